Source: an optimization exercise on an open RTL-to-GDS flow (aim: small area and a short achievable clock period). Production flows keep margins and buffers that such runs may drop. At most, simulation tests tie the RTL to the original design; equivalence was not proved. Runs are listed by start time; runs that overlapped did not see each other's results, and the first one shown may already differ from the original design. Not every run is shown, and edits may drop behaviour that the tests do not exercise. No functional check of the RTL was part of runs 3 to 6. Power is estimated from default activity; no workload was simulated.

[flow/config.mk]
export PLATFORM = sky130hd
export DESIGN_NAME = posit8_mul
export DESIGN_NICKNAME = posit8_mul
export VERILOG_FILES = /design/flow/design.v
export SDC_FILE = /design/flow/constraint.sdc
export NUM_CORES = 4
export LEC_CHECK = 0
export CAP_MARGIN = 20
export CORE_MARGIN = 2
export CORE_UTILIZATION = 40
export SLEW_MARGIN = 20
[flow/constraint.sdc]
create_clock -name core_clock -period 9.0 [get_ports {clock}]
set_input_delay 1.8000 -clock core_clock [delete_from_list [all_inputs] [get_ports {clock}]]
set_output_delay 1.8000 -clock core_clock [all_outputs]
set_load 0.01 [all_outputs]
[flow/design.v]
module ZeroPadRight(  
  input  [9:0] io_in,  
  output [2:0] io_out  
);
  wire [3:0] _T_9;  
  assign _T_9 = io_in[9:6];  
  assign io_out = _T_9[2:0];  
endmodule
module ShiftRightSticky(  
  input  [9:0] io_in,  
  output [2:0] io_out,  
  output       io_sticky  
);
  wire [9:0] padding_io_in;  
  wire [2:0] padding_io_out;  
  wire  valVectorOfVecs_0_2;  
  wire  valVectorOfVecs_0_1;  
  wire  valVectorOfVecs_0_0;  
  wire [2:0] valVector_0;  
  wire  valVectorOfVecs_1_2;  
  wire  valVectorOfVecs_1_1;  
  wire  valVectorOfVecs_1_0;  
  wire [2:0] valVector_1;  
  wire  valVectorOfVecs_2_2;  
  wire  valVectorOfVecs_2_1;  
  wire [1:0] _T_109;  
  wire  valVectorOfVecs_2_0;  
  wire [6:0] _T_141;  
  wire  valStickyVec_0;  
  wire [2:0] valSticky;  
  ZeroPadRight padding (  
    .io_in(padding_io_in),
    .io_out(padding_io_out)
  );
  assign valVectorOfVecs_0_2 = padding_io_out[2];  
  assign valVectorOfVecs_0_1 = padding_io_out[1];  
  assign valVectorOfVecs_0_0 = padding_io_out[0];  
  assign valVector_0 = {valVectorOfVecs_0_2,valVectorOfVecs_0_1,valVectorOfVecs_0_0};  
  assign valVectorOfVecs_1_2 = valVector_0[2];  
  assign valVectorOfVecs_1_1 = valVector_0[1];  
  assign valVectorOfVecs_1_0 = valVector_0[0];  
  assign valVector_1 = {valVectorOfVecs_1_2,valVectorOfVecs_1_1,valVectorOfVecs_1_0};  
  assign valVectorOfVecs_2_2 = valVector_1[2];  
  assign valVectorOfVecs_2_1 = valVector_1[1];  
  assign _T_109 = {valVectorOfVecs_2_2,valVectorOfVecs_2_1};  
  assign valVectorOfVecs_2_0 = valVector_1[0];  
  assign _T_141 = io_in[6:0];  
  assign valStickyVec_0 = _T_141 != 7'h0;  
  assign valSticky = {valStickyVec_0,valStickyVec_0,valStickyVec_0};  
  assign io_out = {_T_109,valVectorOfVecs_2_0};  
  assign io_sticky = valSticky[2];  
  assign padding_io_in = io_in;  
endmodule
module ZeroPadRight_1(  
  input  [3:0] io_in,  
  output [1:0] io_out  
);
  wire [2:0] _T_9;  
  assign _T_9 = io_in[3:1];  
  assign io_out = _T_9[1:0];  
endmodule
module PositMultiply(  
  input        io_a_isZero,  
  input        io_a_isInf,  
  input        io_a_sign,  
  input  [4:0] io_a_exponent,  
  input  [3:0] io_a_fraction,  
  input        io_b_isZero,  
  input        io_b_isInf,  
  input        io_b_sign,  
  input  [4:0] io_b_exponent,  
  input  [3:0] io_b_fraction,  
  output       io_out_isZero,  
  output       io_out_isInf,  
  output       io_out_sign,  
  output [4:0] io_out_exponent,  
  output [3:0] io_out_fraction,  
  output [1:0] io_trailingBits,  
  output       io_stickyBit  
);
  wire [9:0] shiftRightWithSticky_io_in;  
  wire [2:0] shiftRightWithSticky_io_out;  
  wire  shiftRightWithSticky_io_sticky;  
  wire [3:0] zeroPadRight_io_in;  
  wire [1:0] zeroPadRight_io_out;  
  wire [4:0] _T_33;  
  wire [4:0] _T_35;  
  wire [9:0] abUnshiftedProduct;  
  wire  abExpShift;  
  wire [8:0] _T_43;  
  wire [9:0] _T_45;  
  wire [9:0] abShiftedProduct;  
  wire  abSign;  
  wire [5:0] _T_38;  
  wire [4:0] _T_39;  
  wire [4:0] _GEN_8;  
  wire [5:0] _T_40;  
  wire [4:0] _T_41;  
  wire [5:0] abExp;  
  wire  abExpTooSmall;  
  wire  abExpTooLarge;  
  wire [6:0] _T_51;  
  wire [6:0] _T_52;  
  wire [5:0] finalExpExtended;  
  wire [4:0] finalExp;  
  wire  _T_62;  
  wire  _T_63;  
  wire  _T_69;  
  wire [4:0] _GEN_1;  
  wire  _T_73;  
  wire  _T_75;  
  wire [3:0] _T_77;  
  wire  _T_78;  
  wire  _T_79;  
  wire  _T_81;  
  wire [2:0] underflowProduct;  
  wire [1:0] _T_84;  
  wire [1:0] normalTrailingBits;  
  wire [1:0] _GEN_4;  
  wire  underflowSticky;  
  wire [1:0] _T_91;  
  wire  normalStickyBit;  
  wire  _GEN_6;  
  ShiftRightSticky shiftRightWithSticky (  
    .io_in(shiftRightWithSticky_io_in),
    .io_out(shiftRightWithSticky_io_out),
    .io_sticky(shiftRightWithSticky_io_sticky)
  );
  ZeroPadRight_1 zeroPadRight (  
    .io_in(zeroPadRight_io_in),
    .io_out(zeroPadRight_io_out)
  );
  assign _T_33 = {1'h1,io_a_fraction};  
  assign _T_35 = {1'h1,io_b_fraction};  
  assign abUnshiftedProduct = _T_33 * _T_35;  
  assign abExpShift = abUnshiftedProduct[9];  
  assign _T_43 = abUnshiftedProduct[8:0];  
  assign _T_45 = {_T_43,1'h0};  
  assign abShiftedProduct = abExpShift ? abUnshiftedProduct : _T_45;  
  assign abSign = io_a_sign ^ io_b_sign;  
  assign _T_38 = io_a_exponent + io_b_exponent;  
  assign _T_39 = io_a_exponent + io_b_exponent;  
  assign _GEN_8 = {{4'd0}, abExpShift};  
  assign _T_40 = _T_39 + _GEN_8;  
  assign _T_41 = _T_39 + _GEN_8;  
  assign abExp = _T_38 + {{5'd0}, abExpShift};  
  assign abExpTooSmall = abExp < 6'hc;  
  assign abExpTooLarge = abExp > 6'h24;  
  assign _T_51 = abExp - 6'hc;  
  assign _T_52 = $unsigned(_T_51);  
  assign finalExpExtended = _T_52[5:0];  
  assign finalExp = finalExpExtended[4:0];  
  assign _T_62 = io_out_isInf == 1'h0;  
  assign _T_63 = io_a_isZero | io_b_isZero;  
  assign _T_69 = io_out_isZero | io_out_isInf;  
  assign _GEN_1 = abExpTooLarge ? 5'h18 : (abExpTooSmall ? 5'h0 : finalExp);  
  assign _T_73 = io_out_isInf | io_out_isZero;  
  assign _T_75 = _T_73 | abExpTooLarge | abExpTooSmall;  
  assign _T_77 = abShiftedProduct[8:5];  
  assign _T_78 = io_out_isInf | io_a_isZero;  
  assign _T_79 = _T_78 | io_b_isZero;  
  assign _T_81 = _T_79 | abExpTooLarge;  
  assign underflowProduct = shiftRightWithSticky_io_out;  
  assign _T_84 = underflowProduct[1:0];  
  assign normalTrailingBits = zeroPadRight_io_out;  
  assign _GEN_4 = abExpTooSmall ? _T_84 : normalTrailingBits;  
  assign underflowSticky = shiftRightWithSticky_io_sticky;  
  assign _T_91 = abShiftedProduct[1:0];  
  assign normalStickyBit = _T_91 != 2'h0;  
  assign _GEN_6 = abExpTooSmall ? underflowSticky : normalStickyBit;  
  assign io_out_isZero = _T_62 & _T_63;  
  assign io_out_isInf = io_a_isInf | io_b_isInf;  
  assign io_out_sign = _T_62 & abSign;  
  assign io_out_exponent = _T_69 ? 5'h0 : _GEN_1;  
  assign io_out_fraction = _T_75 ? 4'h0 : _T_77;  
  assign io_trailingBits = _T_81 ? 2'h0 : _GEN_4;  
  assign io_stickyBit = _T_81 ? 1'h0 : _GEN_6;  
  assign shiftRightWithSticky_io_in = abExpShift ? abUnshiftedProduct : _T_45;  
  assign zeroPadRight_io_in = abShiftedProduct[3:0];  
endmodule
module PositEncode(  
  input        io_in_isZero,  
  input        io_in_isInf,  
  input        io_in_sign,  
  input  [4:0] io_in_exponent,  
  input  [3:0] io_in_fraction,  
  output [7:0] io_out_bits  
);
  wire [3:0] _T_26;  
  wire [4:0] _T_28;  
  wire [4:0] _T_29;  
  wire [3:0] _T_30;  
  wire [3:0] signedRegime;  
  wire  posRegime;  
  wire [1:0] firstBits;  
  wire  _T_20;  
  wire [6:0] _T_22;  
  wire [6:0] esAndFraction;  
  wire [2:0] _T_36;  
  wire [2:0] _T_38;  
  wire [2:0] shiftBits;  
  wire [6:0] esAndFractionShifted;  
  wire  _T_84;  
  wire  _GEN_3;  
  wire  outBitsVec_1;  
  wire  _T_85;  
  wire  _GEN_2;  
  wire  outBitsVec_0;  
  wire  _T_82;  
  wire  _GEN_5;  
  wire  outBitsVec_3;  
  wire  _T_83;  
  wire  _GEN_4;  
  wire  outBitsVec_2;  
  wire [3:0] _T_54;  
  wire  _T_80;  
  wire  _GEN_7;  
  wire  outBitsVec_5;  
  wire  _T_81;  
  wire  _GEN_6;  
  wire  outBitsVec_4;  
  wire  _GEN_9;  
  wire  outBitsVec_7;  
  wire  _T_79;  
  wire  _GEN_8;  
  wire  outBitsVec_6;  
  wire [3:0] _T_57;  
  assign _T_26 = io_in_exponent[4:1];  
  assign _T_28 = _T_26 - 4'h6;  
  assign _T_29 = $unsigned(_T_28);  
  assign _T_30 = _T_29[3:0];  
  assign signedRegime = $signed(_T_30);  
  assign posRegime = $signed(signedRegime) >= $signed(4'sh0);  
  assign firstBits = posRegime ? 2'h2 : 2'h1;  
  assign _T_20 = io_in_exponent[0];  
  assign _T_22 = {firstBits,_T_20,io_in_fraction};  
  assign esAndFraction = $signed(_T_22);  
  assign _T_36 = signedRegime[2:0];  
  assign _T_38 = ~ _T_36;  
  assign shiftBits = posRegime ? _T_36 : _T_38;  
  assign esAndFractionShifted = $signed(esAndFraction) >>> shiftBits;  
  assign _T_84 = esAndFractionShifted[1];  
  assign _GEN_3 = io_in_isInf ? 1'h0 : _T_84;  
  assign outBitsVec_1 = io_in_isZero ? 1'h0 : _GEN_3;  
  assign _T_85 = esAndFractionShifted[0];  
  assign _GEN_2 = io_in_isInf ? 1'h0 : _T_85;  
  assign outBitsVec_0 = io_in_isZero ? 1'h0 : _GEN_2;  
  assign _T_82 = esAndFractionShifted[3];  
  assign _GEN_5 = io_in_isInf ? 1'h0 : _T_82;  
  assign outBitsVec_3 = io_in_isZero ? 1'h0 : _GEN_5;  
  assign _T_83 = esAndFractionShifted[2];  
  assign _GEN_4 = io_in_isInf ? 1'h0 : _T_83;  
  assign outBitsVec_2 = io_in_isZero ? 1'h0 : _GEN_4;  
  assign _T_54 = {outBitsVec_3,outBitsVec_2,outBitsVec_1,outBitsVec_0};  
  assign _T_80 = esAndFractionShifted[5];  
  assign _GEN_7 = io_in_isInf ? 1'h0 : _T_80;  
  assign outBitsVec_5 = io_in_isZero ? 1'h0 : _GEN_7;  
  assign _T_81 = esAndFractionShifted[4];  
  assign _GEN_6 = io_in_isInf ? 1'h0 : _T_81;  
  assign outBitsVec_4 = io_in_isZero ? 1'h0 : _GEN_6;  
  assign _GEN_9 = io_in_isInf ? 1'h1 : io_in_sign;  
  assign outBitsVec_7 = io_in_isZero ? 1'h0 : _GEN_9;  
  assign _T_79 = esAndFractionShifted[6];  
  assign _GEN_8 = io_in_isInf ? 1'h0 : _T_79;  
  assign outBitsVec_6 = io_in_isZero ? 1'h0 : _GEN_8;  
  assign _T_57 = {outBitsVec_7,outBitsVec_6,outBitsVec_5,outBitsVec_4};  
  assign io_out_bits = {_T_57,_T_54};  
endmodule
module CountLeadingZerosTree(  
  input        io_left,  
  input        io_right,  
  output [1:0] io_out  
);
  wire  rCount;  
  wire  lCount;  
  wire  _T_27;  
  wire  _T_33;  
  wire [1:0] _T_35;  
  wire [1:0] _GEN_0;  
  assign rCount = ~ io_right;  
  assign lCount = ~ io_left;  
  assign _T_27 = lCount & rCount;  
  assign _T_33 = lCount == 1'h0;  
  assign _T_35 = {1'h0,lCount};  
  assign _GEN_0 = _T_33 ? _T_35 : 2'h1;  
  assign io_out = _T_27 ? 2'h2 : _GEN_0;  
endmodule
module CountLeadingZerosTree_2(  
  input  [1:0] io_left,  
  input  [1:0] io_right,  
  output [2:0] io_out  
);
  wire  CountLeadingZerosTree_io_left;  
  wire  CountLeadingZerosTree_io_right;  
  wire [1:0] CountLeadingZerosTree_io_out;  
  wire  CountLeadingZerosTree_1_io_left;  
  wire  CountLeadingZerosTree_1_io_right;  
  wire [1:0] CountLeadingZerosTree_1_io_out;  
  wire [1:0] rCount;  
  wire  rCountExtendVec_1;  
  wire  rCountExtendVec_0;  
  wire [1:0] rCountExtend;  
  wire [1:0] lCount;  
  wire  _T_28;  
  wire  _T_29;  
  wire  _T_30;  
  wire  _T_36;  
  wire [2:0] _T_38;  
  wire  _T_40;  
  wire [2:0] _T_41;  
  wire [2:0] _GEN_0;  
  CountLeadingZerosTree CountLeadingZerosTree (  
    .io_left(CountLeadingZerosTree_io_left),
    .io_right(CountLeadingZerosTree_io_right),
    .io_out(CountLeadingZerosTree_io_out)
  );
  CountLeadingZerosTree CountLeadingZerosTree_1 (  
    .io_left(CountLeadingZerosTree_1_io_left),
    .io_right(CountLeadingZerosTree_1_io_right),
    .io_out(CountLeadingZerosTree_1_io_out)
  );
  assign rCount = CountLeadingZerosTree_1_io_out;  
  assign rCountExtendVec_1 = rCount[1];  
  assign rCountExtendVec_0 = rCount[0];  
  assign rCountExtend = {rCountExtendVec_1,rCountExtendVec_0};  
  assign lCount = CountLeadingZerosTree_io_out;  
  assign _T_28 = lCount[1];  
  assign _T_29 = rCountExtend[1];  
  assign _T_30 = _T_28 & _T_29;  
  assign _T_36 = _T_28 == 1'h0;  
  assign _T_38 = {1'h0,lCount};  
  assign _T_40 = rCountExtend[0];  
  assign _T_41 = {2'h1,_T_40};  
  assign _GEN_0 = _T_36 ? _T_38 : _T_41;  
  assign io_out = _T_30 ? 3'h4 : _GEN_0;  
  assign CountLeadingZerosTree_io_left = io_left[1];  
  assign CountLeadingZerosTree_io_right = io_left[0];  
  assign CountLeadingZerosTree_1_io_left = io_right[1];  
  assign CountLeadingZerosTree_1_io_right = io_right[0];  
endmodule
module CountLeadingZerosTree_4(  
  input  [3:0] io_left,  
  input  [1:0] io_right,  
  output [2:0] io_out  
);
  wire [1:0] CountLeadingZerosTree_io_left;  
  wire [1:0] CountLeadingZerosTree_io_right;  
  wire [2:0] CountLeadingZerosTree_io_out;  
  wire  CountLeadingZerosTree_1_io_left;  
  wire  CountLeadingZerosTree_1_io_right;  
  wire [1:0] CountLeadingZerosTree_1_io_out;  
  wire [1:0] rCount;  
  wire  rCountExtendVec_1;  
  wire  rCountExtendVec_0;  
  wire [2:0] rCountExtend;  
  wire [2:0] lCount;  
  wire  _T_31;  
  wire  _T_32;  
  wire  _T_33;  
  wire  _T_39;  
  wire [3:0] _T_41;  
  wire [1:0] _T_43;  
  wire [3:0] _T_44;  
  wire [3:0] _GEN_0;  
  wire [3:0] _GEN_1;  
  CountLeadingZerosTree_2 CountLeadingZerosTree (  
    .io_left(CountLeadingZerosTree_io_left),
    .io_right(CountLeadingZerosTree_io_right),
    .io_out(CountLeadingZerosTree_io_out)
  );
  CountLeadingZerosTree CountLeadingZerosTree_1 (  
    .io_left(CountLeadingZerosTree_1_io_left),
    .io_right(CountLeadingZerosTree_1_io_right),
    .io_out(CountLeadingZerosTree_1_io_out)
  );
  assign rCount = CountLeadingZerosTree_1_io_out;  
  assign rCountExtendVec_1 = rCount[1];  
  assign rCountExtendVec_0 = rCount[0];  
  assign rCountExtend = {1'h0,rCountExtendVec_1,rCountExtendVec_0};  
  assign lCount = CountLeadingZerosTree_io_out;  
  assign _T_31 = lCount[2];  
  assign _T_32 = rCountExtend[2];  
  assign _T_33 = _T_31 & _T_32;  
  assign _T_39 = _T_31 == 1'h0;  
  assign _T_41 = {1'h0,lCount};  
  assign _T_43 = rCountExtend[1:0];  
  assign _T_44 = {2'h1,_T_43};  
  assign _GEN_0 = _T_39 ? _T_41 : _T_44;  
  assign _GEN_1 = _T_33 ? 4'h4 : _GEN_0;  
  assign io_out = _GEN_1[2:0];  
  assign CountLeadingZerosTree_io_left = io_left[3:2];  
  assign CountLeadingZerosTree_io_right = io_left[1:0];  
  assign CountLeadingZerosTree_1_io_left = io_right[1];  
  assign CountLeadingZerosTree_1_io_right = io_right[0];  
endmodule
module CountLeadingZeros(  
  input  [5:0] io_in,  
  output [2:0] io_out  
);
  wire [3:0] tree_io_left;  
  wire [1:0] tree_io_right;  
  wire [2:0] tree_io_out;  
  wire  inPadVec_5;  
  wire  inPadVec_4;  
  wire  inPadVec_3;  
  wire  inPadVec_2;  
  wire  inPadVec_1;  
  wire  inPadVec_0;  
  wire [5:0] inPad;  
  CountLeadingZerosTree_4 tree (  
    .io_left(tree_io_left),
    .io_right(tree_io_right),
    .io_out(tree_io_out)
  );
  assign inPadVec_5 = io_in[5];  
  assign inPadVec_4 = io_in[4];  
  assign inPadVec_3 = io_in[3];  
  assign inPadVec_2 = io_in[2];  
  assign inPadVec_1 = io_in[1];  
  assign inPadVec_0 = io_in[0];  
  assign inPad = {inPadVec_5,inPadVec_4,inPadVec_3,inPadVec_2,inPadVec_1,inPadVec_0};  
  assign io_out = tree_io_out;  
  assign tree_io_left = inPad[5:2];  
  assign tree_io_right = io_in[1:0];  
endmodule
module PositDecode(  
  input  [7:0] io_in_bits,  
  output       io_out_isZero,  
  output       io_out_isInf,  
  output       io_out_sign,  
  output [4:0] io_out_exponent,  
  output [3:0] io_out_fraction  
);
  wire [5:0] countingLeadingZeros_io_in;  
  wire [2:0] countingLeadingZeros_io_out;  
  wire [6:0] remainderBits;  
  wire  _T_28;  
  wire  _T_29;  
  wire  remainderXorVec_5;  
  wire  _T_32;  
  wire  remainderXorVec_4;  
  wire  _T_35;  
  wire  remainderXorVec_3;  
  wire  _T_38;  
  wire  remainderXorVec_2;  
  wire  _T_41;  
  wire  remainderXorVec_1;  
  wire  _T_44;  
  wire  remainderXorVec_0;  
  wire [2:0] _T_47;  
  wire [2:0] _T_49;  
  wire [4:0] _T_51;  
  wire [2:0] cl0;  
  wire [11:0] _GEN_2;  
  wire [11:0] _T_52;  
  wire  _T_56;  
  wire  isSpecial;  
  wire [2:0] _T_67;  
  wire [3:0] _T_68;  
  wire [2:0] _T_69;  
  wire [3:0] cl0extended;  
  wire [3:0] _GEN_0;  
  wire [3:0] unsignedRegime;  
  wire  _T_70;  
  wire  _T_75;  
  wire  _T_79;  
  wire [4:0] esAndFractionBits;  
  wire  _T_84;  
  CountLeadingZeros countingLeadingZeros (  
    .io_in(countingLeadingZeros_io_in),
    .io_out(countingLeadingZeros_io_out)
  );
  assign remainderBits = io_in_bits[6:0];  
  assign _T_28 = remainderBits[6];  
  assign _T_29 = remainderBits[5];  
  assign remainderXorVec_5 = _T_28 ^ _T_29;  
  assign _T_32 = remainderBits[4];  
  assign remainderXorVec_4 = _T_29 ^ _T_32;  
  assign _T_35 = remainderBits[3];  
  assign remainderXorVec_3 = _T_32 ^ _T_35;  
  assign _T_38 = remainderBits[2];  
  assign remainderXorVec_2 = _T_35 ^ _T_38;  
  assign _T_41 = remainderBits[1];  
  assign remainderXorVec_1 = _T_38 ^ _T_41;  
  assign _T_44 = remainderBits[0];  
  assign remainderXorVec_0 = _T_41 ^ _T_44;  
  assign _T_47 = {remainderXorVec_2,remainderXorVec_1,remainderXorVec_0};  
  assign _T_49 = {remainderXorVec_5,remainderXorVec_4,remainderXorVec_3};  
  assign _T_51 = remainderBits[4:0];  
  assign cl0 = countingLeadingZeros_io_out;  
  assign _GEN_2 = {{7'd0}, _T_51};  
  assign _T_52 = _GEN_2 << cl0;  
  assign _T_56 = remainderBits != 7'h0;  
  assign isSpecial = _T_56 == 1'h0;  
  assign _T_67 = ~ cl0;  
  assign _T_68 = 3'h6 + _T_67;  
  assign _T_69 = 3'h6 + _T_67;  
  assign cl0extended = {{1'd0}, cl0};  
  assign _GEN_0 = _T_28 ? (4'h6 + cl0extended) : {{1'd0}, _T_69};  
  assign unsignedRegime = isSpecial ? 4'h0 : _GEN_0;  
  assign _T_70 = io_in_bits[7];  
  assign _T_75 = _T_70 == 1'h0;  
  assign _T_79 = isSpecial == 1'h0;  
  assign esAndFractionBits = _T_52[4:0];  
  assign _T_84 = esAndFractionBits[4];  
  assign io_out_isZero = _T_75 & isSpecial;  
  assign io_out_isInf = _T_70 & isSpecial;  
  assign io_out_sign = _T_79 & _T_70;  
  assign io_out_exponent = {unsignedRegime,_T_84};  
  assign io_out_fraction = esAndFractionBits[3:0];  
  assign countingLeadingZeros_io_in = {_T_49,_T_47};  
endmodule
module PositMultiplyPackedToPacked(  
  input  [7:0] io_a_bits,  
  input  [7:0] io_b_bits,  
  output [7:0] io_out_bits  
);
  wire [7:0] decodeA_io_in_bits;  
  wire  decodeA_io_out_isZero;  
  wire  decodeA_io_out_isInf;  
  wire  decodeA_io_out_sign;  
  wire [4:0] decodeA_io_out_exponent;  
  wire [3:0] decodeA_io_out_fraction;  
  wire [7:0] decodeB_io_in_bits;  
  wire  decodeB_io_out_isZero;  
  wire  decodeB_io_out_isInf;  
  wire  decodeB_io_out_sign;  
  wire [4:0] decodeB_io_out_exponent;  
  wire [3:0] decodeB_io_out_fraction;  
  wire  multiply_io_a_isZero;  
  wire  multiply_io_a_isInf;  
  wire  multiply_io_a_sign;  
  wire [4:0] multiply_io_a_exponent;  
  wire [3:0] multiply_io_a_fraction;  
  wire  multiply_io_b_isZero;  
  wire  multiply_io_b_isInf;  
  wire  multiply_io_b_sign;  
  wire [4:0] multiply_io_b_exponent;  
  wire [3:0] multiply_io_b_fraction;  
  wire  multiply_io_out_isZero;  
  wire  multiply_io_out_isInf;  
  wire  multiply_io_out_sign;  
  wire [4:0] multiply_io_out_exponent;  
  wire [3:0] multiply_io_out_fraction;  
  wire [1:0] multiply_io_trailingBits;  
  wire  multiply_io_stickyBit;  
  wire  encode_io_in_isZero;  
  wire  encode_io_in_isInf;  
  wire  encode_io_in_sign;  
  wire [4:0] encode_io_in_exponent;  
  wire [3:0] encode_io_in_fraction;  
  wire [7:0] encode_io_out_bits;  
  PositDecode decodeA (  
    .io_in_bits(decodeA_io_in_bits),
    .io_out_isZero(decodeA_io_out_isZero),
    .io_out_isInf(decodeA_io_out_isInf),
    .io_out_sign(decodeA_io_out_sign),
    .io_out_exponent(decodeA_io_out_exponent),
    .io_out_fraction(decodeA_io_out_fraction)
  );
  PositDecode decodeB (  
    .io_in_bits(decodeB_io_in_bits),
    .io_out_isZero(decodeB_io_out_isZero),
    .io_out_isInf(decodeB_io_out_isInf),
    .io_out_sign(decodeB_io_out_sign),
    .io_out_exponent(decodeB_io_out_exponent),
    .io_out_fraction(decodeB_io_out_fraction)
  );
  PositMultiply multiply (  
    .io_a_isZero(multiply_io_a_isZero),
    .io_a_isInf(multiply_io_a_isInf),
    .io_a_sign(multiply_io_a_sign),
    .io_a_exponent(multiply_io_a_exponent),
    .io_a_fraction(multiply_io_a_fraction),
    .io_b_isZero(multiply_io_b_isZero),
    .io_b_isInf(multiply_io_b_isInf),
    .io_b_sign(multiply_io_b_sign),
    .io_b_exponent(multiply_io_b_exponent),
    .io_b_fraction(multiply_io_b_fraction),
    .io_out_isZero(multiply_io_out_isZero),
    .io_out_isInf(multiply_io_out_isInf),
    .io_out_sign(multiply_io_out_sign),
    .io_out_exponent(multiply_io_out_exponent),
    .io_out_fraction(multiply_io_out_fraction),
    .io_trailingBits(multiply_io_trailingBits),
    .io_stickyBit(multiply_io_stickyBit)
  );
  PositEncode encode (  
    .io_in_isZero(encode_io_in_isZero),
    .io_in_isInf(encode_io_in_isInf),
    .io_in_sign(encode_io_in_sign),
    .io_in_exponent(encode_io_in_exponent),
    .io_in_fraction(encode_io_in_fraction),
    .io_out_bits(encode_io_out_bits)
  );
  assign io_out_bits = encode_io_out_bits;  
  assign decodeA_io_in_bits = io_a_bits;  
  assign decodeB_io_in_bits = io_b_bits;  
  assign multiply_io_a_isZero = decodeA_io_out_isZero;  
  assign multiply_io_a_isInf = decodeA_io_out_isInf;  
  assign multiply_io_a_sign = decodeA_io_out_sign;  
  assign multiply_io_a_exponent = decodeA_io_out_exponent;  
  assign multiply_io_a_fraction = decodeA_io_out_fraction;  
  assign multiply_io_b_isZero = decodeB_io_out_isZero;  
  assign multiply_io_b_isInf = decodeB_io_out_isInf;  
  assign multiply_io_b_sign = decodeB_io_out_sign;  
  assign multiply_io_b_exponent = decodeB_io_out_exponent;  
  assign multiply_io_b_fraction = decodeB_io_out_fraction;  
  assign encode_io_in_isZero = multiply_io_out_isZero;  
  assign encode_io_in_isInf = multiply_io_out_isInf;  
  assign encode_io_in_sign = multiply_io_out_sign;  
  assign encode_io_in_exponent = multiply_io_out_exponent;  
  assign encode_io_in_fraction = multiply_io_out_fraction;  
endmodule
module posit8_mul (
  input        clock,
  input  [7:0] io_a_bits,
  input  [7:0] io_b_bits,
  output [7:0] io_out_bits
);
  reg  [7:0] a_q;
  reg  [7:0] b_q;
  reg  [7:0] out_q;
  wire [7:0] prod;
  PositMultiplyPackedToPacked mul (
    .io_a_bits(a_q),
    .io_b_bits(b_q),
    .io_out_bits(prod)
  );
  always @(posedge clock) begin
    a_q   <= io_a_bits;
    b_q   <= io_b_bits;
    out_q <= prod;
  end
  assign io_out_bits = out_q;
endmodule
[flow/run.sh]
#!/bin/bash
# synth_recipe.tcl (not shown) runs the flow's synth.tcl, then flattens the netlist and writes it again
# the make line also repeats each setting of config.mk as NAME=value (left out here)
make -C /OpenROAD-flow-scripts/flow DESIGN_CONFIG=/design/flow/config.mk WORK_HOME=/design/flow/orfs CLKGATE_MAP_FILE= SYNTH_SCRIPT=/design/flow/synth_recipe.tcl finish
==> results of run 1 <==
layout make-up:
| type | count | share of cell area |
|---|---|---|
| multi-input cells | 270 | 0.662 |
| flip-flops and latches | 24 | 0.148 |
| repair buffers | 36 | 0.102 |
| inverters | 39 | 0.0451 |
| well taps | 80 | 0.0308 |
| clock buffers | 3 | 0.0127 |
cells in the mapped netlist (all sizes together), types with 4 or more instances:
cell,instances,area share
inv,39,0.053
nor2,30,0.044
ha,29,0.13
nand2,28,0.038
a21oi,26,0.047
dfxtp,24,0.17
o21ai,19,0.034
mux2i,11,0.040
xnor2,11,0.035
fa,10,0.072
nor2b,9,0.020
nand3,7,0.013
nor3,7,0.014
clkbuf,6,0.0081
xor2,6,0.034
and3,5,0.013
buf,5,0.0090
a211oi,4,0.013
a31oi,4,0.0090
and2,4,0.0095
nand2b,4,0.0090
nor4,4,0.014
o31ai,4,0.016
sequential cells by signal, summed over array words and instances (netlist names):
register	cells
a_q	8
b_q	8
out_q	8
path summary, 6_finish.rpt:
check	cells after the start	to	startpoint	slack, ns
setup / recovery	35	out_q[0]	b_q[5]	0.54
setup reg to reg	35	out_q[0]	b_q[5]	0.54
hold / removal	2	out_q[7]	a_q[7]	0.48
hold reg to reg	2	out_q[7]	a_q[7]	0.48
stage by stage:
step / instances / hold slack, ns / instance area, µm²
after floorplan: 344 / 0.436 / 2780
after global placement: 447 / 0.465 / 3140
after detailed placement: 447 / 0.457 / 3140
after CTS: 450 / 0.474 / 3180
after global routing: 452 / 0.524 / 3250
final: 452 / 0.476 / 3250
kinds of logic after synthesis:
kind of cell,after synthesis,synth area share
and+or+nand+nor,115,0.222
AOI/OAI and AO/OA,86,0.213
buffers and inverters,50,0.0699
adders and majority gates,39,0.203
DFF,24,0.173
xor gates and xnor gates,17,0.0685
muxes,13,0.0505
what timing repair did:
| action | CTS | global route |
|---|---|---|
| gates resized for setup | 0 | 12 |
| endpoints found under the setup margin | 0 | 5 |
| setup buffers | 0 | 2 |
where the power goes:
part	internal (µW)	switching (µW)	total [µW]
combinational	389	504	893
clock	30.0	35.5	65.5
sequential	132	8.09	140
total	551	547	1100
layer usage:
metal  vias to the layer above  part of all wire  track usage
met1                      1128              0.46        0.221
met4                         0             0.018       0.0531
met3                         8             0.037       0.0199
li1                       1267                 -            -
met2                        55              0.48        0.292
met5                         -                 0            0
worst register-to-register path: cells and delay by family (launching register included):
| family | cells | cell delay, ns |
|---|---|---|
| multiplexers | 1 | 0.16 |
| flip-flops | 1 | 0.37 |
| XOR/XNOR | 2 | 0.37 |
| buffers and inverters | 6 | 0.62 |
| AND/OR/NAND/NOR | 8 | 1.37 |
| AO/OA/AOI/OAI | 9 | 2.23 |
| adder cells (fa/ha/maj) | 9 | 3.22 |
==> out/results.tsv, run 1 <==
stage	metric	value	unit
status	status	finished clean	
routing	vias	2458	
die	num_rows	30	
logic_synthesis	synth_ff_type	dfxtp_1	
worst_setup_path	critPathRequiredTime	9.17	ns
die	ios	25	
global_routing	grt_usage	0.170	
worst_setup_path	critPathBufInv	6	
clock_network	worstSkewPairLatency	0.27	ns
clock_network	cts_inserted_buffers	3	
global_routing	globalRouteOverflowTotal	0	
layout	register_area	480	µm²
clock_network	clk_pin_slew	0.10	ns
clock_network	clock-sinks	24	
worst_setup_path	crit_fanout	18	
global_routing	grt_antenna_before_repair	0	
sta	fmax	118	MHz
pwr	power.density	339	nW/µm²
worst_setup_path	slowest_stage	fa_1	
sta	rsz0062_at_grt	false	
routing	drtIter0Drc	52	
layout	multi_input_area	2150	µm²
placement	hpwl	4.86	mm
clock_network	ctsRootBufferMaster	clkbuf_8	
clock_network	cts_hold_buf	0	
routing	ant_nets	0	
pwr	power	1100	µW
logic_synthesis	syn_area_per_cell	8.07	µm²
sta	fin_worst_skew	0.0143	ns
die	dieArea	7620	µm²
worst_setup_path	critical_path.top_delay_family	adder cells	
sta	setup_violations	0	
worst_setup_path	critPathLaunchType	register	
worst_hold_path	min_path_type	reg -> reg	
worst_setup_path	crit_type	reg -> reg	
sta	slew_viol_final	0	
flow_run	maxCapViolCount	0	
routing	viasPerCell	5.44	
logic_synthesis	synth_fp_nets	400	
sta	slew_headroom	0.733	
clock_network	cts_buffer_depth	2	
logic_synthesis	synth_edf_count	0	
die	core-area	6760	µm²
layout	fin_util	0.480	
logic_synthesis	ys_warn_count	1	
sta	setup_ws	0.541	ns
logic_synthesis	synth_seq_cells	24	
logic_synthesis	synth.distinct_cells	67	
sta	setup_tns	0	ns
clock_network	tritoncts	built	
placement	io_buffers	24	
worst_setup_path	cp-end-kind	register	
layout	insertedDiodeCount	0	
routing	wirelength	5.97	mm
layout	final_common_cell	inv_1	
routing	route.detailed.drc	0	
sta	tightest_slew	0.396	ns
logic_synthesis	syn_area	2780	µm²
global_routing	grt_pass1_wl	10.5	mm
logic_synthesis	async_reset_ff_frac	0	
worst_setup_path	max_stage_delay	0.54	ns
layout	drive_gt1_frac	0.113	
sta	min_period	8.46	ns
die	start_util	0.411	
pwr	power_leakage	0.00144	µW
layout	final_nets	430	
sta	hold_viol_final	0	
layout	fillers	672	
layout	final_cell_mix	inv_1 (39), ha_1 (28), nand2_1 (27), nor2_1 (27), a21oi_1 (26)	
logic_synthesis	ys_seq_area_frac	0.173	
sta	period_share	0.940	
global_routing	grt_start_max_net_pins	19	
global_routing	grt_pass1_vias	2367	
pwr	vdd_drop_max	0.000148	V
routing	drt-wirelength-per-cell	13.2	µm
worst_setup_path	cp_data_arrival_time	8.63	ns
placement	gp_congestion	0.840	
layout	area_growth	17.0	%
placement	dp_slack	0.110	ns
die	die_x	87.3	µm
logic_synthesis	netlist_instances	344	
routing	firstDrtPassIters	4	
clock_network	cts_max_level	1	
die	die_y	87.3	µm
==> run 2: changes to the inputs <==
==> flow/design.v (replaced) <==
module posit8_decode (
  input  [6:0] m,
  output signed [4:0] scale,
  output [3:0] frac
);
  wire       s = m[6];
  wire [5:0] x = m[5:0] ^ {6{s}};    
  reg  [2:0] lz;
  always @* begin
    casez (x)
      6'b1?????: lz = 3'd0;
      6'b01????: lz = 3'd1;
      6'b001???: lz = 3'd2;
      6'b0001??: lz = 3'd3;
      6'b00001?: lz = 3'd4;
      6'b000001: lz = 3'd5;
      default:   lz = 3'd6;
    endcase
  end
  wire [4:0] rest = m[4:0] << lz;
  wire signed [4:0] regime = s ? {2'b00, lz} : ~{2'b00, lz};
  assign scale = {regime[3:0], rest[4]};
  assign frac  = rest[3:0];
endmodule
module PositMultiplyPackedToPacked (
  input  [7:0] io_a_bits,
  input  [7:0] io_b_bits,
  output [7:0] io_out_bits
);
  wire za = io_a_bits[6:0] == 7'd0;
  wire zb = io_b_bits[6:0] == 7'd0;
  wire nar = (za & io_a_bits[7]) | (zb & io_b_bits[7]);
  wire zero = za | zb;
  wire signed [4:0] sa, sb;
  wire [3:0] fa, fb;
  posit8_decode da (.m(io_a_bits[6:0]), .scale(sa), .frac(fa));
  posit8_decode db (.m(io_b_bits[6:0]), .scale(sb), .frac(fb));
  wire [9:0] p = {1'b1, fa} * {1'b1, fb};
  wire       c = p[9];
  wire [3:0] f = c ? p[8:5] : p[7:4];
  wire signed [6:0] s = sa + sb + $signed({1'b0, c});
  reg [6:0] mag;
  always @* begin
    if (s >= 7'sd12)       mag = 7'h7f;
    else if (s <= -7'sd12) mag = 7'h01;
    else begin : enc
      reg signed [3:0] r;
      reg [2:0] sh;
      reg signed [7:0] w;
      r = s[4:1];
      if (!r[3]) begin sh = r[2:0];  w = {2'b10, s[0], f, 1'b0}; end
      else       begin sh = ~r[2:0]; w = {2'b01, s[0], f, 1'b0}; end
      w = w >>> sh;
      mag = w[7:1];
    end
  end
  assign io_out_bits = nar ? 8'h80 : zero ? 8'h00 : {io_a_bits[7] ^ io_b_bits[7], mag};
endmodule
module posit8_mul (
  input        clock,
  input  [7:0] io_a_bits,
  input  [7:0] io_b_bits,
  output [7:0] io_out_bits
);
  reg  [7:0] a_q;
  reg  [7:0] b_q;
  reg  [7:0] out_q;
  wire [7:0] prod;
  PositMultiplyPackedToPacked mul (
    .io_a_bits(a_q),
    .io_b_bits(b_q),
    .io_out_bits(prod)
  );
  always @(posedge clock) begin
    a_q   <= io_a_bits;
    b_q   <= io_b_bits;
    out_q <= prod;
  end
  assign io_out_bits = out_q;
endmodule
--- a/flow/config.mk
+++ b/flow/config.mk
@@ -5,6 +5,7 @@
 export SDC_FILE = /design/flow/constraint.sdc
 export NUM_CORES = 4
 export LEC_CHECK = 0
+export ABC_AREA = 1
 export CAP_MARGIN = 20
 export CORE_MARGIN = 2
 export CORE_UTILIZATION = 40
==> out/results.tsv, run 2 <==
stage	metric	value	unit
logic_synthesis	synth_area_leader_cell	dfxtp_1	
die	die_x	85.8	µm
pwr	switchingPower	410	µW
sta	setup_tns	0	ns
clock_network	cts_inserted_buffers	3	
clock_network	ctsRootBufferMaster	clkbuf_8	
layout	reg.largest.list	a_q x8, b_q x8, out_q x8	
global_routing	globalRouteOverflowTotal	0	
layout	area_growth	14.4	%
layout	fin_cells	493	
logic_synthesis	yosysMostFrequentCell	nand2_1	
pwr	seq_power_share	0.163	
sta	min_period	7.15	ns
routing	wirelength	5.39	mm
global_routing	grt_pass1_vias	2333	
routing	route.detailed.drc	0	
worst_setup_path	critPathLaunchType	register	
logic_synthesis	synth.distinct_cells	37	
routing	firstDrtPassIters	4	
clock_network	cts_buffer_depth	2	
layout	final_nets	465	
sta	fin_worst_skew	0.00424	ns
sta	tightest_slew	0.732	ns
global_routing	grt_usage	0.159	
worst_setup_path	max_stage_delay	0.61	ns
logic_synthesis	ys_seq_area_frac	0.179	
worst_setup_path	cp-end-kind	register	
routing	drtIter0Drc	110	
sta	period_share	0.795	
routing	vias	2380	
pwr	power_leakage	0.00155	µW
logic_synthesis	synth_ff_type	dfxtp_1	
logic_synthesis	syn_area	2680	µm²
die	core-area	6420	µm²
worst_setup_path	slowest_stage	dfxtp_1	
die	die_y	85.8	µm
pwr	power.density	269	nW/µm²
logic_synthesis	ys_warn_count	3	
worst_setup_path	crit_fanout	11	
global_routing	grt_start_max_net_pins	15	
clock_network	worstSkewPairLatency	0.27	ns
worst_setup_path	crit_type	reg -> reg	
clock_network	tritoncts	built	
routing	ant_nets	0	
die	start_util	0.417	
clock_network	postCtsSetupBuffers	0	
pwr	pwr-share-clk	0.114	
logic_synthesis	synth_top_area_share	0.179	
clock_network	post_cts_resized	0	
routing	viasPerCell	4.83	
logic_synthesis	netlist_instances	390	
logic_synthesis	synth_seq_cells	24	
placement	hpwl	4.64	mm
pwr	p_int	415	µW
pwr	power	824	µW
routing	drt-wirelength-per-cell	10.9	µm
logic_synthesis	synth_edf_count	0	
logic_synthesis	synthTopCellsByArea	dfxtp_1 (18%), nand2_1 (13%), ha_1 (10%)	
sta	setup_violations	0	
placement	dpl.cell_count	489	
logic_synthesis	async_reset_ff_frac	0	
logic_synthesis	synth_commonest_cells	nand2_1 (90), inv_1 (59), nor2_1 (32)	
pwr	combPwrFrac	0.723	
worst_setup_path	reg2reg_slack	1.85	ns
clock_network	clk_pin_slew	0.08	ns
layout	final_cell_mix	nand2_1 (90), inv_1 (59), nor2_1 (32)	
sta	slew_viol_final	0	
clock_network	cts_hold_buf	0	
pwr	p_sw_frac	0.497	
layout	fin_util	0.477	
die	dieArea	7370	µm²
die	num_rows	29	
logic_synthesis	synth_fp_nets	438	
sta	fmax	140	MHz
logic_synthesis	syn_area_per_cell	6.87	µm²
flow_run	maxCapViolCount	0	
status	status	finished clean	
layout	drive_gt1_frac	0.135	
sta	rsz0062_at_grt	false	
layout	final_common_cell	nand2_1	
global_routing	grt_pass1_wl	9.79	mm
layout	insertedDiodeCount	0	
worst_setup_path	cp_data_arrival_time	7.30	ns
sta	hold_viol_final	0	
layout	fillers	630	
sta	slew_headroom	0.507	
global_routing	grt_antenna_before_repair	0	
pwr	vdd_drop_max	0.000134	V
placement	io_buffers	24	
placement	gp_congestion	0.925	
worst_hold_path	min_path_type	reg -> reg	
clock_network	cts_max_level	1	
worst_setup_path	critPathRequiredTime	9.15	ns
clock_network	clock-sinks	24	
die	ios	25	
-- run 2: changes by cell type in the layout (fill, tap and decap cells not counted), moves of 5 or more --
cell | before | now
nand2_1 | 27 | 90
mux2i_1 | 10 | 0
nand2_2 | 1 | 17
nor2b_1 | 9 | 0
xor2_1 | 1 | 9
nand3_1 | 7 | 26
inv_1 | 39 | 59
nor2_1 | 27 | 32
buf_4 | 12 | 0
ha_1 | 28 | 22
inv_2 | 0 | 7
-- run 2: cell families (layout without fill, tap and decap cells) --
family | Yosys count | count (layout) | synth area share
simple gates | 198 | 198 | 0.378
buf+inv | 68 | 94 | 0.101
compound gates | 51 | 51 | 0.110
fa+ha+maj | 31 | 31 | 0.170
flops | 24 | 24 | 0.179
xor+xnor | 18 | 18 | 0.0617
-- run 2: final timing paths --
check | startpoint | end | cells after the start
worst max-delay path | a_q[6] | out_q[4] | 32
worst min-delay path | b_q[7] | out_q[7] | 2
worst max register to register | a_q[6] | out_q[4] | 32
worst min register to register | b_q[7] | out_q[7] | 2
-- run 2: stage by stage --
stage | instance area [µm²] | hold slack [ns] | worst slack (ns)
after floorplan | 2680 | 0.456 | 2.85
after global routing | 3060 | 0.581 | 1.06
after CTS | 3060 | 0.516 | 1.94
after global placement | 2990 | 0.487 | 2.26
final | 3060 | 0.517 | 1.85
after detailed placement | 2990 | 0.494 | 1.97
-- run 2: cell type report --
type,count,area (µm²),area share
timing repair buffer,24,240,0.0784
clock buffer,3,41.3,0.0135
tap,77,96.3,0.0314
sequential,24,480,0.157
inverter,66,248,0.0808
clock inverter,1,30.0,0.00980
multi-input combinational,298,1930,0.629
-- run 2: per-layer routing --
layer / vias up / GRT usage / share of wire
met2: 30 / 0.262 / 0.43
met1: 1053 / 0.221 / 0.53
met3: 7 / 0.0154 / 0.021
li1: 1290 / - / -
met5: - / 0 / 0
met4: 0 / 0.0447 / 0.015
-- run 2: worst max-delay path: cells and delay by family, from the launching register on --
kind                     cells  cell delay (ns)
adder cells (fa/ha/maj)      6             2.27
flip-flops                   1             0.61
AO/OA/AOI/OAI                6             1.32
AND/OR/NAND/NOR             14             1.94
XOR/XNOR                     1             0.36
buffers and inverters        5             0.52
-- run 2: power by group through the flow --
stage | Combinational [µW] | Sequential [µW] | Clock, µW
CTS | 596 | 135 | 97.3
global route | 691 | 137 | 102
detailed placement | 592 | 137 | 0
floorplan | 455 | 141 | 0
global placement | 592 | 136 | 0
finish | 596 | 134 | 94.1
==> run 3: changes to the inputs <==
==> flow/design.v (replaced) <==
module posit8_decode (
  input  [6:0] m,
  output [4:0] scale,
  output [3:0] frac
);
  wire       s = m[6];
  wire [5:0] x = m[5:0] ^ {6{s}};    
  reg  [2:0] lz;
  always @* begin
    casez (x)
      6'b1?????: lz = 3'd0;
      6'b01????: lz = 3'd1;
      6'b001???: lz = 3'd2;
      6'b0001??: lz = 3'd3;
      6'b00001?: lz = 3'd4;
      6'b000001: lz = 3'd5;
      default:   lz = 3'd6;
    endcase
  end
  wire [4:0] rest = m[4:0] << lz;
  wire [3:0] regime = s ? {1'b0, lz} : ~{1'b0, lz};
  assign scale = {regime, rest[4]};
  assign frac  = rest[3:0];
endmodule
module posit8_mul_operands (
  input  [7:0] a,
  input  [7:0] b,
  output [5:0] ssum,      
  output [3:0] fa,
  output [3:0] fb,
  output       special,   
  output       sign       
);
  wire za = a[6:0] == 7'd0;
  wire zb = b[6:0] == 7'd0;
  wire nar = (za & a[7]) | (zb & b[7]);
  wire [4:0] sa, sb;
  posit8_decode da (.m(a[6:0]), .scale(sa), .frac(fa));
  posit8_decode db (.m(b[6:0]), .scale(sb), .frac(fb));
  assign ssum    = {sa[4], sa} + {sb[4], sb};
  assign special = za | zb;
  assign sign    = nar | (~special & (a[7] ^ b[7]));
endmodule
module posit8_mul_product (
  input  [5:0] ssum,
  input  [3:0] fa,
  input  [3:0] fb,
  input        special,
  input        sign,
  output [7:0] out
);
  wire [9:0] p = {1'b1, fa} * {1'b1, fb};
  wire       c = p[9];
  wire [3:0] f = c ? p[8:5] : p[7:4];
  wire signed [6:0] s = $signed({ssum[5], ssum}) + $signed({1'b0, c});
  reg [6:0] mag;
  always @* begin
    if (s >= 7'sd12)       mag = 7'h7f;
    else if (s <= -7'sd12) mag = 7'h01;
    else begin : enc
      reg signed [3:0] r;
      reg [2:0] sh;
      reg signed [7:0] w;
      r = s[4:1];
      if (!r[3]) begin sh = r[2:0];  w = {2'b10, s[0], f, 1'b0}; end
      else       begin sh = ~r[2:0]; w = {2'b01, s[0], f, 1'b0}; end
      w = w >>> sh;
      mag = w[7:1];
    end
  end
  assign out = {sign, special ? 7'd0 : mag};
endmodule
module posit8_mul (
  input        clock,
  input  [7:0] io_a_bits,
  input  [7:0] io_b_bits,
  output [7:0] io_out_bits
);
  wire [5:0] ssum;
  wire [3:0] fa, fb;
  wire       special, sign;
  reg  [5:0] ssum_q;
  reg  [3:0] fa_q, fb_q;
  reg        special_q, sign_q;
  reg  [7:0] out_q;
  wire [7:0] prod;
  posit8_mul_operands ops (
    .a(io_a_bits), .b(io_b_bits),
    .ssum(ssum), .fa(fa), .fb(fb), .special(special), .sign(sign)
  );
  posit8_mul_product mul (
    .ssum(ssum_q), .fa(fa_q), .fb(fb_q), .special(special_q), .sign(sign_q),
    .out(prod)
  );
  always @(posedge clock) begin
    ssum_q    <= ssum;
    fa_q      <= fa;
    fb_q      <= fb;
    special_q <= special;
    sign_q    <= sign;
    out_q     <= prod;
  end
  assign io_out_bits = out_q;
endmodule
==> out/results.tsv, run 3 <==
stage	metric	value	unit
die	ios	25	
clock_network	clock-sinks	24	
routing	wl_met1	2.23	mm
clock_network	ctsRootBufferMaster	clkbuf_8	
worst_setup_path	timing.critical_path.mode_cell	nand2_1	
layout	fin_cells	484	
die	start_util	0.408	
logic_synthesis	synth_ff_type	dfxtp_1	
logic_synthesis	ys_seq_area_frac	0.189	
placement	hpwl	4.09	mm
sta	setup_violations	0	
placement	io_buffers	24	
global_routing	grt_pass1_wl	8.39	mm
routing	firstDrtPassIters	4	
sta	rsz0062_at_grt	false	
sta	fin_worst_skew	0.00954	ns
routing	wirelength	4.60	mm
logic_synthesis	synth_fp_nets	429	
status	status	finished clean	
worst_setup_path	critPathBufInv	4	
sta	tightest_slew	0.507	ns
placement	dpl.cell_count	480	
worst_setup_path	slowest_stage	fa_1	
worst_setup_path	crit_fanout	6	
layout	drive_gt1_frac	0.0860	
layout	top_register	out_q	
worst_setup_path	r2r_end	out_q[0]	
layout	largest_register_ffs	8	
worst_setup_path	crit_end	out_q[0]	
routing	vias	2263	
pwr	power_leakage	0.00160	µW
logic_synthesis	synth_area_leader_cell	dfxtp_1	
logic_synthesis	netlist_instances	381	
layout	design_area	2930	µm²
die	die_x	83.7	µm
global_routing	grt_antenna_before_repair	0	
logic_synthesis	ys_warn_count	3	
routing	topRoutingLayerUsed	met4	
die	num_rows	29	
routing	drtIter0Drc	65	
layout	insertedDiodeCount	0	
worst_hold_path	min_path_type	reg -> reg	
pwr	power.density	300	nW/µm²
logic_synthesis	synth_top_area_share	0.189	
placement	dp_slack	3.98	ns
worst_setup_path	ff2ff_path_depth	27	
routing	route.met3.wl	87	µm
clock_network	postCtsSetupBuffers	0	
clock_network	cts_max_level	1	
sta	hold_viol_final	0	
layout	area_growth	15.2	%
sta	setup_ws	4.14	ns
routing	drt-wirelength-per-cell	9.51	µm
clock_network	post_cts_resized	0	
worst_setup_path	crit_type	reg -> reg	
sta	min_period	4.86	ns
sta	fmax	206	MHz
global_routing	grt_usage	0.140	
layout	fillers	682	
sta	setup_tns	0	ns
logic_synthesis	async_reset_ff_frac	0	
global_routing	grt_pass1_vias	2185	
layout	final_cell_mix	nand2_1 (94), inv_1 (70), nand3_1 (28)	
logic_synthesis	synth_seq_cells	24	
worst_setup_path	critPathRequiredTime	9.21	ns
pwr	vdd_drop_max	0.000173	V
layout	final_common_cell	nand2_1	
layout	final_nets	456	
worst_setup_path	startpoint	fb_q[3]	
worst_setup_path	cp-end-kind	register	
worst_setup_path	r2r-start	fb_q[3]	
clock_network	tritoncts	built	
logic_synthesis	synth_commonest_cells	nand2_1 (94), inv_1 (70), nand3_1 (28)	
clock_network	clk_pin_slew	0.09	ns
placement	dpl_cell_area	2860	µm²
placement	gp_congestion	0.858	
routing	route.detailed.drc	0	
sta	slew_viol_final	0	
layout	fin_util	0.469	
worst_setup_path	critPathLaunchType	register	
logic_synthesis	synthTopCellsByArea	dfxtp_1 (19%), nand2_1 (14%), ha_1 (11%)	
worst_setup_path	worst-path-stages	27	
logic_synthesis	synth.distinct_cells	37	
die	core-area	6240	µm²
clock_network	cts_buffer_depth	2	
worst_setup_path	max_stage_delay	0.51	ns
global_routing	grt_start_max_net_pins	15	
logic_synthesis	yosysMostFrequentCell	nand2_1	
clock_network	cts_inserted_buffers	3	
routing	met2_wirelength	2.19	mm
worst_setup_path	cp_data_arrival_time	5.07	ns
logic_synthesis	synth_edf_count	0	
worst_setup_path	reg2reg_slack	4.14	ns
clock_network	worstSkewPairLatency	0.27	ns
global_routing	globalRouteOverflowTotal	0	
flow_run	maxCapViolCount	0	
routing	ant_nets	0	
worst_setup_path	critical_path.top_delay_family	adder cells	
sta	period_share	0.540	
layout	reg.largest.list	out_q x8, ssum_q x6	
clock_network	cts_hold_buf	0	
logic_synthesis	syn_area	2540	µm²
die	dieArea	7010	µm²
die	die_y	83.7	µm
sta	slew_headroom	0.661	
routing	viasPerCell	4.68	
logic_synthesis	syn_area_per_cell	6.68	µm²
## run 3: through the flow
stage,hold WS (ns),power [µW]
finish,0.333,877
global route,0.346,999
floorplan,0.310,650
detailed placement,0.314,790
CTS,0.335,887
global placement,0.311,786
## run 3: per-layer routing
layer	vias to the layer above	track usage
met3	12	0.0119
met2	38	0.262
met5	-	0
met1	966	0.164
met4	0	0.0499
li1	1247	-
## run 3: report_power, final
group          switching, µW  total [µW]  internal [µW]
registers               17.1         158            141
clock network           32.7        92.1           59.4
logic                    380         627            247
## run 3: worst reg2reg max path, delay by kind of cell (launching register included)
kind	cells	cell delay, ns
adder cells (fa/ha/maj)	6	2.20
AO/OA/AOI/OAI	4	0.57
AND/OR/NAND/NOR	12	1.16
buffers and inverters	4	0.20
XOR/XNOR	1	0.30
flip-flops	1	0.36
## run 3: area by class of cell
type                    count  area [µm²]  share of cell area
flip-flops and latches     24         480               0.164
clock inverters             1        30.0              0.0103
clock buffers               3        41.3              0.0141
well taps                  77        96.3              0.0329
inverters                  79         297               0.101
multi-input cells         276        1740               0.595
repair buffers             24         240              0.0820
## run 3: cell families after synthesis
logic type / Yosys count / synth area share
compound gates: 57 / 0.135
xor+xnor: 18 / 0.0708
fa+ha+maj: 31 / 0.179
buf+inv: 81 / 0.125
flops: 24 / 0.189
simple gates: 170 / 0.301
## run 3: worst min path at each step
stage	cells after the start	slack, ns	to	startpoint
CTS	0	0.33	out_q[7]	sign_q
floorplan	0	0.31	out_q[7]	sign_q
global placement	0	0.31	out_q[7]	sign_q
finish	0	0.33	out_q[7]	sign_q
global route	0	0.35	out_q[7]	sign_q
detailed placement	0	0.31	out_q[7]	sign_q
==> run 4: changes to the inputs <==
--- a/flow/config.mk
+++ b/flow/config.mk
@@ -9,4 +9,5 @@
 export CAP_MARGIN = 20
 export CORE_MARGIN = 2
 export CORE_UTILIZATION = 40
+export SETUP_SLACK_MARGIN = 5
 export SLEW_MARGIN = 20
==> out/results.tsv, run 4 <==
stage	metric	value	unit
sta	hold_viol_final	0	
sta	period_share	0.483	
worst_setup_path	max_stage_delay	0.50	ns
placement	dpl.cell_count	480	
sta	slew_viol_final	0	
worst_setup_path	crit_fanout	6	
pwr	vdd_drop_max	0.000271	V
clock_network	ctsRootBufferMaster	clkbuf_8	
worst_setup_path	crit_type	reg -> reg	
worst_setup_path	reg2reg_slack	4.65	ns
global_routing	grt_start_max_net_pins	14	
layout	reg.largest.list	out_q x8, ssum_q x6	
logic_synthesis	synth.distinct_cells	37	
global_routing	grt_pass1_vias	2355	
sta	min_period	4.35	ns
pwr	combPwrFrac	0.792	
global_routing	globalRouteOverflowTotal	0	
logic_synthesis	synth_edf_count	0	
status	status	finished clean	
logic_synthesis	netlist_instances	381	
sta	fin_worst_skew	0.0109	ns
clock_network	cts_buffer_depth	2	
logic_synthesis	ys_seq_area_frac	0.189	
clock_network	cts_inserted_buffers	3	
die	core-area	6240	µm²
logic_synthesis	synth_area_leader_cell	dfxtp_1	
worst_hold_path	min_path_type	reg -> reg	
worst_setup_path	crit_end	out_q[2]	
pwr	power.density	313	nW/µm²
pwr	switchingPower	540	µW
clock_network	clock-sinks	24	
die	num_rows	29	
routing	viasPerCell	4.82	
logic_synthesis	ys_warn_count	3	
layout	register_area	494	µm²
worst_setup_path	slowest_stage	fa_1	
logic_synthesis	async_reset_ff_frac	0	
logic_synthesis	syn_area	2540	µm²
global_routing	grt_pass1_wl	9.49	mm
worst_setup_path	cp_data_arrival_time	4.51	ns
logic_synthesis	synth_ff_type	dfxtp_1	
routing	wirelength	5.74	mm
logic_synthesis	synth_seq_cells	24	
clock_network	cts_hold_buf	0	
pwr	pwr-share-clk	0.064	
pwr	power_leakage	0.00193	µW
sta	tightest_slew	0.322	ns
worst_setup_path	ff2ff_path_depth	29	
logic_synthesis	syn_area_per_cell	6.68	µm²
layout	fillers	604	
routing	vias	2545	
placement	gp_congestion	0.857	
layout	fin_cells	528	
layout	fin_util	0.572	
placement	io_buffers	24	
global_routing	grt_antenna_before_repair	0	
sta	slew_headroom	0.783	
routing	ant_nets	0	
die	die_x	83.7	µm
layout	design_area	3570	µm²
layout	insertedDiodeCount	0	
die	dieArea	7010	µm²
layout	largest_register_ffs	8	
routing	route.detailed.drc	0	
clock_network	worstSkewPairLatency	0.27	ns
logic_synthesis	synth_commonest_cells	nand2_1 (94), inv_1 (70), nand3_1 (28)	
routing	firstDrtPassIters	4	
clock_network	cts_max_level	1	
logic_synthesis	synthTopCellsByArea	dfxtp_1 (19%), nand2_1 (14%), ha_1 (11%)	
pwr	seq_power_share	0.144	
sta	fmax	230	MHz
global_routing	grt_usage	0.160	
placement	hpwl	4.25	mm
worst_setup_path	critPathRequiredTime	9.16	ns
layout	final_nets	500	
sta	fin_hold_ws	0.324	ns
die	ios	25	
clock_network	clk_pin_slew	0.08	ns
logic_synthesis	synth_fp_nets	429	
layout	final_cell_mix	nand2_1 (75), inv_1 (59), buf_4 (43)	
layout	area_growth	40.4	%
pwr	p_int	577	µW
worst_setup_path	cp-end-kind	register	
sta	rsz0062_at_grt	true	
sta	setup_violations	0	
flow_run	maxCapViolCount	0	
logic_synthesis	synth_top_area_share	0.189	
worst_setup_path	critPathLaunchType	register	
die	start_util	0.408	
die	die_y	83.7	µm
sta	setup_tns	0	ns
layout	top_register	out_q	
routing	drt-wirelength-per-cell	10.9	µm
pwr	p_sw_frac	0.483	
layout	final_common_cell	nand2_1	
logic_synthesis	yosysMostFrequentCell	nand2_1	
placement	dpl_cell_area	2950	µm²
worst_setup_path	r2r-start	fb_q[3]	
clock_network	tritoncts	built	
worst_setup_path	startpoint	fb_q[3]	
routing	drtIter0Drc	55	
layout	drive_gt1_frac	0.341	
worst_setup_path	r2r_end	out_q[2]	
layout	multi_input_area	2050	µm²
## run 4: cell counts after synthesis
Identical to the previous run, type by type.
## run 4: worst max-delay path: cells and delay by family, from the launching register on
kind	cells	cell delay (ns)
AOI/OAI and AO/OA	1	0.07
xor gates and xnor gates	1	0.23
adders and majority gates	6	1.98
buffers and inverters	6	0.45
DFF	1	0.35
and+or+nand+nor	15	1.16
## run 4: logic make-up after synthesis
family	count (synthesis)	synth area share
buf+inv	81	0.125
compound gates	57	0.135
flops	24	0.189
simple gates	170	0.301
xor+xnor	18	0.0708
fa+ha+maj	31	0.179
## run 4: repair_timing
| action | in CTS | in global routing |
|---|---|---|
| resized for setup | 36 | 64 |
| setup endpoints to repair | 11 | 12 |
| setup buffers | 29 | 15 |
| pin swaps | 22 | 30 |
| gates cloned | 0 | 0 |
## run 4: per-stage QoR
stage               total power, µW  setup slack [ns]
finish                         1120              4.65
global route                   1240              4.41
CTS                            1010              4.64
detailed placement              849              4.02
global placement                846              4.12
floorplan                       705              4.80
## run 4: final cells by class
cell class,count,area share
Multi-Input combinational cell,276,0.573
Timing Repair Buffer,68,0.163
Inverter,79,0.0837
Sequential cell,24,0.138
Clock buffer,4,0.0154
Tap cell,77,0.0270
## run 4: how the worst min path moves through the flow
stage	startpoint	end	slack, ns	cells after the start
2_1_floorplan	sign_q	out_q[7]	0.31	0
3_3_place_gp	sign_q	out_q[7]	0.31	0
3_5_place_dp	sign_q	out_q[7]	0.33	0
4_1_cts	sign_q	out_q[7]	0.33	0
5_1_grt	sign_q	out_q[7]	0.33	0
6_report	sign_q	out_q[7]	0.32	0
## run 4: per-layer routing
metal | routed length, µm | part of all wire | vias up | GRT usage
met5 | 0 | 0 | - | 0
met4 | 151 | 0.026 | 0 | 0.0587
met3 | 133 | 0.023 | 10 | 0.0148
met2 | 2950 | 0.51 | 44 | 0.295
met1 | 2510 | 0.44 | 1147 | 0.192
li1 | - | - | 1344 | -
## run 4: power by group through the flow
stage / clock [µW] / combinational (µW) / sequential (µW)
after floorplan: 0 / 535 / 169
after global placement: 0 / 682 / 164
after detailed placement: 0 / 684 / 165
after CTS: 75.4 / 776 / 160
after global routing: 78.3 / 1000 / 164
final: 71.7 / 884 / 161
==> run 5: changes to the inputs <==
==> flow/flow/run.sh (new file) <==
#!/bin/bash
# Standard ORFS layout with three changes: adders are left to ABC (no
# extract_fa / adder cells), and ports are buffered with a small buffer.
set -euo pipefail
bash standard.sh ADDER_MAP_FILE= \
  "BUFFER_PORTS_ARGS=-buffer_cell sky130_fd_sc_hd__buf_2" \
  finish > flow_make.log 2>&1
==> flow/standard.sh (new file) <==
#!/bin/bash
# synth_recipe.tcl (not shown) runs the flow's synth.tcl, then flattens the netlist and writes it again
# the make line also repeats each setting of config.mk as NAME=value (left out here)
make -C /OpenROAD-flow-scripts/flow DESIGN_CONFIG=/design/flow/config.mk WORK_HOME=/design/flow/orfs CLKGATE_MAP_FILE= SYNTH_SCRIPT=/design/flow/synth_recipe.tcl "${@:-finish}"
--- a/flow/config.mk
+++ b/flow/config.mk
@@ -9,5 +9,4 @@
 export CAP_MARGIN = 20
 export CORE_MARGIN = 2
 export CORE_UTILIZATION = 40
-export SETUP_SLACK_MARGIN = 5
 export SLEW_MARGIN = 20
removed: flow/run.sh
==> out/results.tsv, run 5 <==
stage	metric	value	unit
worst_setup_path	ff2ff_path_depth	22	
logic_synthesis	synth.distinct_cells	31	
worst_setup_path	startpoint	io_b_bits[6]	
routing	vias	2586	
clock_network	tritoncts	built	
worst_setup_path	cp_data_arrival_time	4.22	ns
layout	drive_gt1_frac	0.156	
worst_setup_path	r2r_end	out_q[0]	
worst_setup_path	crit_end	ssum_q[5]	
clock_network	clk_pin_slew	0.09	ns
logic_synthesis	syn_area	2490	µm²
worst_setup_path	critPathBufInv	3	
die	start_util	0.418	
die	core-area	5960	µm²
routing	route.met3.wl	111	µm
pwr	power.density	301	nW/µm²
placement	hpwl	4.41	mm
worst_setup_path	timing.critical_path.mode_cell	nand2_1	
sta	period_share	0.451	
routing	wl_met1	2.64	mm
placement	io_buffers	24	
clock_network	cts_max_level	1	
logic_synthesis	synth_commonest_cells	nand2_1 (146), inv_1 (59), nand3_1 (41)	
worst_setup_path	max_stage_delay	0.30	ns
worst_setup_path	r2r-start	fb_q[2]	
worst_setup_path	reg2reg_slack	5.98	ns
die	num_rows	28	
routing	wirelength	5.09	mm
logic_synthesis	synth_seq_cells	24	
sta	tightest_slew	0.489	ns
global_routing	grt_pass1_wl	9.43	mm
worst_setup_path	crit_fanout	9	
global_routing	grt_antenna_before_repair	0	
worst_hold_path	min_path_type	reg -> reg	
clock_network	cts_hold_buf	0	
die	ios	25	
routing	drt-wirelength-per-cell	9.35	µm
global_routing	grt_usage	0.156	
placement	dpl.cell_count	540	
placement	gp_congestion	0.797	
logic_synthesis	async_reset_ff_frac	0	
routing	firstDrtPassIters	4	
pwr	power_leakage	0.00157	µW
layout	final_common_cell	nand2_1	
sta	fin_hold_ws	0.337	ns
layout	fin_cells	544	
layout	largest_register_ffs	8	
logic_synthesis	netlist_instances	443	
logic_synthesis	yosysMostFrequentCell	nand2_1	
global_routing	grt_start_max_net_pins	15	
worst_setup_path	critPathLaunchType	input pin	
status	status	finished clean	
die	die_x	82.9	µm
clock_network	ctsRootBufferMaster	clkbuf_8	
logic_synthesis	ys_warn_count	3	
sta	setup_tns	0	ns
sta	slew_headroom	0.671	
worst_setup_path	critical_path.top_delay_family	simple AND/OR/NAND/NOR gates	
clock_network	clock-sinks	24	
routing	topRoutingLayerUsed	met4	
clock_network	worstSkewPairLatency	0.27	ns
global_routing	grt_pass1_vias	2294	
clock_network	postCtsSetupBuffers	0	
layout	reg.largest.list	out_q x8, ssum_q x6	
worst_setup_path	cp_cell_sequence	buf_2 > inv_2 > nand2_1 > nand2_1 > nand2_1 > nor2_1 > nand2_1 > o21ai_1 > inv_1 > o21ai_1 > nand2_1 > o21ai_0 > nand2_1 > o21ai_1 > nand2_1 > nand2_1 > and3_1 > nor2_1 > nand2_1 > o21ai_0	
layout	fin_util	0.464	
layout	top_register	out_q	
die	dieArea	6860	µm²
sta	rsz0062_at_grt	false	
worst_setup_path	critPathRequiredTime	9.16	ns
routing	drtIter0Drc	129	
logic_synthesis	syn_area_per_cell	5.61	µm²
layout	final_nets	487	
logic_synthesis	synth_edf_count	0	
sta	setup_violations	0	
worst_setup_path	cp-end-kind	register	
worst_setup_path	worst-path-stages	20	
routing	met2_wirelength	2.27	mm
pwr	vdd_drop_max	0.000121	V
flow_run	maxCapViolCount	0	
logic_synthesis	synth_ff_type	dfxtp_1	
global_routing	globalRouteOverflowTotal	0	
logic_synthesis	synth_top_area_share	0.220	
sta	fin_worst_skew	0.0183	ns
logic_synthesis	synth_area_leader_cell	nand2_1	
logic_synthesis	ys_seq_area_frac	0.193	
layout	fillers	666	
sta	fmax	247	MHz
routing	viasPerCell	4.75	
layout	final_cell_mix	nand2_1 (146), inv_1 (59), nand3_1 (41)	
routing	route.detailed.drc	0	
clock_network	cts_buffer_depth	2	
logic_synthesis	synth_fp_nets	460	
sta	slew_viol_final	0	
layout	insertedDiodeCount	0	
clock_network	cts_inserted_buffers	3	
layout	multi_input_area	1730	µm²
routing	ant_nets	0	
clock_network	post_cts_resized	0	
layout	area_growth	11.1	%
layout	register_area	480	µm²
sta	hold_viol_final	0	
worst_setup_path	slowest_stage	o21ai_1	
worst_setup_path	crit_type	in -> reg	
die	die_y	82.9	µm
logic_synthesis	synthTopCellsByArea	nand2_1 (22%), dfxtp_1 (19%), inv_1 (8.9%)	
sta	min_period	4.06	ns
run 5: cell count changes in the layout (fill, tap and decap cells not counted), moves of 7 or more:
cell / delta
nand2_1: +71
buf_4: -43
buf_2: +23
nand3_1: +18
nor2_1: +18
o21ai_0: +18
ha_1: -16
clkdlybuf4s50_1: -12
inv_2: -10
fa_1: -8
o21ai_2: -8
dlymetal6s2s_1: -7
xnor2_1: +7
run 5: logic make-up after synthesis:
kind of cell    share of synthesized area
buf+inv                             0.111
simple gates                        0.491
compound gates                      0.130
xor+xnor                           0.0739
flops                               0.193
run 5: metrics by stage:
stage	worst slack, ns	cell area [µm²]	power (µW)
after floorplan	4.95	2490	636
after detailed placement	4.63	2690	744
after CTS	4.92	2760	840
final	4.94	2760	832
after global routing	4.48	2760	939
after global placement	4.70	2690	738
run 5: report_power, final:
| part | internal [µW] | leakage, µW | switching [µW] |
|---|---|---|---|
| Clock | 59.4 | 0.0000357 | 33.6 |
| Combinational | 201 | 0.00134 | 370 |
| Sequential | 142 | 0.000202 | 26.0 |
run 5: worst min path at each step:
stage	startpoint	end	slack [ns]	depth (start not counted)
floorplan	sign_q	out_q[7]	0.31	0
global placement	sign_q	out_q[7]	0.31	0
detailed placement	sign_q	out_q[7]	0.32	0
CTS	sign_q	out_q[7]	0.34	0
global route	sign_q	out_q[7]	0.34	0
finish	sign_q	out_q[7]	0.34	0
run 5: final cells by class:
cell class | instances | area share
Sequential cell | 24 | 0.174
Inverter | 71 | 0.0965
Timing Repair Buffer | 24 | 0.0435
Clock buffer | 3 | 0.0149
Clock inverter | 1 | 0.0109
Tap cell | 75 | 0.0340
Multi-Input combinational cell | 346 | 0.626
run 5: per-layer routing:
layer / track usage / vias up
met5: 0 / -
met3: 0.0149 / 4
met1: 0.215 / 1096
li1: - / 1450
met2: 0.265 / 36
met4: 0.0343 / 0
run 5: worst register-to-register path, cell delays in order, from the launching register on:
cell and delay (ns):
dfxtp_1 0.47, inv_1 0.11, o21ai_1 0.17, nand2_1 0.10, nor2_2 0.14, inv_2 0.06, nand3_1 0.10, nand3_1 0.10
nand2_1 0.11, nand3_2 0.12, nand3_1 0.14, nand2_1 0.12, nand2_2 0.11, nand3_4 0.17, nand2_2 0.13, nand2_1 0.05
nand2_1 0.11, nand3_2 0.13, nand2_2 0.13, nand2_1 0.08, nand3_1 0.07, nand3_1 0.11, a21oi_1 0.15
==> run 6: changes to the inputs <==
==> flow/design.v (replaced) <==
module posit8_decode (
  input  [6:0] m,
  output [4:0] scale,
  output [3:0] frac
);
  wire [5:0] y = ~(m[5:0] ^ {6{m[6]}});
  wire t1 = y[5];
  wire t2 = t1 & y[4];
  wire t3 = t2 & y[3];
  wire t4 = t3 & y[2];
  wire t5 = t4 & y[1];
  wire t6 = t5 & y[0];
  wire [6:0] h = {t6, t5 & ~t6, t4 & ~t5, t3 & ~t4, t2 & ~t3, t1 & ~t2, ~t1};
  wire [2:0] lz = {h[4] | h[5] | h[6], h[2] | h[3] | h[6], h[1] | h[3] | h[5]};
  wire [4:0] rest;
  assign rest[4] = (h[0] & m[4]) | (h[1] & m[3]) | (h[2] & m[2]) | (h[3] & m[1]) | (h[4] & m[0]);
  assign rest[3] = (h[0] & m[3]) | (h[1] & m[2]) | (h[2] & m[1]) | (h[3] & m[0]);
  assign rest[2] = (h[0] & m[2]) | (h[1] & m[1]) | (h[2] & m[0]);
  assign rest[1] = (h[0] & m[1]) | (h[1] & m[0]);
  assign rest[0] = h[0] & m[0];
  wire [3:0] regime = m[6] ? {1'b0, lz} : ~{1'b0, lz};
  assign scale = {regime, rest[4]};
  assign frac  = rest[3:0];
endmodule
module posit8_mul_operands (
  input  [7:0] a,
  input  [7:0] b,
  output [4:0] sa,        
  output [4:0] sb,        
  output [3:0] fa,
  output [3:0] fb,
  output       special,   
  output       sign       
);
  wire za = a[6:0] == 7'd0;
  wire zb = b[6:0] == 7'd0;
  wire nar = (za & a[7]) | (zb & b[7]);
  posit8_decode da (.m(a[6:0]), .scale(sa), .frac(fa));
  posit8_decode db (.m(b[6:0]), .scale(sb), .frac(fb));
  assign special = za | zb;
  assign sign    = nar | (~special & (a[7] ^ b[7]));
endmodule
module posit8_mul_product (
  input  [4:0] sa,
  input  [4:0] sb,
  input  [3:0] fa,
  input  [3:0] fb,
  input        special,
  input        sign,
  output [7:0] out
);
  wire [9:0] p = {1'b1, fa} * {1'b1, fb};
  wire       c = p[9];
  wire [3:0] f = c ? p[8:5] : p[7:4];
  wire signed [6:0] s = $signed(sa) + $signed(sb) + $signed({1'b0, c});
  reg [6:0] mag;
  always @* begin
    if (s >= 7'sd12)       mag = 7'h7f;
    else if (s <= -7'sd12) mag = 7'h01;
    else begin : enc
      reg signed [3:0] r;
      reg [2:0] sh;
      reg signed [7:0] w;
      r = s[4:1];
      if (!r[3]) begin sh = r[2:0];  w = {2'b10, s[0], f, 1'b0}; end
      else       begin sh = ~r[2:0]; w = {2'b01, s[0], f, 1'b0}; end
      w = w >>> sh;
      mag = w[7:1];
    end
  end
  assign out = {sign, special ? 7'd0 : mag};
endmodule
module posit8_mul (
  input        clock,
  input  [7:0] io_a_bits,
  input  [7:0] io_b_bits,
  output [7:0] io_out_bits
);
  wire [4:0] sa, sb;
  wire [3:0] fa, fb;
  wire       special, sign;
  reg  [4:0] sa_q, sb_q;
  reg  [3:0] fa_q, fb_q;
  reg        special_q, sign_q;
  reg  [7:0] out_q;
  wire [7:0] prod;
  posit8_mul_operands ops (
    .a(io_a_bits), .b(io_b_bits),
    .sa(sa), .sb(sb), .fa(fa), .fb(fb), .special(special), .sign(sign)
  );
  posit8_mul_product mul (
    .sa(sa_q), .sb(sb_q), .fa(fa_q), .fb(fb_q), .special(special_q), .sign(sign_q),
    .out(prod)
  );
  always @(posedge clock) begin
    sa_q      <= sa;
    sb_q      <= sb;
    fa_q      <= fa;
    fb_q      <= fb;
    special_q <= special;
    sign_q    <= sign;
    out_q     <= prod;
  end
  assign io_out_bits = out_q;
endmodule
==> flow/flow/run.sh (replaced) <==
#!/bin/bash
# Layout flow: the standard ORFS flow (standard.sh) with these changes:
#  - synthesis maps the operand stage (input ports to the first registers)
#    and the rest of the logic in two ABC runs, each with its own delay
#    target (flow/synth_stages.tcl, flow/abc_stage*.script);
#  - adders are left to ABC instead of being mapped to adder cells;
#  - ports are buffered with sky130_fd_sc_hd__buf_2.
# Each tool's output goes to the ORFS logs under orfs/logs; make's own
# output goes to flow_make.log.
set -euo pipefail
export STAGE_FLOW="$PWD/flow"
bash standard.sh \
  "SYNTH_SCRIPT=$PWD/flow/synth_stages.tcl" \
  ADDER_MAP_FILE= \
  "BUFFER_PORTS_ARGS=-buffer_cell sky130_fd_sc_hd__buf_2" \
  finish > flow_make.log 2>&1
==> flow/flow/abc_stage1.script (new file) <==
strash
dch
map -D 900
topo
buffer -c
upsize -D 900
dnsize -D 900
==> flow/flow/abc_stage2.script (new file) <==
strash
dch
map -D 2600
topo
buffer -c
upsize -D 2600
dnsize -D 2600
==> flow/flow/synth_stages.tcl (new file) <==
# The standard synthesis (synth_recipe.tcl), except that ABC maps the
# operand stage (input ports to the first registers) and the rest of the
# logic separately, each with a delay target of its own.
proc synth {args} { yosys synth -nofsm -noshare {*}$args }

proc stage_abc {abc_args} {
  set rest {}
  for {set i 0} {$i < [llength $abc_args]} {incr i} {
    set a [lindex $abc_args $i]
    if {$a eq "-script" || $a eq "-D"} { incr i; continue }
    lappend rest $a
  }
  yosys select -set stage1 w:io_a_bits w:io_b_bits %co*:-sky130_fd_sc_hd__dfxtp_1\[D\]
  yosys abc -script $::env(STAGE_FLOW)/abc_stage1.script {*}$rest @stage1
  yosys abc -script $::env(STAGE_FLOW)/abc_stage2.script {*}$rest
  yosys select -clear
}

set fh [open $::env(SCRIPTS_DIR)/synth.tcl]
set synth_src [read $fh]
close $fh
set n [regsub -all {log_cmd abc \{\*\}\$abc_args} $synth_src {stage_abc $abc_args} synth_src]
if { $n != 1 } { error "synth_stages.tcl: expected one abc call in synth.tcl, found $n" }
eval $synth_src

# left out here: clear keep_hierarchy, flatten, clean up, hide names made inside functions, write 1_2_yosys.v
==> out/results.tsv, run 6 <==
stage	metric	value	unit
routing	drt-wirelength-per-cell	10.5	µm
routing	vias	2457	
layout	insertedDiodeCount	0	
logic_synthesis	synthAdderAreaFrac	0	
worst_setup_path	cp_data_arrival_time	3.93	ns
die	dieArea	6800	µm²
logic_synthesis	synth_fp_nets	405	
worst_hold_path	hold_path.startpoint	sign_q	
sta	min_period	3.77	ns
global_routing	grt_antenna_before_repair	0	
layout	drive_gt1_frac	0.157	
logic_synthesis	syn_area_per_cell	6.34	µm²
logic_synthesis	yosysMostFrequentCell	nand2_1	
clock_network	cts_buffer_depth	2	
worst_setup_path	cp_cell_sequence	nand2_1 > inv_2 > nand3_1 > nand3_1 > inv_2 > or2_1 > xor2_1 > nor3_1 > a2111oi_0 > nand2_1 > o21ai_2 > nand3_2 > nand3_4 > nand4_2 > nand2_2 > nand4_1 > a221oi_1 > o22ai_1 > nand2_1 > a21oi_1	
logic_synthesis	synth_top_family_by_area	simple AND/OR/NAND/NOR gates	
global_routing	grt_pass1_wl	8.75	mm
worst_setup_path	critPathLaunchType	register	
worst_setup_path	reg2reg_slack	5.23	ns
pwr	power_leakage	0.00133	µW
global_routing	grt_pass1_vias	2097	
clock_network	cts_hold_buf	0	
clock_network	cts_max_level	1	
global_routing	grt_start_max_net_pins	16	
pwr	combPwrFrac	0.624	
global_routing	grt_usage	0.161	
worst_setup_path	crit_fanout	9	
logic_synthesis	synth_xor_xnor_area_share	0.117	
logic_synthesis	ys_warn_count	2	
sta	setup_violations	0	
placement	hpwl	4.27	mm
clock_network	post_cts_resized	0	
placement	dp_slack	5.27	ns
layout	top_register	out_q	
logic_synthesis	synth_simple_gate_area_frac	0.386	
logic_synthesis	synthMuxAreaShare	0	
routing	drtIter0Drc	117	
sta	fin_worst_skew	0.00503	ns
routing	wirelength	5.13	mm
sta	slew_viol_final	0	
sta	slew_headroom	0.688	
worst_setup_path	slowest_stage	dfxtp_1	
global_routing	globalRouteOverflowTotal	0	
pwr	power.density	231	nW/µm²
layout	area_growth	10.2	%
worst_setup_path	crit_type	reg -> reg	
layout	reg.largest.list	out_q x8, sa_q x5, sb_q x5	
die	core-area	5920	µm²
logic_synthesis	synth_commonest_cells	nand2_1 (89), nor2_1 (55), inv_1 (46)	
pwr	power	625	µW
pwr	vdd_drop_max	0.0000882	V
logic_synthesis	synth.distinct_cells	48	
clock_network	clock-sinks	28	
die	die_x	82.4	µm
clock_network	cts_inserted_buffers	3	
worst_setup_path	r2r_end	out_q[0]	
logic_synthesis	synth_seq_cells	28	
die	ios	25	
worst_hold_path	holdPathStages	0	
logic_synthesis	synth_area_leader_cell	dfxtp_1	
pwr	p_int	329	µW
layout	fin_util	0.458	
layout	final_nets	431	
logic_synthesis	synth_compound_area_frac	0.181	
die	start_util	0.416	
logic_synthesis	syn_area	2460	µm²
logic_synthesis	netlist_instances	388	
pwr	pwr-share-clk	0.119	
worst_setup_path	ff2ff_path_depth	20	
placement	gp_congestion	0.930	
logic_synthesis	async_reset_ff_frac	0	
worst_hold_path	min_path_type	reg -> reg	
pwr	seq_power_share	0.257	
pwr	switchingPower	296	µW
worst_setup_path	max_stage_delay	0.39	ns
die	num_rows	28	
flow_run	maxCapViolCount	0	
worst_setup_path	r2r-start	fb_q[3]	
worst_setup_path	cp-end-kind	register	
routing	viasPerCell	5.03	
layout	fillers	621	
routing	ant_nets	0	
worst_hold_path	worstHoldEndpoint	out_q[7]	
sta	tightest_slew	0.466	ns
placement	io_buffers	24	
pwr	p_sw_frac	0.473	
layout	largest_register_ffs	8	
logic_synthesis	synth_edf_count	0	
worst_setup_path	timing.critical_path.mode_cell	nand2_1	
logic_synthesis	synthTopCellsByArea	dfxtp_1 (23%), nand2_1 (14%), nor2_1 (8.4%)	
sta	period_share	0.419	
layout	final_cell_mix	nand2_1 (89), nor2_1 (55), inv_1 (46)	
die	die_y	82.4	µm
clock_network	ctsRootBufferMaster	clkbuf_8	
sta	fmax	265	MHz
logic_synthesis	ys_seq_area_frac	0.228	
clock_network	worstSkewPairLatency	0.27	ns
routing	route.detailed.drc	0	
logic_synthesis	synth_top_area_share	0.228	
clock_network	tritoncts	built	
sta	setup_ws	5.23	ns
clock_network	postCtsSetupBuffers	0	
sta	rsz0062_at_grt	false	
sta	hold_viol_final	0	
routing	firstDrtPassIters	7	
sta	setup_tns	0	ns
logic_synthesis	synth_ff_type	dfxtp_1	
worst_setup_path	critPathRequiredTime	9.16	ns
layout	final_common_cell	nand2_1	
clock_network	clk_pin_slew	0.09	ns
status	status	finished clean	
-- run 6: cell count changes after synthesis, sizes merged, moves of 10 or more --
cell / delta
inv: -15
nand3: -26
nand2: -70
o21ai: -14
nor2: +17
nand4: +10
-- run 6: metal layers --
layer	vias to the layer above	GRT usage	wire length [µm]
li1	1326	-	-
met1	1065	0.206	2510
met2	62	0.290	2400
met3	4	0.0130	170
met4	0	0.0400	48
met5	-	0	0
-- run 6: final cells by class --
| class | instances | area [µm²] | area share |
|---|---|---|---|
| repair buffers | 24 | 120 | 0.0443 |
| inverters | 53 | 199 | 0.0734 |
| well taps | 75 | 93.8 | 0.0346 |
| clock buffers | 4 | 55.1 | 0.0203 |
| flip-flops and latches | 28 | 561 | 0.207 |
| multi-input cells | 304 | 1680 | 0.621 |
-- run 6: power by group through the flow --
| stage | combinational (µW) | sequential (µW) | clock (µW) |
|---|---|---|---|
| 6_report | 390 | 161 | 74.1 |
| 4_1_cts | 389 | 161 | 78.3 |
| 2_1_floorplan | 303 | 171 | 0 |
| 5_1_grt | 449 | 165 | 81.3 |
| 3_5_place_dp | 387 | 164 | 0 |
| 3_3_place_gp | 393 | 164 | 0 |
-- run 6: worst max-delay path by stage --
stage,from,to,cells after the start
after floorplan,io_a_bits[6],sa_q[2],12
after global placement,fb_q[3],out_q[0],20
after detailed placement,fb_q[3],out_q[0],20
after CTS,fb_q[3],out_q[0],20
after global routing,fb_q[3],out_q[0],20
final,fb_q[3],out_q[0],20
-- run 6: per-stage QoR --
step           instance area [µm²]  hold slack [ns]  cells
4_1_cts                       2710            0.338    488
3_3_place_gp                  2660            0.313    484
6_report                      2710            0.334    488
2_1_floorplan                 2460            0.310    388
5_1_grt                       2710            0.343    488
3_5_place_dp                  2660            0.314    484
-- run 6: kinds of logic after synthesis --
family | after synthesis
and+or+nand+nor | 208
AOI/OAI and AO/OA | 67
buffers and inverters | 56
xor gates and xnor gates | 29
DFF | 28
-- run 6: worst max-delay path, delay by kind of cell, from the launching register on --
| kind | cells | cell delay, ns |
|---|---|---|
| buffers and inverters | 2 | 0.12 |
| flip-flops | 1 | 0.39 |
| XOR/XNOR | 1 | 0.19 |
| AND/OR/NAND/NOR | 12 | 1.81 |
| AO/OA/AOI/OAI | 5 | 1.13 |
==> run 7: changes to the inputs <==
==> flow/design.v (replaced) <==
module posit8_decode (
  input  [6:0] m,
  output [3:0] regime,    
  output       exp,
  output [3:0] frac
);
  wire [5:0] y = ~(m[5:0] ^ {6{m[6]}});
  wire t1 = y[5];
  wire t2 = t1 & y[4];
  wire t3 = t2 & y[3];
  wire t4 = t3 & y[2];
  wire t5 = t4 & y[1];
  wire t6 = t5 & y[0];
  wire [6:0] h = {t6, t5 & ~t6, t4 & ~t5, t3 & ~t4, t2 & ~t3, t1 & ~t2, ~t1};
  wire [2:0] lz = {h[4] | h[5] | h[6], h[2] | h[3] | h[6], h[1] | h[3] | h[5]};
  wire [4:0] rest;
  assign rest[4] = (h[0] & m[4]) | (h[1] & m[3]) | (h[2] & m[2]) | (h[3] & m[1]) | (h[4] & m[0]);
  assign rest[3] = (h[0] & m[3]) | (h[1] & m[2]) | (h[2] & m[1]) | (h[3] & m[0]);
  assign rest[2] = (h[0] & m[2]) | (h[1] & m[1]) | (h[2] & m[0]);
  assign rest[1] = (h[0] & m[1]) | (h[1] & m[0]);
  assign rest[0] = h[0] & m[0];
  assign regime = m[6] ? {1'b0, lz} : ~{1'b0, lz};
  assign exp    = rest[4];
  assign frac   = rest[3:0];
endmodule
module posit8_mul_operands (
  input  [7:0] a,
  input  [7:0] b,
  output [3:0] ra,        
  output [3:0] rb,
  output       ea,
  output       eb,
  output [3:0] fa,
  output [3:0] fb,
  output       special,   
  output       sign       
);
  wire za = a[6:0] == 7'd0;
  wire zb = b[6:0] == 7'd0;
  wire nar = (za & a[7]) | (zb & b[7]);
  posit8_decode da (.m(a[6:0]), .regime(ra), .exp(ea), .frac(fa));
  posit8_decode db (.m(b[6:0]), .regime(rb), .exp(eb), .frac(fb));
  assign special = za | zb;
  assign sign    = nar | (~special & (a[7] ^ b[7]));
endmodule
module posit8_mul_product (
  input  [3:0] ra,
  input  [3:0] rb,
  input        ea,
  input        eb,
  input  [3:0] fa,
  input  [3:0] fb,
  input        special,
  input        sign,
  output [7:0] out
);
  wire [9:0] p = {1'b1, fa} * {1'b1, fb};
  wire       c = p[9];
  wire [4:0] rs  = {ra[3], ra} + {rb[3], rb};
  wire [4:0] rs0 = rs + {4'd0, ea & eb};      
  wire [4:0] rs1 = rs + {4'd0, ea | eb};      
  wire       ex  = ea ^ eb;
  wire [6:0] mag0, mag1;
  posit8_encode enc0 (.r(rs0), .w({ex, p[7:4]}), .mag(mag0));
  posit8_encode enc1 (.r(rs1), .w({~ex, p[8:5]}), .mag(mag1));
  wire [6:0] mag = c ? mag1 : mag0;
  assign out = {sign, special ? 7'd0 : mag};
endmodule
module posit8_encode (
  input  [4:0] r,
  input  [4:0] w,
  output [6:0] mag
);
  wire neg = r[4];
  wire sat_hi = ~neg & (r[3:0] >= 4'd6);
  wire sat_lo = neg & (r[3:0] <= 4'd10);      
  wire [2:0] sh = neg ? ~r[2:0] : r[2:0];
  reg [6:0] m;
  always @* begin
    case (sh)
      3'd0: m = {~neg, neg, w};
      3'd1: m = {~neg, ~neg, neg, w[4:1]};
      3'd2: m = {{3{~neg}}, neg, w[4:2]};
      3'd3: m = {{4{~neg}}, neg, w[4:3]};
      3'd4: m = {{5{~neg}}, neg, w[4]};
      default: m = {{6{~neg}}, neg};
    endcase
  end
  assign mag = sat_hi ? 7'h7f : sat_lo ? 7'h01 : m;
endmodule
module posit8_mul (
  input        clock,
  input  [7:0] io_a_bits,
  input  [7:0] io_b_bits,
  output [7:0] io_out_bits
);
  wire [3:0] ra, rb;
  wire       ea, eb;
  wire [3:0] fa, fb;
  wire       special, sign;
  reg  [3:0] ra_q, rb_q;
  reg        ea_q, eb_q;
  reg  [3:0] fa_q, fb_q;
  reg        special_q, sign_q;
  reg  [7:0] out_q;
  wire [7:0] prod;
  posit8_mul_operands ops (
    .a(io_a_bits), .b(io_b_bits),
    .ra(ra), .rb(rb), .ea(ea), .eb(eb), .fa(fa), .fb(fb),
    .special(special), .sign(sign)
  );
  posit8_mul_product mul (
    .ra(ra_q), .rb(rb_q), .ea(ea_q), .eb(eb_q), .fa(fa_q), .fb(fb_q),
    .special(special_q), .sign(sign_q),
    .out(prod)
  );
  always @(posedge clock) begin
    ra_q      <= ra;
    rb_q      <= rb;
    ea_q      <= ea;
    eb_q      <= eb;
    fa_q      <= fa;
    fb_q      <= fb;
    special_q <= special;
    sign_q    <= sign;
    out_q     <= prod;
  end
  assign io_out_bits = out_q;
endmodule
==> flow/flow/abc_stage2.script (replaced) <==
strash
dch
map -D 2200
topo
buffer -c
upsize -D 2200
dnsize -D 2200
==> out/results.tsv, run 7 <==
stage	metric	value	unit
clock_network	cts_hold_buf	0	
worst_setup_path	cp-end-kind	register	
status	status	finished clean	
clock_network	clk_pin_slew	0.10	ns
die	die_y	87.7	µm
sta	setup_ws	5.90	ns
global_routing	grt_antenna_before_repair	0	
sta	setup_violations	0	
layout	fin_util	0.453	
placement	dp_slack	5.62	ns
layout	design_area	3080	µm²
logic_synthesis	synth_commonest_cells	nand2_1 (85), nor2_1 (74), inv_1 (67)	
logic_synthesis	ys_warn_count	2	
logic_synthesis	synth_top_family_by_area	simple AND/OR/NAND/NOR gates	
routing	drt-wirelength-per-cell	11.1	µm
worst_setup_path	crit_type	in -> reg	
layout	top_register	out_q	
sta	fmax	322	MHz
layout	insertedDiodeCount	0	
global_routing	grt_usage	0.170	
routing	viasPerCell	5.06	
die	die_x	87.7	µm
routing	drtIter0Drc	156	
logic_synthesis	synth_edf_count	0	
logic_synthesis	async_reset_ff_frac	0	
clock_network	postCtsSetupBuffers	0	
die	start_util	0.413	
pwr	power_leakage	0.00149	µW
logic_synthesis	synth_simple_gate_area_frac	0.382	
clock_network	tritoncts	built	
clock_network	ctsRootBufferMaster	clkbuf_8	
worst_setup_path	crit_fanout	9	
logic_synthesis	synth_fp_nets	471	
logic_synthesis	synth_top_area_share	0.200	
die	num_rows	30	
logic_synthesis	syn_area_per_cell	6.18	µm²
sta	tightest_slew	0.595	ns
placement	hpwl	5.34	mm
logic_synthesis	synth_compound_area_frac	0.214	
global_routing	grt_pass1_vias	2514	
layout	drive_gt1_frac	0.132	
sta	hold_viol_final	0	
logic_synthesis	ys_seq_area_frac	0.200	
logic_synthesis	synth_area_leader_cell	dfxtp_1	
clock_network	cts_inserted_buffers	3	
sta	setup_tns	0	ns
layout	area_growth	9.86	%
logic_synthesis	synth_seq_cells	28	
pwr	power.density	218	nW/µm²
sta	min_period	3.10	ns
sta	slew_headroom	0.600	
clock_network	clock-sinks	28	
worst_hold_path	min_path_type	reg -> reg	
placement	gp_congestion	0.919	
global_routing	grt_start_max_net_pins	16	
layout	final_nets	497	
logic_synthesis	netlist_instances	454	
placement	dpl_cell_area	3030	µm²
global_routing	grt_pass1_wl	10.6	mm
layout	final_cell_mix	nand2_1 (85), nor2_1 (74), inv_1 (67)	
routing	ant_nets	0	
layout	final_common_cell	nand2_1	
layout	largest_register_ffs	8	
global_routing	globalRouteOverflowTotal	0	
sta	fin_worst_skew	0.0104	ns
logic_synthesis	yosysMostFrequentCell	nand2_1	
worst_setup_path	cp_data_arrival_time	3.32	ns
clock_network	post_cts_resized	0	
pwr	vdd_drop_max	0.0000754	V
die	core-area	6790	µm²
placement	io_buffers	24	
sta	slew_viol_final	0	
clock_network	cts_buffer_depth	2	
logic_synthesis	synth.distinct_cells	53	
die	dieArea	7700	µm²
logic_synthesis	synth_xor_xnor_area_share	0.101	
logic_synthesis	synthTopCellsByArea	dfxtp_1 (20%), nand2_1 (11%), nor2_1 (9.9%)	
sta	rsz0062_at_grt	false	
logic_synthesis	synth_ff_type	dfxtp_1	
sta	period_share	0.345	
routing	firstDrtPassIters	4	
routing	wirelength	6.38	mm
routing	route.detailed.drc	0	
flow_run	maxCapViolCount	0	
clock_network	cts_max_level	1	
logic_synthesis	syn_area	2800	µm²
logic_synthesis	synthMuxAreaShare	0	
worst_setup_path	critPathRequiredTime	9.22	ns
worst_setup_path	critPathLaunchType	input pin	
logic_synthesis	synthAdderAreaFrac	0	
pwr	power	670	µW
routing	vias	2907	
clock_network	worstSkewPairLatency	0.28	ns
die	ios	25	
## run 7: final timing paths
kind / from / to / slack (ns) / depth (start not counted)
max: io_a_bits[6] / ra_q[0] / 5.90 / 11
min: sign_q / out_q[7] / 0.34 / 0
max reg2reg: fb_q[2] / out_q[3] / 5.91 / 16
min reg2reg: sign_q / out_q[7] / 0.34 / 0
## run 7: stage by stage
stage | std cells | hold slack [ns]
final | 575 | 0.336
after global routing | 575 | 0.363
after CTS | 575 | 0.335
after detailed placement | 571 | 0.313
after global placement | 571 | 0.315
after floorplan | 454 | 0.310
## run 7: area by class of cell
type | count | area (µm²)
timing repair buffer | 24 | 120
fill | 709 | 3710
clock buffer | 4 | 55.1
inverter | 72 | 270
tap | 96 | 120
multi-input combinational | 351 | 1950
sequential | 28 | 561
## run 7: cells by family after synthesis
family | Yosys count
buf+inv | 75
compound gates | 89
flops | 28
xor+xnor | 23
simple gates | 239
## run 7: routing by layer
metal | track usage | up-vias | wire [µm]
li1 | - | 1548 | -
met3 | 0.0226 | 8 | 307
met1 | 0.216 | 1272 | 2970
met4 | 0.0587 | 0 | 113
met2 | 0.293 | 79 | 2990
met5 | 0 | - | 0
## run 7: critical path, stage by stage
cell,delay (ns)
buf_2,0.16
inv_1,0.16
nor2_1,0.06
nor2_1,0.31
a21oi_1,0.09
inv_1,0.10
nor2_1,0.06
inv_1,0.10
nor2_1,0.07
nor3_1,0.25
xor2_1,0.16
## run 7: power by group
group / switching [µW] / internal (µW) / leakage, µW
Clock: 39.5 / 39.2 / 0.0000288
Combinational: 273 / 156 / 0.00122
Sequential: 12.0 / 151 / 0.000235
==> run 8: changes to the inputs <==
==> flow/design.v (replaced) <==
module posit8_decode (
  input  [6:0] m,
  output       rsign,     
  output [2:0] lz,        
  output       exp,
  output [3:0] frac
);
  wire [5:0] y = ~(m[5:0] ^ {6{m[6]}});
  wire t1 = y[5];
  wire t2 = t1 & y[4];
  wire t3 = t2 & y[3];
  wire t4 = t3 & y[2];
  wire t5 = t4 & y[1];
  wire t6 = t5 & y[0];
  wire [6:0] h = {t6, t5 & ~t6, t4 & ~t5, t3 & ~t4, t2 & ~t3, t1 & ~t2, ~t1};
  assign lz = {h[4] | h[5] | h[6], h[2] | h[3] | h[6], h[1] | h[3] | h[5]};
  wire [4:0] rest;
  assign rest[4] = (h[0] & m[4]) | (h[1] & m[3]) | (h[2] & m[2]) | (h[3] & m[1]) | (h[4] & m[0]);
  assign rest[3] = (h[0] & m[3]) | (h[1] & m[2]) | (h[2] & m[1]) | (h[3] & m[0]);
  assign rest[2] = (h[0] & m[2]) | (h[1] & m[1]) | (h[2] & m[0]);
  assign rest[1] = (h[0] & m[1]) | (h[1] & m[0]);
  assign rest[0] = h[0] & m[0];
  assign rsign  = m[6];
  assign exp    = rest[4];
  assign frac   = rest[3:0];
endmodule
module posit8_mul_operands (
  input  [7:0] a,
  input  [7:0] b,
  output       rsa,       
  output [2:0] lza,       
  output       rsb,
  output [2:0] lzb,
  output       ea,
  output       eb,
  output [3:0] fa,
  output [3:0] fb,
  output       special,   
  output       sign       
);
  wire za = a[6:0] == 7'd0;
  wire zb = b[6:0] == 7'd0;
  wire nar = (za & a[7]) | (zb & b[7]);
  posit8_decode da (.m(a[6:0]), .rsign(rsa), .lz(lza), .exp(ea), .frac(fa));
  posit8_decode db (.m(b[6:0]), .rsign(rsb), .lz(lzb), .exp(eb), .frac(fb));
  assign special = za | zb;
  assign sign    = nar | (~special & (a[7] ^ b[7]));
endmodule
module posit8_mul_product (
  input        rsa,
  input  [2:0] lza,
  input        rsb,
  input  [2:0] lzb,
  input        ea,
  input        eb,
  input  [3:0] fa,
  input  [3:0] fb,
  input        special,
  input        sign,
  output [7:0] out
);
  wire [3:0] ra = rsa ? {1'b0, lza} : ~{1'b0, lza};
  wire [3:0] rb = rsb ? {1'b0, lzb} : ~{1'b0, lzb};
  wire [4:0] r0 = {ra[3], ra} + {rb[3], rb} + {4'd0, ea & eb};    
  wire       e0 = ea ^ eb;
  wire       s  = ~r0[4];                         
  wire [3:0] k  = s ? r0[3:0] : ~r0[3:0];          
  wire       sat_hi = s & (r0[3:0] >= 4'd6);       
  wire       sat_lo = ~s & (r0[3:0] <= 4'd9);      
  wire       r0_m1  = r0 == 5'b11111;              
  wire [5:0] q;
  posit8_fracmul fm (.fa(fa), .fb(fb), .q(q));
  wire       c = q[5];
  wire [5:0] g0 = {1'b0, e0, q[3:0]};
  wire [5:0] g1 = ~e0  ? {2'b01, q[4:1]} :
                  s     ? {3'b100, q[4:2]} :
                  r0_m1 ? {2'b10, q[4:1]} :
                          {1'b1, q[4:1], 1'b0};
  wire [5:0] g = c ? g1 : g0;
  wire [6:0] y = {s | g[5], g[5] ^ ~s, g[4:0]};
  reg [6:0] code;
  always @* begin
    case (k[2:0])
      3'd0: code = y;
      3'd1: code = {s, y[6:1]};
      3'd2: code = {{2{s}}, y[6:2]};
      3'd3: code = {{3{s}}, y[6:3]};
      3'd4: code = {{4{s}}, y[6:4]};
      default: code = {{5{s}}, y[6:5]};
    endcase
  end
  wire [6:0] mag = sat_hi ? 7'h7f : sat_lo ? 7'h01 : code;
  assign out = {sign, special ? 7'd0 : mag};
endmodule
module posit8_fracmul (
  input  [3:0] fa,
  input  [3:0] fb,
  output [5:0] q       
);
  wire [15:0] pp;
  genvar gi, gj;
  generate
    for (gi = 0; gi < 4; gi = gi + 1) begin : g_row
      for (gj = 0; gj < 4; gj = gj + 1) begin : g_col
        assign pp[gi*4+gj] = fa[gi] & fb[gj];
      end
    end
  endgenerate
  wire w1 = pp[7] ^ pp[10];
  wire w2 = pp[7] & pp[10];
  wire w3 = pp[11] ^ pp[14];
  wire w4 = pp[11] & pp[14];
  wire w5 = pp[3] ^ pp[6];
  wire w6 = pp[3] & pp[6];
  wire w7 = pp[13] ^ fa[0] ^ fb[0];
  wire w8 = (pp[13] & fa[0]) | (pp[13] & fb[0]) | (fa[0] & fb[0]);
  wire w9 = fa[1] ^ fb[1] ^ w2;
  wire w10 = (fa[1] & fb[1]) | (fa[1] & w2) | (fb[1] & w2);
  wire w11 = pp[15] ^ fa[2] ^ fb[2];
  wire w12 = (pp[15] & fa[2]) | (pp[15] & fb[2]) | (fa[2] & fb[2]);
  wire w13 = pp[2] ^ pp[5];
  wire w14 = pp[2] & pp[5];
  wire w15 = pp[9] ^ pp[12] ^ w5;
  wire w16 = (pp[9] & pp[12]) | (pp[9] & w5) | (pp[12] & w5);
  wire w17 = w1 ^ w6 ^ w7;
  wire w18 = (w1 & w6) | (w1 & w7) | (w6 & w7);
  wire w19 = w3 ^ w8 ^ w9;
  wire w20 = (w3 & w8) | (w3 & w9) | (w8 & w9);
  wire w21 = w4 ^ w10 ^ w11;
  wire w22 = (w4 & w10) | (w4 & w11) | (w10 & w11);
  wire w23 = fa[3] ^ fb[3] ^ w12;
  wire w24 = (fa[3] & fb[3]) | (fa[3] & w12) | (fb[3] & w12);
  wire [9:0] ra = {1'b0, 1'b1, w22, w20, w18, w16, w14, pp[8], pp[1], pp[0]};
  wire [9:0] rb = {1'b0, w24, w23, w21, w19, w17, w15, w13, pp[4], 1'b0};
  wire [9:0] g0 = ra & rb;
  wire [9:0] p0 = ra ^ rb;
  wire [9:0] g1 = g0 | (p0 & {g0[8:0], 1'b0});
  wire [9:0] p1 = p0 & {p0[8:0], 1'b0};
  wire [9:0] g2 = g1 | (p1 & {g1[7:0], 2'b0});
  wire [9:0] p2 = p1 & {p1[7:0], 2'b0};
  wire [9:0] g3 = g2 | (p2 & {g2[5:0], 4'b0});
  wire [9:0] p3 = p2 & {p2[5:0], 4'b0};
  wire [9:0] g4 = g3 | (p3 & {g3[1:0], 8'b0});
  wire [9:0] sum = p0 ^ {g4[8:0], 1'b0};
  assign q = sum[9:4];
endmodule
module posit8_mul (
  input        clock,
  input  [7:0] io_a_bits,
  input  [7:0] io_b_bits,
  output [7:0] io_out_bits
);
  wire       rsa, rsb;
  wire [2:0] lza, lzb;
  wire       ea, eb;
  wire [3:0] fa, fb;
  wire       special, sign;
  reg        rsa_q, rsb_q;
  reg  [2:0] lza_q, lzb_q;
  reg        ea_q, eb_q;
  reg  [3:0] fa_q, fb_q;
  reg        special_q, sign_q;
  reg  [7:0] out_q;
  wire [7:0] prod;
  posit8_mul_operands ops (
    .a(io_a_bits), .b(io_b_bits),
    .rsa(rsa), .lza(lza), .rsb(rsb), .lzb(lzb), .ea(ea), .eb(eb), .fa(fa), .fb(fb),
    .special(special), .sign(sign)
  );
  posit8_mul_product mul (
    .rsa(rsa_q), .lza(lza_q), .rsb(rsb_q), .lzb(lzb_q), .ea(ea_q), .eb(eb_q), .fa(fa_q), .fb(fb_q),
    .special(special_q), .sign(sign_q),
    .out(prod)
  );
  always @(posedge clock) begin
    rsa_q     <= rsa;
    lza_q     <= lza;
    rsb_q     <= rsb;
    lzb_q     <= lzb;
    ea_q      <= ea;
    eb_q      <= eb;
    fa_q      <= fa;
    fb_q      <= fb;
    special_q <= special;
    sign_q    <= sign;
    out_q     <= prod;
  end
  assign io_out_bits = out_q;
endmodule
--- a/flow/flow/run.sh
+++ b/flow/flow/run.sh
@@ -13,4 +13,5 @@
   "SYNTH_SCRIPT=$PWD/flow/synth_stages.tcl" \
   ADDER_MAP_FILE= \
   "BUFFER_PORTS_ARGS=-buffer_cell sky130_fd_sc_hd__buf_2" \
+  $(cat flow/make_args 2>/dev/null || true) \
   finish > flow_make.log 2>&1
==> flow/flow/abc_stage2.script (replaced) <==
strash
dch
map -D 2500
topo
buffer -c
upsize -D 2500
dnsize -D 2500
==> out/results.tsv, run 8 <==
stage	metric	value	unit
global_routing	grt_pass1_wl	7.98	mm
layout	final_cell_mix	nand2_1 (62), nor2_1 (45), inv_1 (42)	
routing	ant_nets	0	
clock_network	clk_pin_slew	0.09	ns
logic_synthesis	netlist_instances	347	
logic_synthesis	synthTopCellsByArea	dfxtp_1 (23%), nand2_1 (9.7%), xor2_1 (7.3%)	
pwr	seq_power_share	0.274	
layout	fin_util	0.449	
die	dieArea	6650	µm²
die	die_y	81.5	µm
logic_synthesis	syn_area_per_cell	6.93	µm²
clock_network	tritoncts	built	
global_routing	grt_antenna_before_repair	0	
worst_setup_path	critPathLaunchType	register	
clock_network	ctsRootBufferMaster	clkbuf_8	
clock_network	worstSkewPairLatency	0.26	ns
placement	gp_congestion	0.842	
pwr	power_leakage	0.00121	µW
sta	min_period	3.26	ns
global_routing	grt_start_max_net_pins	15	
layout	top_register	out_q	
placement	dp_slack	5.68	ns
clock_network	cts_buffer_depth	2	
die	core-area	5850	µm²
worst_setup_path	critical_path.top_delay_family	simple AND/OR/NAND/NOR gates	
logic_synthesis	ys_warn_count	2	
routing	route.detailed.drc	0	
global_routing	grt_usage	0.148	
clock_network	cts_max_level	1	
sta	fin_worst_skew	0.00712	ns
global_routing	grt_pass1_vias	1878	
worst_setup_path	crit_fanout	8	
pwr	power.density	225	nW/µm²
layout	insertedDiodeCount	0	
routing	firstDrtPassIters	4	
sta	slew_headroom	0.499	
pwr	p_sw_frac	0.454	
layout	final_nets	388	
die	start_util	0.411	
global_routing	globalRouteOverflowTotal	0	
worst_setup_path	cp-end-kind	register	
logic_synthesis	async_reset_ff_frac	0	
sta	setup_violations	0	
clock_network	clock-sinks	28	
pwr	vdd_drop_max	0.000130	V
layout	area_growth	9.26	%
worst_setup_path	max_stage_delay	0.49	ns
layout	final_common_cell	nand2_1	
logic_synthesis	synth_seq_cells	28	
die	ios	25	
routing	viasPerCell	5.01	
placement	io_buffers	24	
clock_network	post_cts_resized	0	
logic_synthesis	syn_area	2400	µm²
clock_network	cts_hold_buf	0	
sta	fmax	307	MHz
layout	reg.largest.list	out_q x8, fa_q x4, fb_q x4	
pwr	pwr-share-clk	0.106	
pwr	p_int	322	µW
routing	vias	2224	
worst_setup_path	slowest_stage	dfxtp_1	
routing	wirelength	4.66	mm
routing	drtIter0Drc	93	
worst_hold_path	min_path_type	reg -> reg	
sta	setup_tns	0	ns
logic_synthesis	synth_top_area_share	0.233	
sta	hold_viol_final	0	
sta	period_share	0.362	
die	die_x	81.5	µm
layout	largest_register_ffs	8	
layout	drive_gt1_frac	0.209	
logic_synthesis	synth_fp_nets	364	
logic_synthesis	synth_edf_count	0	
worst_setup_path	cp_data_arrival_time	3.40	ns
clock_network	cts_inserted_buffers	3	
logic_synthesis	ys_seq_area_frac	0.233	
pwr	switchingPower	268	µW
logic_synthesis	synth_area_leader_cell	dfxtp_1	
logic_synthesis	synth_commonest_cells	nand2_1 (62), nor2_1 (45), inv_1 (42)	
worst_setup_path	critPathBufInv	2	
logic_synthesis	yosysMostFrequentCell	nand2_1	
worst_setup_path	cp_cell_sequence	inv_2 > nor2_4 > a21oi_2 > or2_1 > nand2_1 > xor2_1 > nor2_1 > or2_4 > nor2_2 > nand2_2 > o21ai_2 > maj3_4 > nor2_4 > nor2_4 > inv_2 > nand2_2 > nand2_2 > a221oi_2 > o211ai_2 > o211ai_2 > a21oi_2	
logic_synthesis	synth_ff_type	dfxtp_1	
flow_run	maxCapViolCount	0	
pwr	combPwrFrac	0.620	
die	num_rows	28	
sta	tightest_slew	0.744	ns
sta	rsz0062_at_grt	false	
worst_setup_path	crit_type	reg -> reg	
logic_synthesis	synth.distinct_cells	50	
sta	setup_ws	5.74	ns
status	status	finished clean	
routing	drt-wirelength-per-cell	10.5	µm
placement	hpwl	3.94	mm
worst_setup_path	critPathRequiredTime	9.14	ns
clock_network	postCtsSetupBuffers	0	
sta	slew_viol_final	0	
run 8: changes by cell type in the layout (fill, tap and decap cells not counted), moves of 5 or more:
cell	previous run	this run
inv_1	67	42
xor2_1	9	20
nand4_1	13	4
o22ai_1	2	8
a21oi_1	16	9
nor2_1	74	45
o21ai_0	19	9
nand2_1	85	62
nand3_1	29	11
a31oi_1	6	1
run 8: final timing paths:
check	start	endpoint	slack (ns)	cells past startpoint
worst max-delay path	fb_q[2]	out_q[1]	5.74	21
worst min-delay path	sign_q	out_q[7]	0.34	0
worst max register to register	fb_q[2]	out_q[1]	5.74	21
worst min register to register	sign_q	out_q[7]	0.34	0
run 8: kinds of logic after synthesis:
| group | after synthesis | share of synthesized area |
|---|---|---|
| xor+xnor | 32 | 0.123 |
| flops | 28 | 0.233 |
| fa+ha+maj | 3 | 0.0151 |
| buf+inv | 57 | 0.0957 |
| compound gates | 67 | 0.215 |
| simple gates | 160 | 0.318 |
run 8: area by class of cell:
type | count | area (µm²)
Fill cell | 579 | 3220
Timing Repair Buffer | 24 | 120
Tap cell | 75 | 93.8
Sequential cell | 28 | 561
Clock buffer | 3 | 41.3
Inverter | 52 | 198
Multi-Input combinational cell | 262 | 1610
run 8: metal layers:
| layer | vias to the layer above | GRT usage | wire length (µm) |
|---|---|---|---|
| li1 | 1193 | - | - |
| met1 | 982 | 0.196 | 2240 |
| met2 | 42 | 0.253 | 2210 |
| met3 | 7 | 0.0231 | 145 |
| met4 | 0 | 0.0339 | 60 |
| met5 | - | 0 | 0 |
run 8: worst reg2reg max path: cells and delay by family (launching register included):
kind,cells,cell delay [ns]
compound gates,6,0.69
buf+inv,2,0.14
fa+ha+maj,1,0.24
xor+xnor,1,0.16
flops,1,0.49
simple gates,11,1.44
run 8: metrics by stage:
stage	cells	power [µW]	cell area, µm²	hold slack (ns)
5_1_grt	444	643	2630	0.349
2_1_floorplan	347	460	2400	0.310
3_3_place_gp	441	530	2590	0.313
4_1_cts	444	593	2630	0.343
3_5_place_dp	441	530	2590	0.321
6_report	444	591	2630	0.336
run 8: power groups by stage:
stage                     Clock (µW)  Combinational [µW]  Sequential, µW
after floorplan                    0                 289             171
after global placement             0                 365             165
after detailed placement           0                 364             165
after CTS                       65.7                 365             162
after global routing            69.5                 409             165
final                           62.8                 366             162
==> run 9: changes to the inputs <==
==> flow/flow/abc_stage2.script (replaced) <==
strash
dch
map -D 2200
topo
buffer -c
upsize -D 2200
dnsize -D 2200
--- a/flow/flow/synth_stages.tcl
+++ b/flow/flow/synth_stages.tcl
@@ -14,6 +14,12 @@
   yosys abc -script $::env(STAGE_FLOW)/abc_stage1.script {*}$rest @stage1
   yosys abc -script $::env(STAGE_FLOW)/abc_stage2.script {*}$rest
   yosys select -clear
+  if { [file exists $::env(STAGE_FLOW)/stage1_ff] } {
+    set fh [open $::env(STAGE_FLOW)/stage1_ff]
+    set ff [string trim [read $fh]]
+    close $fh
+    yosys chtype -set $ff t:sky130_fd_sc_hd__dfxtp_1 c:out_q* %d
+  }
 }
 
 set fh [open $::env(SCRIPTS_DIR)/synth.tcl]
==> out/results.tsv, run 9 <==
stage	metric	value	unit
sta	hold_viol_final	0	
worst_setup_path	startpoint	rsa_q	
logic_synthesis	yosysMostFrequentCell	nand2_1	
logic_synthesis	synth_xor_xnor_area_share	0.137	
worst_setup_path	max_stage_delay	0.43	ns
logic_synthesis	synth.distinct_cells	45	
worst_setup_path	critPathLaunchType	register	
worst_setup_path	r2r-start	rsa_q	
sta	tightest_slew	0.646	ns
routing	firstDrtPassIters	4	
layout	drive_gt1_frac	0.218	
logic_synthesis	netlist_instances	353	
logic_synthesis	synth_fp_nets	370	
worst_setup_path	cp-end-kind	register	
worst_setup_path	crit_type	reg -> reg	
clock_network	tritoncts	built	
die	num_rows	28	
logic_synthesis	ys_warn_count	2	
sta	min_period	3.06	ns
logic_synthesis	synth_area_leader_cell	dfxtp_1	
global_routing	grt_pass1_vias	2056	
routing	wirelength	5.02	mm
sta	period_share	0.340	
logic_synthesis	ys_seq_area_frac	0.227	
routing	route.detailed.drc	0	
worst_setup_path	slowest_stage	dfxtp_1	
worst_hold_path	min_path_type	reg -> reg	
sta	slew_headroom	0.566	
logic_synthesis	synth_top_family_by_area	simple AND/OR/NAND/NOR gates	
clock_network	worstSkewPairLatency	0.27	ns
die	start_util	0.414	
clock_network	cts_hold_buf	0	
routing	drt-wirelength-per-cell	11.1	µm
worst_setup_path	critical_path.top_delay_family	compound AO/OA/AOI/OAI gates	
routing	viasPerCell	5.04	
routing	ant_nets	0	
worst_setup_path	critPathRequiredTime	9.16	ns
worst_hold_path	hold_path.startpoint	sign_q	
worst_setup_path	critPathBufInv	2	
routing	vias	2279	
worst_setup_path	crit_fanout	10	
die	core-area	5960	µm²
layout	largest_register_ffs	8	
die	die_y	82.5	µm
global_routing	grt_start_max_net_pins	16	
logic_synthesis	synth_edf_count	0	
clock_network	clk_pin_slew	0.09	ns
layout	multi_input_area	1710	µm²
sta	fmax	327	MHz
layout	fin_util	0.454	
logic_synthesis	syn_area_per_cell	6.99	µm²
die	dieArea	6810	µm²
clock_network	post_cts_resized	0	
sta	fin_hold_ws	0.332	ns
logic_synthesis	synth_ff_type	dfxtp_1	
layout	final_common_cell	nand2_1	
layout	reg.largest.list	out_q x8, fa_q x4, fb_q x4	
clock_network	cts_max_level	1	
layout	final_nets	395	
worst_setup_path	cp_data_arrival_time	3.22	ns
sta	slew_viol_final	0	
logic_synthesis	async_reset_ff_frac	0	
global_routing	grt_antenna_before_repair	0	
logic_synthesis	synthMuxAreaShare	0	
placement	io_buffers	24	
layout	top_register	out_q	
pwr	vdd_drop_max	0.0000872	V
placement	hpwl	4.22	mm
global_routing	grt_usage	0.161	
clock_network	cts_inserted_buffers	3	
status	status	finished clean	
worst_setup_path	timing.critical_path.mode_cell	nand2_1	
die	ios	25	
clock_network	ctsRootBufferMaster	clkbuf_8	
sta	setup_violations	0	
layout	area_growth	9.69	%
logic_synthesis	synth_top_area_share	0.227	
logic_synthesis	synth_compound_area_frac	0.189	
die	die_x	82.5	µm
sta	rsz0062_at_grt	false	
sta	setup_tns	0	ns
layout	insertedDiodeCount	0	
layout	register_area	561	µm²
layout	fillers	630	
logic_synthesis	synth_seq_cells	28	
pwr	power.density	233	nW/µm²
logic_synthesis	synth_commonest_cells	nand2_1 (70), nor2_1 (41), inv_1 (37)	
pwr	power_leakage	0.00124	µW
sta	fin_worst_skew	0.00258	ns
flow_run	maxCapViolCount	0	
layout	final_cell_mix	nand2_1 (70), nor2_1 (41), inv_1 (37)	
logic_synthesis	syn_area	2470	µm²
routing	drtIter0Drc	103	
logic_synthesis	synthTopCellsByArea	dfxtp_1 (23%), nand2_1 (11%), xor2_1 (7.1%)	
clock_network	cts_buffer_depth	2	
placement	gp_congestion	0.864	
clock_network	postCtsSetupBuffers	0	
logic_synthesis	synth_simple_gate_area_frac	0.358	
worst_setup_path	cp_cell_sequence	xor2_1 > maj3_2 > o21ai_2 > nand3_2 > nand2_2 > a21oi_4 > inv_2 > or2_1 > nand2_4 > nor2_1 > nand2_1 > inv_1 > o22ai_2 > nand2_1 > o31ai_1 > a21oi_1	
global_routing	globalRouteOverflowTotal	0	
logic_synthesis	synthAdderAreaFrac	0.00913	
global_routing	grt_pass1_wl	8.70	mm
clock_network	clock-sinks	28	
-- run 9: cell count changes in the layout (fill, tap and decap cells not counted), moves of 3 or more --
cell     before  now
o21ai_0       9    5
a21oi_1       9   14
inv_1        42   37
nand4_1       4   10
o22ai_1       8    5
xnor2_1      10   13
nand2_1      62   70
nand2_4       1    4
nand3_1      11   14
nor2_1       45   41
-- run 9: area by class of cell --
class | instances | share of cell area
well taps | 75 | 0.0347
repair buffers | 24 | 0.0444
flip-flops and latches | 28 | 0.207
inverters | 44 | 0.0611
multi-input cells | 277 | 0.632
clock buffers | 4 | 0.0204
-- run 9: path summary, 6_finish.rpt --
kind                                 end  cells past startpoint  slack [ns]
worst min register to register  out_q[7]                      0        0.33
worst min-delay path            out_q[7]                      0        0.33
worst max-delay path            out_q[5]                     16        5.94
worst max register to register  out_q[5]                     16        5.94
-- run 9: metal layers --
layer | track usage | part of all wire | vias to the layer above
li1 | - | - | 1215
met1 | 0.210 | 0.48 | 1012
met2 | 0.283 | 0.48 | 47
met3 | 0.0130 | 0.031 | 5
met4 | 0.0443 | 0.013 | 0
met5 | 0 | 0 | -
-- run 9: logic make-up after synthesis --
family,Yosys count
AND/OR/NAND/NOR,177
buffers and inverters,48
XOR/XNOR,36
adder cells (fa/ha/maj),2
flip-flops,28
AO/OA/AOI/OAI,62
-- run 9: stage by stage --
stage | area [µm²] | worst slack, ns | total power [µW] | cells
floorplan | 2470 | 5.84 | 474 | 353
global placement | 2650 | 5.82 | 553 | 448
detailed placement | 2650 | 5.75 | 555 | 448
CTS | 2710 | 5.92 | 631 | 452
global route | 2710 | 5.62 | 689 | 452
finish | 2710 | 5.94 | 629 | 452
-- run 9: power by group --
group          total, µW  switching (µW)  internal [µW]
logic                392             247            145
clock network       74.4            35.3           39.1
registers            163            12.5            150
==> run 10: changes to the inputs <==
==> flow/flow/abc_stage1.script (replaced) <==
strash
dch
map -D 900 -F 2
topo
buffer -c
upsize -D 900
dnsize -D 900
==> flow/flow/abc_stage2.script (replaced) <==
strash
dch
map -D 2200 -F 2
topo
buffer -c
upsize -D 2200
dnsize -D 2200
==> out/results.tsv, run 10 <==
stage	metric	value	unit
logic_synthesis	synth_top_area_share	0.235	
die	dieArea	6600	µm²
logic_synthesis	ys_seq_area_frac	0.235	
layout	largest_register_ffs	8	
routing	ant_nets	0	
clock_network	clk_pin_slew	0.10	ns
logic_synthesis	async_reset_ff_frac	0	
worst_setup_path	critPathBufInv	0	
clock_network	post_cts_resized	0	
pwr	combPwrFrac	0.595	
die	num_rows	28	
die	die_x	81.3	µm
logic_synthesis	synth.distinct_cells	45	
logic_synthesis	synth_area_leader_cell	dfxtp_1	
worst_setup_path	cp-end-kind	register	
sta	period_share	0.330	
pwr	seq_power_share	0.275	
sta	rsz0062_at_grt	false	
pwr	power.density	224	nW/µm²
global_routing	grt_start_max_net_pins	16	
logic_synthesis	synthTopCellsByArea	dfxtp_1 (23%), nand2_1 (12%), inv_1 (6.9%)	
worst_setup_path	critical_path.top_delay_family	compound AO/OA/AOI/OAI gates	
clock_network	cts_buffer_depth	2	
worst_setup_path	max_stage_delay	0.48	ns
worst_setup_path	reg2reg_slack	6.03	ns
logic_synthesis	synth_ff_type	dfxtp_1	
global_routing	grt_pass1_vias	2117	
logic_synthesis	synth_seq_cells	28	
worst_setup_path	crit_type	reg -> reg	
clock_network	worstSkewPairLatency	0.27	ns
worst_setup_path	r2r_end	out_q[0]	
worst_setup_path	slowest_stage	dfxtp_1	
routing	drtIter0Drc	117	
logic_synthesis	synthMuxAreaShare	0	
clock_network	postCtsSetupBuffers	0	
routing	drt-wirelength-per-cell	10.7	µm
logic_synthesis	synth_fp_nets	377	
flow_run	maxCapViolCount	0	
logic_synthesis	syn_area	2390	µm²
layout	drive_gt1_frac	0.169	
global_routing	grt_antenna_before_repair	0	
pwr	switchingPower	268	µW
layout	final_common_cell	nand2_1	
clock_network	ctsRootBufferMaster	clkbuf_8	
layout	top_register	out_q	
worst_setup_path	critPathRequiredTime	9.16	ns
pwr	power_leakage	0.00124	µW
logic_synthesis	synth_simple_gate_area_frac	0.338	
worst_setup_path	crit_fanout	8	
routing	firstDrtPassIters	5	
routing	route.detailed.drc	0	
layout	area_growth	9.70	%
logic_synthesis	synth_top_family_by_area	simple AND/OR/NAND/NOR gates	
routing	wirelength	4.93	mm
layout	final_nets	402	
die	ios	25	
die	start_util	0.408	
placement	hpwl	4.10	mm
sta	tightest_slew	0.422	ns
global_routing	grt_usage	0.163	
worst_setup_path	startpoint	rsb_q	
layout	reg.largest.list	out_q x8, fa_q x4, fb_q x4	
logic_synthesis	synthAdderAreaFrac	0.00891	
worst_hold_path	min_path_type	reg -> reg	
sta	setup_tns	0	ns
sta	fmax	337	MHz
clock_network	cts_inserted_buffers	3	
worst_setup_path	worst-path-stages	19	
pwr	p_sw_frac	0.457	
worst_setup_path	crit_end	out_q[0]	
worst_setup_path	ff2ff_path_depth	19	
worst_setup_path	cp_data_arrival_time	3.13	ns
logic_synthesis	synth_commonest_cells	nand2_1 (76), inv_1 (44), nor2_1 (43)	
worst_setup_path	r2r-start	rsb_q	
sta	fin_worst_skew	0.00867	ns
clock_network	tritoncts	built	
clock_network	cts_hold_buf	0	
sta	slew_headroom	0.718	
die	core-area	5850	µm²
worst_setup_path	critPathLaunchType	register	
routing	vias	2336	
placement	io_buffers	24	
sta	setup_violations	0	
sta	min_period	2.97	ns
clock_network	clock-sinks	28	
logic_synthesis	ys_warn_count	2	
global_routing	grt_pass1_wl	8.84	mm
logic_synthesis	netlist_instances	360	
sta	slew_viol_final	0	
placement	dpl.cell_count	455	
worst_setup_path	cp_cell_sequence	xnor2_1 > nand2_1 > nand2_1 > nor2_2 > a21oi_1 > o21ai_2 > nand3_2 > nand2_2 > nand2_2 > o21ai_2 > nor2_2 > nand4_1 > nand2_1 > o21ai_1 > a32o_1 > a21oi_1 > nand4_1 > o31ai_1 > a21oi_1	
die	die_y	81.3	µm
pwr	pwr-share-clk	0.130	
pwr	p_int	319	µW
logic_synthesis	yosysMostFrequentCell	nand2_1	
layout	final_cell_mix	nand2_1 (76), inv_1 (44), nor2_1 (43)	
layout	fin_cells	459	
logic_synthesis	synth_edf_count	0	
global_routing	globalRouteOverflowTotal	0	
layout	insertedDiodeCount	0	
pwr	vdd_drop_max	0.000102	V
sta	hold_viol_final	0	
logic_synthesis	syn_area_per_cell	6.63	µm²
logic_synthesis	synth_compound_area_frac	0.197	
logic_synthesis	synth_xor_xnor_area_share	0.131	
clock_network	cts_max_level	1	
placement	gp_congestion	0.917	
routing	viasPerCell	5.09	
status	status	finished clean	
[run 10: cell count changes in the layout (fill, tap and decap cells not counted), moves of 3 or more]
cell,delta
a21oi_1,+3
inv_1,+7
inv_2,-5
nand2_1,+6
nand2_4,-3
o21ai_0,+4
o22ai_1,+4
o22ai_2,-3
[run 10: logic make-up (layout without fill, tap and decap cells)]
kind of cell,Yosys count,count (layout)
flip-flops,28,28
adder cells (fa/ha/maj),2,2
XOR/XNOR,33,33
buffers and inverters,51,75
AO/OA/AOI/OAI,70,70
AND/OR/NAND/NOR,176,176
[run 10: layout make-up]
| cell class | instances | area [µm²] |
|---|---|---|
| Sequential cell | 28 | 561 |
| Tap cell | 75 | 93.8 |
| Fill cell | 604 | 3230 |
| Clock buffer | 4 | 55.1 |
| Multi-Input combinational cell | 281 | 1610 |
| Timing Repair Buffer | 24 | 120 |
| Inverter | 47 | 179 |
[run 10: layer usage]
layer  up-vias  GRT usage  share of wire  wire length [µm]
li1       1245          -              -                 -
met1      1047      0.210           0.47              2330
met2        36      0.288           0.49              2410
met3         8     0.0167          0.022               106
met4         0     0.0441          0.016                80
met5         -          0              0                 0
[run 10: worst min path at each step]
stage                      start        to  slack, ns  cells past startpoint
after floorplan           sign_q  out_q[7]       0.31                      0
after global placement    sign_q  out_q[7]       0.32                      0
after CTS                 sign_q  out_q[7]       0.34                      0
final                     sign_q  out_q[7]       0.33                      0
after detailed placement  sign_q  out_q[7]       0.31                      0
after global routing      sign_q  out_q[7]       0.35                      0
[run 10: power by group through the flow]
| stage | clock [µW] | combinational (µW) | sequential [µW] |
|---|---|---|---|
| 6_report | 76.0 | 349 | 161 |
| 5_1_grt | 83.0 | 400 | 164 |
| 4_1_cts | 78.8 | 348 | 162 |
| 3_5_place_dp | 0 | 347 | 165 |
| 3_3_place_gp | 0 | 344 | 164 |
| 2_1_floorplan | 0 | 269 | 171 |
[run 10: per-stage QoR]
stage                util  setup slack [ns]  cell area (µm²)  total power, µW  hold slack, ns
detailed placement  0.438              5.76             2560              512           0.313
finish              0.448              6.03             2620              586           0.334
CTS                 0.448              6.02             2620              588           0.337
floorplan               -              5.84             2390              441           0.310
global route        0.448              5.65             2620              647           0.348
global placement    0.438              5.81             2560              508           0.317

-- static timing again, ports no longer ideal --
The flow's constraints put no driver on any port. The routed layouts listed below were extracted and timed again, unchanged, in two steps.
Step 1 assumes that a clkbuf_16 drives the clock port and a buf_2 every other input.
Step 2 also shifts input and output timing later by t, the mid clock arrival at the registers, as if the neighbouring blocks saw the same clock.
a / b / c = no drivers / after step 1 / after step 2; a / b = the first two.
| run | t (ns) | setup WS [ns] | worst setup path after step 2 | latest minus earliest clock arrival (ns) | worst data-port slew with drivers (ns) |
|---|---|---|---|---|---|
| run 1 | 0.295 | 0.541 / 0.541 / 0.541 | register to register | 0.014 / 0.015 | 0.03 |
| run 2 | 0.294 | 1.847 / 1.847 / 1.847 | register to register | 0.004 / 0.005 | 0.04 |
| run 3 | 0.287 | 4.136 / 4.136 / 3.987 | input to register | 0.009 / 0.010 | 0.03 |
| run 4 | 0.291 | 4.653 / 4.653 / 4.653 | register to register | 0.011 / 0.012 | 0.03 |
| run 5 | 0.288 | 4.944 / 4.954 / 4.665 | input to register | 0.018 / 0.019 | 0.03 |
| run 6 | 0.293 | 5.231 / 5.231 / 5.231 | register to register | 0.007 / 0.006 | 0.03 |
| run 7 | 0.305 | 5.898 / 5.909 / 5.604 | input to register | 0.011 / 0.011 | 0.03 |
| run 8 | 0.289 | 5.738 / 5.738 / 5.681 | input to register | 0.007 / 0.008 | 0.03 |
| run 9 | 0.296 | 5.943 / 5.943 / 5.760 | input to register | 0.003 / 0.002 | 0.03 |
| run 10 | 0.293 | 6.031 / 6.031 / 5.762 | input to register | 0.009 / 0.010 | 0.03 |
After both steps setup and hold are still met in every run listed. For run 7, which loses most, drivers alone change the setup slack by +0.011 ns; drivers and shift together by -0.294 ns.
